Source: an optimization exercise on an open RTL-to-GDS flow (aim: small area and a short achievable clock period). Production flows keep margins and buffers that such runs may drop.
RTL that was checked went through simulation tests only; none was proved equivalent to the original.
Order is by start time. A run may have started before the one above it ended, and the first run may already hold edits.
Not every run is shown, and edits may drop behaviour that the tests do not exercise.
No functional check of the RTL was part of run 2.
Power figures rest on the tool's default switching activity, not on a simulated workload.

## flow/constraint.sdc

```tcl
create_clock -name core_clock -period 3.3 [get_ports {clock}]
set_input_delay 0.6600 -clock core_clock [delete_from_list [all_inputs] [get_ports {clock}]]
set_output_delay 0.6600 -clock core_clock [all_outputs]
set_load 0.01 [all_outputs]
```

## flow/design.v

```verilog
module counter #(
    parameter W = 32  
    )(
        input logic clock, reset,
        input logic load, cnt_up,
        input logic [W-1:0] cnt_in,
        output logic [W-1:0] cnt_out
    );
    logic [W-1:0] cnt_ff;
    assign cnt_out = cnt_ff;
    always_ff@(posedge clock) begin
        if (reset)
            cnt_ff <= '0;
        else if(load)
            cnt_ff <= cnt_in;
        else if(cnt_up)
            cnt_ff <= cnt_ff + 1'b1;
    end
endmodule
module processing_element1#(
    parameter WIDTH=64
    )(
        input logic clock,
        input logic reset,
        input logic we,
        input logic [WIDTH-1:0] start_range_in, end_range_in,
        input logic [WIDTH-1:0] id_in,
        input logic in_range_in,
        input logic valid_in,
        output logic [WIDTH-1:0] start_range_out, end_range_out,
        output logic [WIDTH-1:0] id_out,
        output logic in_range_out,
        output logic valid_out
    );
    logic [WIDTH-1:0] start_reg, end_reg;
    assign start_range_out = start_reg;
    assign end_range_out = end_reg;
    always_ff@(posedge clock) begin
        if(reset) begin
            start_reg <= '0;
            end_reg <= '0;
            id_out <= '0;
            in_range_out <= '0;
            valid_out <= '0;
        end
        else begin
            if(we) begin
                start_reg <= start_range_in;
                end_reg <= end_range_in;
                in_range_out <= '0;
                valid_out <= '0;
            end
            else begin
                if(valid_in && ((start_reg <= id_in && id_in <= end_reg) || in_range_in)) begin
                    in_range_out <= '1;
                end
                else
                    in_range_out <= '0;
                valid_out <= valid_in;
            end
            id_out <= id_in;
        end
    end
endmodule
module day5_puzzle1#(
    parameter WIDTH=64,
    parameter DEPTH=183
    )(
        input logic clock, reset,
        input logic load_ranges,
        input logic [WIDTH-1:0] start_range, end_range,
        input logic [WIDTH-1:0] id,
        output logic [31:0] total_fresh
    );
    generate
        logic [DEPTH:0][WIDTH-1:0] start_ranges;
        logic [DEPTH:0][WIDTH-1:0] end_ranges;
        logic [DEPTH:0][WIDTH-1:0] ids;
        logic [DEPTH:0] in_range;
        logic [DEPTH:0] valid;
        assign start_ranges[0] = start_range;
        assign end_ranges[0] = end_range;
        assign ids[0] = id;
        assign in_range[0] = '0;
        assign valid[0] = ~load_ranges;
        genvar i;
        for(i=0;i<DEPTH;i++) begin : g_pe
            processing_element1#(.WIDTH(WIDTH)) processing_element_inst(
                .clock(clock),
                .reset(reset),
                .we(load_ranges),
                .start_range_in(start_ranges[i]),
                .end_range_in(end_ranges[i]),
                .start_range_out(start_ranges[i+1]),
                .end_range_out(end_ranges[i+1]),
                .id_in(ids[i]),
                .id_out(ids[i+1]),
                .in_range_in(in_range[i]),
                .in_range_out(in_range[i+1]),
                .valid_in(valid[i]),
                .valid_out(valid[i+1])
                );
        end
        counter #(.W(32)) counter_inst(.clock(clock), .reset(reset), .load('0), .cnt_up(in_range[DEPTH] & ~load_ranges), .cnt_in('0), .cnt_out(total_fresh));
    endgenerate
endmodule
module day5_top(
        input  logic        clock,
        input  logic        reset,
        input  logic        load_ranges,
        input  logic [63:0] start_range,
        input  logic [63:0] end_range,
        input  logic [63:0] id,
        output logic [31:0] total_fresh
    );
    day5_puzzle1 #(.WIDTH(64), .DEPTH(16)) day5_puzzle_inst(
        .clock(clock), .reset(reset), .load_ranges(load_ranges),
        .start_range(start_range), .end_range(end_range), .id(id),
        .total_fresh(total_fresh));
endmodule
```

## flow/config.mk

```make
export PLATFORM = sky130hd
export DESIGN_NAME = day5_top
export DESIGN_NICKNAME = day5_top
export VERILOG_FILES = /design/flow/design.v
export SDC_FILE = /design/flow/constraint.sdc
export NUM_CORES = 4
export LEC_CHECK = 0
export CAP_MARGIN = 20
export CORE_MARGIN = 2
export CORE_UTILIZATION = 40
export SLEW_MARGIN = 20
```

## flow/run.sh

```bash
#!/bin/bash
# synth_recipe.tcl (not shown) runs the flow's synth.tcl, then flattens the netlist and writes it again
# the make line also repeats each setting of config.mk as NAME=value (left out here)
make -C /OpenROAD-flow-scripts/flow DESIGN_CONFIG=/design/flow/config.mk WORK_HOME=/design/flow/orfs CLKGATE_MAP_FILE= SYNTH_SCRIPT=/design/flow/synth_recipe.tcl finish
```

==> results of run 1 <==
## power by group through the flow
stage               Combinational [µW]  Sequential [µW]  Clock, µW
floorplan                         3060            38400          0
global placement                  4290            38500          0
detailed placement                4350            38500          0
CTS                               4360            37700      38900
global route                      4760            37700      40400
finish                            4330            37700      38000
## worst register-to-register path, stage by stage, from the launching register on
cell	delay [ns]
dfxtp_1	0.36
inv_1	0.07
ha_1	0.29
nand4_1	0.21
nor3_1	0.39
nor4b_1	0.70
buf_4	0.27
and4_1	0.21
a31oi_1	0.08
a21boi_0	0.13
a211oi_1	0.20
## metrics by stage
step,setup slack (ns),utilization [%],cells
2_1_floorplan,0.901,-,16100
3_3_place_gp,0.00552,42.3,20900
3_5_place_dp,0.0121,42.3,20900
4_1_cts,0.278,45.3,21500
5_1_grt,0.201,45.3,21500
6_report,0.310,45.3,21500
## final cells by class
type / count / area [µm²]
well taps: 4950 / 6190
inverters: 2095 / 7860
diodes: 2 / 5.00
fillers: 35600 / 202000
clock inverters: 117 / 1390
multi-input cells: 10400 / 76300
repair buffers: 384 / 3910
clock buffers: 476 / 9790
flip-flops and latches: 3071 / 61500
## final timing paths
kind	cells after the start	slack [ns]	endpoint	from
worst max-delay path	10	0.31	register	register
worst max register to register	10	0.31	register	register
worst min-delay path	2	0.17	register	reset
worst min register to register	2	0.45	register	register
## Yosys cell counts (12+ instances only)
master    number  area (µm²)
nand2_1      442        1660
a221o_1       19         190
dfxtp_1     3071       61500
nand3_1      123         616
a211oi_1      69         518
mux2i_1     2049       20500
a21o_1       340        2550
a21boi_0      12        90.1
nand2b_1      13        81.3
a31oi_1       19         119
nor2b_1       53         332
and4_1        77         674
a221oi_1      60         526
nor2_1      3178       11900
o31ai_1       12        90.1
nor4_1        54         338
o21ai_0      278        1390
clkbuf_1     373        1400
and3_1        16         100
o21bai_1      21         158
a21oi_1      761        3810
nor3_1        62         310
buf_1         78         293
xor2_1        18         158
inv_1       2095        7860
ha_1        2049       25600
o21a_1        26         195
buf_2        116         581
o211ai_1      52         390
nand4_1      370        2310
## cell families (layout without fill, tap and decap cells)
logic type / count (synthesis) / in the layout / share of synthesized area (%)
buffers and inverters: 2662 / 3072 / 6.85
XOR/XNOR: 27 / 27 / 0.160
AO/OA/AOI/OAI: 1766 / 1766 / 7.38
other: 0 / 2 / 0
adder cells (fa/ha/maj): 2049 / 2049 / 17.3
multiplexers: 2052 / 2052 / 13.9
AND/OR/NAND/NOR: 4468 / 4468 / 12.8
flip-flops: 3071 / 3071 / 41.6
## metal layers
metal	vias to the layer above	global-route usage, %	wire [µm]
li1	54600	-	-
met1	48200	26.6	182000
met2	1298	28.1	146000
met3	618	1.62	8350
met4	0	8.18	16700
met5	-	0	0
==> impl_metrics.tcl, run 1 <==
set metrics [dict create \
    cp.required_ns 4.13 \
    area_growth_pct 12.9 \
    worst-setup-path-type "register to register" \
    grt_max_degree 200 \
    start_kind "register" \
    cp-end-kind "register" \
    p_sw_share_pct 22.6 \
    slew_headroom_pct 30.5 \
    synth_nets 18300 \
    clockBufferDepth 4 \
    cts_hold_buf 0 \
    finalSetupTns_ns 0 \
    ctsResizeCount 0 \
    wl_per_cell_um 16.5 \
    clkTransAtPathRegs_ns 0.06 \
    root_buffer "clkbuf_16" \
    power-per-cell-area_mw_per_mm2 479 \
    rows 223 \
    fin_area_mm2 0.167 \
    finalWirelength_um 353000 \
    drive_above_1_share_pct 4.44 \
    drc_errors 0 \
    synthCells 16100 \
    via_per_inst 4.88 \
    grt_pass1_wl_um 565000 \
    slowest_delay_ns 0.70 \
    drtPass1Iterations 5 \
    crit_fanout 3 \
    nets 18500 \
    post-route-period-util_pct 90.6 \
    hp-class "input pin to register" \
    setup_viol 0 \
    ys_warn_count 2 \
    maxSlewViolCount 0 \
    clock.fmax_mhz 334 \
    crit_chain "inv_1, ha_1, nand4_1, nor3_1, nor4b_1, buf_4, and4_1, a31oi_1, a21boi_0, a211oi_1" \
    avgSynthCellArea_um2 9.19 \
    gp_congestion 0.865 \
    rsz0062_at_grt "no" \
    die_w_um 612 \
    grt_use_total_pct 18.5 \
    synthArstFlopShare_pct 0 \
    final_common_cell "nor2_1" \
    ir_worst_vdd_mv 0.437 \
    grt_pass1_vias 103000 \
    status "finished clean" \
    syn_area_mm2 0.148 \
    cts_setup_buffers 0 \
    fin_hold_ws_ns 0.168 \
    synth.ff_latch_count 3071 \
    synth_edf_count 0 \
    power_frac_clock_pct 47.5 \
    start_util_pct 40.1 \
    die_area_mm2 0.375 \
    cts_tree "yes" \
    numClockSinks 3071 \
    numCtsBuffers 333 \
    cts_htree_levels 5 \
    hpwlAfterDp_um 270000 \
    post-route-min-period_ns 2.99 \
    clk-insertion-delay-late_ns 0.90 \
    crit_buf_inv 2 \
    fp.coreArea_mm2 0.369 \
    die_h_um 612 \
    power_frac_seq_pct 47.1 \
    final_cell_mix "3,177 x nor2_1, 3,071 x dfxtp_1, 2,095 x inv_1" \
    power.leakage_uw 0.0762 \
    yosysSeqAreaShare_pct 41.6 \
    cp_slowest_cell "nor4b_1" \
    tightest_slew_ns 1.04 \
    dr_total_vias 105000 \
    antenna_found_initial 1 \
    dpl-instance-area_mm2 0.156 \
    ant_nets 0 \
    p_switching_uw 18100 \
    cp.arrival_ns 3.82 \
    fin_worst_skew_ns 0.0338 \
    ys.flop_type "dfxtp_1" \
    total_power_uw 80000 \
    cpLargestDelayFamily "simple AND/OR/NAND/NOR gates" \
    maxCapViolCount 0 \
    ioPinCount 227 \
    gr-total-overflow 0 \
    internal_power_uw 61900 \
    ys_types 75 \
    portBuffers 226 \
    first_iter_violations 5504 \
    combPwrFrac_pct 5.4 \
    finalHoldViolations 0 \
]
==> run 2, diff against run 1 <==
==> flow/design.v (replaced) <==
module day5_top(
        input  logic        clock,
        input  logic        reset,
        input  logic        load_ranges,
        input  logic [63:0] start_range,
        input  logic [63:0] end_range,
        input  logic [63:0] id,
        output logic [31:0] total_fresh
    );
    localparam int DEPTH = 16;
    function automatic logic ge64(input logic [63:0] a, input logic [63:0] b);
        logic [63:0] g, t;
        g = a & ~b;
        t = a | ~b;
        for (int w = 1; w < 64; w = w * 2)
            for (int i = 0; i < 64; i = i + 2 * w) begin
                g[i] = g[i + w] | (t[i + w] & g[i]);
                t[i] = t[i + w] & t[i];
            end
        ge64 = g[0] | t[0];
    endfunction
    logic [DEPTH-1:0][63:0] rs, re;
    always_ff @(posedge clock) begin
        rs[0] <= load_ranges ? start_range : rs[DEPTH-1];
        re[0] <= load_ranges ? end_range   : re[DEPTH-1];
        for (int k = 1; k < DEPTH; k++) begin
            rs[k] <= rs[k-1];
            re[k] <= re[k-1];
        end
    end
    logic [DEPTH-1:0] hit1;
    logic             v1;
    always_ff @(posedge clock) begin
        for (int k = 0; k < DEPTH; k++)
            hit1[k] <= ge64(id, rs[k]) & ge64(re[k], id);
        v1 <= ~reset & ~load_ranges;
    end
    logic f2;
    always_ff @(posedge clock)
        f2 <= ~reset & v1 & (|hit1);
    always_ff @(posedge clock) begin
        if (reset)
            total_fresh <= '0;
        else if (f2)
            total_fresh <= total_fresh + 32'd1;
    end
endmodule
--- a/flow/config.mk
+++ b/flow/config.mk
@@ -6,6 +6,7 @@
 export NUM_CORES = 4
 export LEC_CHECK = 0
+export ABC_AREA = 1
 export CAP_MARGIN = 20
 export CORE_MARGIN = 2
-export CORE_UTILIZATION = 40
+export CORE_UTILIZATION = 55
 export SLEW_MARGIN = 20
==> run 2 against run 1 <==
Compared with the run above: synthesized cell count shrank 28%; combinational power grew 100%; first-iteration DRC count grew 3.0%; largest power group is now sequential cells.
==> impl_metrics.tcl, run 2 <==
set metrics [dict create \
    setup_viol 0 \
    die_area_mm2 0.154 \
    internal_power_uw 45800 \
    syn_area_mm2 0.0830 \
    worst_slack_ns 0.428 \
    synth_edf_count 0 \
    clockBufferDepth 3 \
    fin_hold_ws_ns 0.283 \
    status "finished clean" \
    cts_hold_buf 0 \
    wl_per_cell_um 18.1 \
    rows 142 \
    slowest_delay_ns 0.60 \
    nets 12200 \
    drc_errors 0 \
    fill_cells 13100 \
    diodes 0 \
    start_util_pct 55.4 \
    cts_tree "yes" \
    maxSlewViolCount 0 \
    synth_top_cell_area_share_pct 50.6 \
    finalHoldViolations 0 \
    numCtsBuffers 213 \
    dp_slack_ns -0.302 \
    avgSynthCellArea_um2 7.14 \
    power_frac_clock_pct 39.7 \
    finalWirelength_um 256000 \
    post-route-period-util_pct 87.0 \
    cp-end-kind "register" \
    ys.flop_type "dfxtp_1" \
    reg2reg_depth 13 \
    timing.rr.end "hit1[15]" \
    rsz0062_at_grt "no" \
    ys_types 48 \
    crit_fanout 31 \
    synth.most_common_cell "nand2_1" \
    hold_path_depth 2 \
    drive_above_1_share_pct 6.88 \
    worstSetupEndpoint "hit1[13]" \
    worst-setup-path-type "input pin to register" \
    root_buffer "clkbuf_16" \
    yosysSeqAreaShare_pct 50.6 \
    synth_nets 11800 \
    hpwlAfterDp_um 193000 \
    synthTopCellsByCount "3,567 x nand2_1, 2,098 x dfxtp_1, 1,444 x nor2_1, 1,391 x inv_1, 919 x o21ai_0" \
    power_frac_seq_pct 46.5 \
    min_from "load_ranges" \
    yosysTopAreaCell "dfxtp_1" \
    timing.rr.start "re[1023]" \
    die_h_um 392 \
    synthCells 11600 \
    gp_congestion 1.00 \
    ys_warn_count 1 \
    combPwrFrac_pct 13.8 \
    grt_pass1_vias 68700 \
    numClockSinks 2098 \
    clock.fmax_mhz 348 \
    clk-insertion-delay-late_ns 0.83 \
    crit_chain "clkdlybuf4s50_1, inv_2, nand2_1, nand2_1, nor3_1, nand2_1, nor2_1, nand2_1, nand2_1, nor2_1, nand2_1, nand2_1, nand2_1, nand2_1, inv_1" \
    cp.required_ns 4.06 \
    fp.coreArea_mm2 0.150 \
    ioPinCount 227 \
    p_switching_uw 17600 \
    cts_setup_buffers 0 \
    power.leakage_uw 0.0466 \
    slew_headroom_pct 36.3 \
    hp-class "input pin to register" \
    final_common_cell "nand2_1" \
    gr-total-overflow 0 \
    fin_worst_skew_ns 0.0335 \
    ant_nets 0 \
    grt_max_degree 64 \
    clkTransAtPathRegs_ns 0.06 \
    drtPass1Iterations 8 \
    die_w_um 392 \
    p_sw_share_pct 27.8 \
    antenna_found_initial 9 \
    area_growth_pct 16.1 \
    crit_start "id[6]" \
    tightest_slew_ns 0.953 \
    power-per-cell-area_mw_per_mm2 658 \
    start_kind "input pin" \
    grt_pass1_wl_um 385000 \
    synthTopCellsByArea "dfxtp_1 51%, nand2_1 16%, nor2_1 6.5%, inv_1 6.3%, o21ai_0 5.5%" \
    synthArstFlopShare_pct 0 \
    cts_htree_levels 4 \
    cp_slowest_cell "clkdlybuf4s50_1" \
    portBuffers 226 \
    r2r_slack_ns 0.91 \
    first_iter_violations 5670 \
    synth.ff_latch_count 2098 \
    ctsResizeCount 0 \
    cpMostUsedCell "nand2_1" \
    via_per_inst 5.29 \
    dr_total_vias 74900 \
    post-route-min-period_ns 2.87 \
    final_cell_mix "3,567 x nand2_1, 2,098 x dfxtp_1, 1,444 x nor2_1" \
    cp.arrival_ns 3.63 \
    grt_use_total_pct 32.5 \
    maxCapViolCount 0 \
    ir_worst_vdd_mv 0.550 \
]
## run 2: layout make-up
cell class              count  area, µm²  area share, %
multi-input cells        7643      33400           34.7
inverters                1443       5420           5.62
flip-flops and latches   2098      42000           43.6
well taps                2016       2520           2.62
clock inverters            67        980           1.02
repair buffers            580       5680           5.90
clock buffers             326       6380           6.62
## run 2: how the worst min path moves through the flow
stage / end / slack, ns
floorplan: re[1001] / 0.33
global placement: re[407] / 0.33
detailed placement: re[789] / 0.33
CTS: v1 / 0.26
global route: v1 / 0.28
finish: v1 / 0.28
## run 2: power groups by stage
| stage | combinational, µW | sequential [µW] | clock, µW |
|---|---|---|---|
| 4_1_cts | 8640 | 29400 | 25400 |
| 3_3_place_gp | 8400 | 29900 | 0 |
| 2_1_floorplan | 5440 | 29300 | 0 |
| 6_report | 8770 | 29500 | 25200 |
| 3_5_place_dp | 8570 | 29900 | 0 |
| 5_1_grt | 9700 | 29700 | 26500 |
## run 2: logic make-up after synthesis
| logic type | share of synthesized area [%] |
|---|---|
| simple gates | 27.0 |
| compound gates | 12.6 |
| buf+inv | 9.15 |
| xor+xnor | 0.0950 |
| mux | 0.570 |
| fa+ha+maj | 0.0151 |
| flops | 50.6 |
## run 2: routing by layer
layer	vias to the layer above	global-route usage [%]	part of all wire, %
li1	37300	-	-
met1	34700	45.0	45
met2	2508	49.8	43
met3	442	6.32	8.5
met4	4	13.2	4.2
met5	-	0	0.0086
## run 2: per-stage QoR
| step | power [µW] | setup TNS [ns] | instance area, µm² | util [%] | cells |
|---|---|---|---|---|---|
| final | 63400 | 0 | 96400 | 64.4 | 14200 |
| after global routing | 65900 | 0 | 96400 | 64.4 | 14200 |
| after CTS | 63500 | 0 | 96400 | 64.4 | 14200 |
| after detailed placement | 38500 | -1.49 | 89000 | 59.4 | 13800 |
| after global placement | 38300 | -1.21 | 89000 | 59.4 | 13800 |
| after floorplan | 34800 | 0 | 83000 | - | 11600 |
## run 2: critical path: cells and delay by family
kind | cells | cell delay [ns]
AND/OR/NAND/NOR | 12 | 1.94
buffers and inverters | 3 | 0.98
==> run 3, diff against run 2 <==
--- a/flow/design.v
+++ b/flow/design.v
@@ -39,9 +39,13 @@
     always_ff @(posedge clock)
         f2 <= ~reset & v1 & (|hit1);
+    logic [31:0] carry;
+    always_comb
+        for (int i = 0; i < 32; i++)
+            carry[i] = f2 & (&(total_fresh | ~((32'd1 << i) - 32'd1)));
     always_ff @(posedge clock) begin
         if (reset)
             total_fresh <= '0;
-        else if (f2)
-            total_fresh <= total_fresh + 32'd1;
+        else
+            total_fresh <= total_fresh ^ carry;
     end
 endmodule
--- a/flow/config.mk
+++ b/flow/config.mk
@@ -10,3 +10,6 @@
 export CORE_MARGIN = 2
 export CORE_UTILIZATION = 55
+export CTS_CLUSTER_DIAMETER = 100
+export CTS_CLUSTER_SIZE = 20
+export SETUP_SLACK_MARGIN = 1.5
 export SLEW_MARGIN = 20
==> run 3 against run 2 <==
Compared with the run above: still clean on timing, DRC and antenna; clock skew increased by 0.0012 ns; via count decreased by 0.10%; die area shrank 0.85%; sequential cell count is the same; maximum frequency rose by 50%; combinational power up 11%; clock power decreased by 42%; synthesized cell count is 2.0% lower; core utilization up 1.4 points; final cell count fell by 2.5%; first-iteration DRC count up 14%; clock-buffer cell count down 209; largest cell class unchanged.
==> impl_metrics.tcl, run 3 <==
set metrics [dict create \
    placed_cells_incl_taps 13500 \
    crit_fanout 5 \
    layout.cells.non_filler 13800 \
    synth_nets 11600 \
    finalWirelength_um 262000 \
    cts_htree_levels 3 \
    ant_nets 0 \
    antenna_found_initial 4 \
    portBuffers 226 \
    synth_top_cell_area_share_pct 51.0 \
    crit_chain "buf_6" \
    grt_use_total_pct 32.7 \
    maxCapViolCount 0 \
    ioPinCount 227 \
    ys_warn_count 1 \
    fp.coreArea_mm2 0.148 \
    finalSetupTns_ns 0 \
    synth.most_common_cell "nand2_1" \
    fin_area_mm2 0.0975 \
    first_iter_violations 6444 \
    clk-insertion-delay-late_ns 0.78 \
    start_util_pct 55.5 \
    timing.rr.start "total_fresh[0]" \
    clkTransAtPathRegs_ns 0.08 \
    cp-end-kind "output port" \
    maxSlewViolCount 0 \
    cts_hold_buf 0 \
    gp_congestion 0.967 \
    drtPass1Iterations 6 \
    worst-setup-path-type "register to output port" \
    setup_viol 0 \
    utilization_pct 65.8 \
    numCtsBuffers 114 \
    avgSynthCellArea_um2 7.23 \
    synth.ff_latch_count 2098 \
    cpLargestDelayFamily "flip-flops" \
    cp.required_ns 2.64 \
    dpl-instance-area_mm2 0.0884 \
    nets 12100 \
    grt_pass1_wl_um 386000 \
    cp_slowest_cell "dfxtp_4" \
    grt_use_met3_pct 3.46 \
    drc_errors 0 \
    yosysSeqAreaShare_pct 51.0 \
    post-route-period-util_pct 57.9 \
    clock.fmax_mhz 523 \
    rows 141 \
    final_common_cell "nand2_1" \
    dr_total_vias 74800 \
    cp.arrival_ns 1.25 \
    min_from "re[375]" \
    crit_buf_inv 1 \
    die_area_mm2 0.153 \
    slowest_delay_ns 0.37 \
    hp-class "register to register" \
    start_kind "register" \
    grt_max_degree 62 \
    power-per-cell-area_mw_per_mm2 552 \
    yosysTopAreaCell "dfxtp_1" \
    gr-total-overflow 0 \
    root_buffer "clkbuf_16" \
    hpwlAfterDp_um 187000 \
    finalHoldViolations 0 \
    status "finished clean" \
    drive_above_1_share_pct 14.4 \
    clockBufferDepth 3 \
    top_usage_layer "met2" \
    syn_area_mm2 0.0823 \
    grt_pass1_vias 68200 \
    fin_worst_skew_ns 0.0347 \
    cts_tree "yes" \
    die_h_um 391 \
    die_w_um 391 \
    final_cell_mix "3,340 x nand2_1, 1,999 x dfxtp_1, 1,275 x inv_1" \
    synthTopCellsByCount "3,574 x nand2_1, 2,098 x dfxtp_1, 1,305 x inv_1, 1,264 x nor2_1, 847 x o21ai_0" \
    synthCells 11400 \
    tightest_slew_ns 0.670 \
    slew_headroom_pct 54.9 \
    ys.flop_type "dfxtp_1" \
    post-route-min-period_ns 1.91 \
    numClockSinks 2098 \
    ys_types 53 \
    grt_util_met2_pct 52.2 \
    synth_edf_count 0 \
    ir_worst_vdd_mv 0.469 \
    via_per_inst 5.42 \
    synthArstFlopShare_pct 0 \
    synthTopCellsByArea "dfxtp_1 51%, nand2_1 16%, inv_1 6.0%, nor2_1 5.8%, o21ai_0 5.2%" \
    power.leakage_uw 0.0465 \
    crit_start "total_fresh[4]" \
    rsz0062_at_grt "yes" \
    area_growth_pct 18.5 \
    wl_per_cell_um 18.9 \
    grtUsageMet1_pct 46.0 \
]
run 3: through the flow:
step / total power, µW / setup slack [ns] / hold WS, ns
floorplan: 34800 / 1.45 / 0.326
global placement: 38100 / -0.206 / 0.333
detailed placement: 38300 / -0.206 / 0.335
CTS: 53200 / 1.35 / 0.329
global route: 56000 / 1.35 / 0.341
finish: 53800 / 1.39 / 0.329
run 3: routing by layer:
metal | wire length, µm | vias up
li1 | - | 37000
met1 | 117000 | 35100
met2 | 117000 | 2356
met3 | 17000 | 425
met4 | 10500 | 4
met5 | 27 | -
run 3: cell families (layout without fill, tap and decap cells):
logic type | count (synthesis) | in the layout | synth area share (%)
flops | 2098 | 2098 | 51.0
mux | 39 | 39 | 0.534
other cells | 0 | 1 | 0
buf+inv | 1785 | 2280 | 8.71
xor+xnor | 1 | 1 | 0.0106
simple gates | 5707 | 5708 | 28.0
fa+ha+maj | 1 | 1 | 0.0152
compound gates | 1755 | 1755 | 11.7
run 3: cell type report:
class                      count  area (µm²)
antenna                        1        2.50
clock inverter                 5        66.3
clock buffer                 117        2920
timing repair buffer         800        8620
sequential                  2098       42100
multi-input combinational   7504       35900
timing repair inverter         9        55.1
fill                       12800       50700
inverter                    1349        5330
tap                         1930        2410
run 3: power by group:
part	total [µW]	leakage, µW	internal (µW)	switching (µW)
Sequential	29500	0.0177	27700	1730
Combinational	9770	0.0273	3610	6160
Clock	14600	0.00147	6270	8290
run 3: final timing paths:
kind | endpoint | slack [ns] | depth (start not counted)
min | re[439] | 0.33 | 0
max reg2reg | total_fresh[29] | 1.44 | 13
min reg2reg | re[439] | 0.33 | 0
max | total_fresh[4] | 1.39 | 1
run 3: worst reg2reg max path, delay by kind of cell (launching register included):
| family | cells | cell delay, ns |
|---|---|---|
| AND/OR/NAND/NOR | 10 | 1.03 |
| buffers and inverters | 3 | 0.38 |
| flip-flops | 1 | 0.36 |
run 3: timing repair:
action | CTS | global route
endpoints found under the setup margin | 62 | 64
setup buffers | 108 | 76
pin swaps | 124 | 263
gates resized for setup | 866 | 672
gates cloned | 31 | 16
==> run 4, diff against run 3 <==
==> flow/design.v (replaced) <==
module cmp_node_n(input logic ghn, thn, gln, tln, output logic g, t);
    assign g = ~(ghn & (thn | gln));
    assign t = ~(thn | tln);
endmodule
module cmp_node_p(input logic gh, th, gl, tl, output logic gn, tn);
    assign gn = ~(gh | (th & gl));
    assign tn = ~(th & tl);
endmodule
module cmp_grp(input logic [7:0] a, nb, output logic g, t);
    always_comb begin
        logic [7:0] gg, tt;
        gg = a & nb;
        tt = a | nb;
        for (int w = 1; w < 8; w = w * 2)
            for (int i = 0; i < 8; i = i + 2 * w) begin
                gg[i] = gg[i + w] | (tt[i + w] & gg[i]);
                tt[i] = tt[i + w] & tt[i];
            end
        g = gg[0];
        t = tt[0];
    end
endmodule
module cmp_ge64(input logic [63:0] a, input logic [63:0] nb, output logic ge);
    logic [63:0] ac, nbc;
    assign ac  = {a[63:1], a[0] | nb[0]};
    assign nbc = {nb[63:1], a[0] | nb[0]};
    logic [7:0] gl0, tl0;   
    for (genvar i = 0; i < 8; i++) begin : lg
        cmp_grp u(.a(ac[8*i+7:8*i]), .nb(nbc[8*i+7:8*i]), .g(gl0[i]), .t(tl0[i]));
    end
    logic [3:0] gl1, tl1;   
    for (genvar i = 0; i < 4; i++) begin : nl1
        cmp_node_p u(.gh(gl0[2*i+1]), .th(tl0[2*i+1]), .gl(gl0[2*i]), .tl(tl0[2*i]), .gn(gl1[i]), .tn(tl1[i]));
    end
    logic [1:0] gl2, tl2;   
    for (genvar i = 0; i < 2; i++) begin : nl2
        cmp_node_n u(.ghn(gl1[2*i+1]), .thn(tl1[2*i+1]), .gln(gl1[2*i]), .tln(tl1[2*i]), .g(gl2[i]), .t(tl2[i]));
    end
    logic [0:0] gl3, tl3;   
    for (genvar i = 0; i < 1; i++) begin : nl3
        cmp_node_p u(.gh(gl2[2*i+1]), .th(tl2[2*i+1]), .gl(gl2[2*i]), .tl(tl2[2*i]), .gn(gl3[i]), .tn(tl3[i]));
    end
    assign ge = ~gl3[0];
endmodule
module day5_top(
        input  logic        clock,
        input  logic        reset,
        input  logic        load_ranges,
        input  logic [63:0] start_range,
        input  logic [63:0] end_range,
        input  logic [63:0] id,
        output logic [31:0] total_fresh
    );
    localparam int DEPTH = 16;
    logic [DEPTH-1:0][63:0] nrs, re;
    always_ff @(posedge clock) begin
        nrs[0] <= load_ranges ? ~start_range : nrs[DEPTH-1];
        re[0]  <= load_ranges ? end_range    : re[DEPTH-1];
        for (int k = 1; k < DEPTH; k++) begin
            nrs[k] <= nrs[k-1];
            re[k]  <= re[k-1];
        end
    end
    logic [63:0]      nid;
    logic [DEPTH-1:0] ge_s, le_e;
    assign nid = ~id;
    for (genvar k = 0; k < DEPTH; k++) begin : g_slot
        cmp_ge64 u_s(.a(id),    .nb(nrs[k]), .ge(ge_s[k]));   
        cmp_ge64 u_e(.a(re[k]), .nb(nid),    .ge(le_e[k]));   
    end
    logic [DEPTH-1:0] hit1;
    logic             v1;
    always_ff @(posedge clock) begin
        hit1 <= ge_s & le_e;
        v1   <= ~reset & ~load_ranges;
    end
    logic f2;
    always_ff @(posedge clock)
        f2 <= ~reset & v1 & (|hit1);
    logic [31:0] carry;
    always_comb
        for (int i = 0; i < 32; i++)
            carry[i] = f2 & (&(total_fresh | ~((32'd1 << i) - 32'd1)));
    always_ff @(posedge clock) begin
        if (reset)
            total_fresh <= '0;
        else
            total_fresh <= total_fresh ^ carry;
    end
endmodule
--- a/flow/config.mk
+++ b/flow/config.mk
@@ -6,10 +6,10 @@
 export NUM_CORES = 4
 export LEC_CHECK = 0
-export ABC_AREA = 1
 export CAP_MARGIN = 20
 export CORE_MARGIN = 2
-export CORE_UTILIZATION = 55
+export CORE_UTILIZATION = 60
 export CTS_CLUSTER_DIAMETER = 100
 export CTS_CLUSTER_SIZE = 20
 export SETUP_SLACK_MARGIN = 1.5
 export SLEW_MARGIN = 20
+export SYNTH_HIERARCHICAL = 1
==> run 4 against run 3 <==
Compared with the run above: core utilization rose by 4.7 points; clock skew shrank 0.013 ns; critical endpoint is now hit1[0]; synthesized cell count down 30%; hold slack gained 0.011 ns; highest routed layer unchanged; clock power about the same; non-clock buffer count fell by 220; power fell by 2.9%; final cell count is 25% lower; sequential power rose by 2%; still clean on timing, DRC and antenna.
==> impl_metrics.tcl, run 4 <==
set metrics [dict create \
    cp.required_ns 3.96 \
    grt_max_degree 50 \
    gp_congestion 0.915 \
    finalWirelength_um 223000 \
    maxSlewViolCount 0 \
    finalHoldViolations 0 \
    start_kind "input pin" \
    tightest_slew_ns 0.771 \
    cp.arrival_ns 2.78 \
    start_util_pct 60.2 \
    antenna_found_initial 8 \
    die_w_um 358 \
    synth_nets 8208 \
    portBuffers 226 \
    die_h_um 358 \
    dpl-instance-area_mm2 0.0822 \
    synthCells 8012 \
    r2r_slack_ns 1.20 \
    clk-insertion-delay-late_ns 0.76 \
    power-per-cell-area_mw_per_mm2 592 \
    min_from "nrs[128]" \
    ys_warn_count 8 \
    status "finished clean" \
    rsz0062_at_grt "yes" \
    final_cell_mix "2,044 x dfxtp_1, 1,459 x nor2_1, 616 x nand2_1" \
    setup_viol 0 \
    nets 8885 \
    crit_fanout 16 \
    wl_per_cell_um 21.5 \
    fp.coreArea_mm2 0.125 \
    drive_above_1_share_pct 15.4 \
    gr-total-overflow 0 \
    via_per_inst 6.29 \
    power.leakage_uw 0.0342 \
    fin_worst_skew_ns 0.0213 \
    hp-class "register to register" \
    clock.fmax_mhz 472 \
    area_growth_pct 17.1 \
    timing.rr.end "hit1[0]" \
    cts_tree "yes" \
    root_buffer "clkbuf_16" \
    worst-setup-path-type "input pin to register" \
    rows 130 \
    avgSynthCellArea_um2 9.41 \
    grt_pass1_wl_um 340000 \
    dr_total_vias 65100 \
    clkTransAtPathRegs_ns 0.09 \
    ant_nets 0 \
    slew_headroom_pct 48.4 \
    dp_slack_ns -0.0912 \
    numCtsBuffers 114 \
    fill_cells 9461 \
    min_to "nrs[192]" \
    ioPinCount 227 \
    drc_errors 0 \
    numClockSinks 2098 \
    reg2reg_depth 8 \
    first_iter_violations 6531 \
    worst_slack_ns 1.18 \
    clockBufferDepth 3 \
    timing.rr.start "nrs[0]" \
    die_area_mm2 0.128 \
    finalSetupTns_ns 0 \
    grt_pass1_vias 60700 \
    syn_area_mm2 0.0754 \
    maxCapViolCount 0 \
    grt_use_total_pct 33.5 \
    hpwlAfterDp_um 151000 \
    post-route-period-util_pct 64.2 \
    ir_worst_vdd_mv 0.452 \
    cts_htree_levels 3 \
    cp-end-kind "register" \
    hold_path_depth 0 \
    final_common_cell "dfxtp_1" \
    post-route-min-period_ns 2.12 \
    drtPass1Iterations 7 \
    fin_area_mm2 0.0882 \
]
[run 4: worst max-delay path by stage]
stage                      start        to  slack (ns)  depth (start not counted)
final                     id[45]   hit1[0]        1.18                         11
after global routing      id[15]  hit1[15]        1.17                         13
after global placement    id[13]  hit1[11]       -0.06                         14
after floorplan            id[2]   hit1[0]        1.10                         10
after CTS                 nrs[0]   hit1[0]        1.22                          8
after detailed placement  id[13]  hit1[11]       -0.09                         14
[run 4: layout make-up]
cell class                 instances  area (µm²)  share of cell area (%)
inverter                         166         717                   0.813
timing repair inverter             5        37.5                  0.0425
timing repair buffer             580        6720                    7.62
clock buffer                     122        3000                    3.40
sequential                      2098       42100                    47.7
multi-input combinational       5724       33600                    38.0
clock inverter                     1        8.76                 0.00993
tap                             1650        2060                    2.34
antenna                            3        7.51                 0.00851
[run 4: report_power, final]
part           switching [µW]  internal [µW]
sequential               2220          27700
clock                    7940           6390
combinational            4670           3290
[run 4: metal layers]
layer / vias to the layer above / GRT usage [%] / wire (µm)
met5: - / 0 / 32
met4: 4 / 16.5 / 11800
met3: 473 / 4.92 / 14700
met2: 2434 / 54.3 / 102000
met1: 31200 / 43.9 / 94000
li1: 30900 / - / -
[run 4: critical path, cell delays in order]
cell,delay [ns]
clkdlybuf4s15_1,0.25
bufbuf_16,0.33
a22oi_1,0.18
nor3_1,0.06
a21oi_1,0.12
o211ai_1,0.20
a21oi_2,0.39
o21ai_2,0.11
a21oi_4,0.25
inv_1,0.07
and2_1,0.13
[run 4: through the flow]
stage | std cells | util [%] | hold slack, ns | power (µW)
final | 10300 | 70.5 | 0.340 | 52300
after global routing | 10300 | 70.5 | 0.350 | 54300
after CTS | 10300 | 70.1 | 0.346 | 52200
after detailed placement | 10100 | 65.8 | 0.330 | 37800
after global placement | 10100 | 65.8 | 0.330 | 37600
after floorplan | 8012 | - | 0.323 | 34400
[run 4: repair_timing]
item | in CTS | in global routing
cloned | 34 | 5
resized for setup | 534 | 98
endpoints found under the setup margin | 62 | 67
hold buffers | 0 | 0
pin swaps | 148 | 67
buffers inserted | 67 | 22
==> run 5, diff against run 4 <==
--- a/flow/design.v
+++ b/flow/design.v
@@ -78,13 +78,15 @@
     always_ff @(posedge clock)
         f2 <= ~reset & v1 & (|hit1);
-    logic [31:0] carry;
+    logic [31:0] count, carry;
     always_comb
         for (int i = 0; i < 32; i++)
-            carry[i] = f2 & (&(total_fresh | ~((32'd1 << i) - 32'd1)));
+            carry[i] = f2 & (&(count | ~((32'd1 << i) - 32'd1)));
     always_ff @(posedge clock) begin
         if (reset)
-            total_fresh <= '0;
+            count <= '0;
         else
-            total_fresh <= total_fresh ^ carry;
+            count <= count ^ carry;
     end
+    always_ff @(posedge clock)
+        total_fresh <= count;
 endmodule
==> run 5 against run 4 <==
Compared with the run above: global-route usage rose by 0.52 points; power rose by 2.1%; hold slack got worse by 0.11 ns; non-clock buffer count rose by 54; largest power group unchanged; sequential cell count rose by 32; still clean on timing, DRC and antenna; register-to-register slack improved by 0.02 ns; clock-buffer cell count fell by 1; core utilization rose by 1.3 points; largest cell class unchanged; highest routed layer is now met4; synthesized area rose by 0.85%.
==> impl_metrics.tcl, run 5 <==
set metrics [dict create \
    status "finished clean" \
    cp_slowest_cell "a21oi_2" \
    clock.fmax_mhz 481 \
    crit_chain "or2_1, a22oi_2, o211ai_1, a21oi_2, o21ai_4, a21oi_4, inv_2, and2_1" \
    synthCells 8044 \
    post-route-min-period_ns 2.08 \
    cp.required_ns 3.95 \
    power-per-cell-area_mw_per_mm2 591 \
    drive_above_1_share_pct 17.4 \
    slew_headroom_pct 47.2 \
    start_util_pct 60.4 \
    drtPass1Iterations 6 \
    grt_use_total_pct 34.0 \
    root_buffer "clkbuf_16" \
    crit_buf_inv 1 \
    maxSlewViolCount 0 \
    hp-class "input pin to register" \
    portBuffers 226 \
    ir_worst_vdd_mv 0.452 \
    final_common_cell "dfxtp_1" \
    die_w_um 360 \
    slowest_delay_ns 0.35 \
    diodes 0 \
    layout.cells.non_filler 10400 \
    gp_congestion 0.923 \
    wl_per_cell_um 22.2 \
    ant_nets 0 \
    grt_pass1_vias 61800 \
    ioPinCount 227 \
    maxCapViolCount 0 \
    via_per_inst 6.33 \
    synth_nets 8240 \
    hpwlAfterDp_um 153000 \
    syn_area_mm2 0.0760 \
    post-route-period-util_pct 63.0 \
    fill_cells 9545 \
    rsz0062_at_grt "yes" \
    dr_total_vias 66000 \
    finalHoldViolations 0 \
    total_power_uw 53400 \
    start_kind "register" \
    nets 8970 \
    final_cell_mix "2,057 x dfxtp_1, 1,417 x nor2_1, 607 x nand2_1" \
    clockBufferDepth 3 \
    rows 130 \
    area_growth_pct 18.8 \
    grt_pass1_wl_um 351000 \
    cts_hold_buf 0 \
    cp-end-kind "register" \
    grt_max_degree 49 \
    cts_htree_levels 3 \
    fp.coreArea_mm2 0.126 \
    ff_latch_area_mm2 0.0428 \
    worst-setup-path-type "register to register" \
    crit_fanout 2 \
    die_h_um 360 \
    setup_viol 0 \
    numCtsBuffers 116 \
    power.leakage_uw 0.0349 \
    avgSynthCellArea_um2 9.45 \
    clkTransAtPathRegs_ns 0.08 \
    die_area_mm2 0.130 \
    placed_cells_incl_taps 10100 \
    clk-insertion-delay-late_ns 0.76 \
    ys_warn_count 8 \
    gr-total-overflow 0 \
    antenna_found_initial 2 \
    first_iter_violations 6616 \
    drc_errors 0 \
    cts_tree "yes" \
    finalWirelength_um 232000 \
    fin_worst_skew_ns 0.0234 \
    multiInputGateArea_mm2 0.0341 \
    tightest_slew_ns 0.785 \
    cp.arrival_ns 2.73 \
    numClockSinks 2130 \
    cpLargestDelayFamily "compound AO/OA/AOI/OAI gates" \
]
[run 5: cell type report]
class                      instances  share of cell area (%)
clock buffer                     121                    3.35
clock inverter                     1                  0.0125
inverter                         166                   0.828
multi-input combinational       5723                    37.8
sequential                      2130                    47.4
tap                             1650                    2.29
timing repair buffer             634                    8.33
timing repair inverter             3                  0.0194
[run 5: repair_timing]
| action | CTS | global route |
|---|---|---|
| pin swaps | 141 | 174 |
| buffers inserted | 82 | 28 |
| gates resized for setup | 620 | 299 |
| gates cloned | 40 | 10 |
| endpoints found under the setup margin | 66 | 66 |
[run 5: path summary, 6_finish.rpt]
kind | from | end | slack [ns] | cells after the start
max | nrs[768] | hit1[12] | 1.22 | 8
max reg2reg | nrs[768] | hit1[12] | 1.22 | 8
min | reset | v1 | 0.23 | 2
min reg2reg | nrs[512] | nrs[576] | 0.34 | 0
[run 5: report_power, final]
group	switching, µW	internal, µW
clock network	8110	6470
logic	4830	3530
registers	2280	28100
[run 5: layer usage]
metal  share of wire (%)  up-vias  global-route usage, %
met2                  46     2714                   55.5
met5                   0        -                      0
met1                  42    31700                   44.8
li1                    -    31200                      -
met4                 5.2        0                   16.6
met3                 6.6      479                   4.31
[run 5: stage by stage]
step	hold WS [ns]	util (%)	worst slack (ns)	instance area (µm²)	setup TNS [ns]
3_3_place_gp	0.327	66.0	-0.0881	82900	-0.111
6_report	0.225	71.8	1.22	90300	0
3_5_place_dp	0.330	66.0	-0.144	82900	-0.165
2_1_floorplan	0.323	-	1.10	76100	0
5_1_grt	0.204	71.8	1.13	90300	0
4_1_cts	0.169	70.6	1.25	88800	0
==> run 6, diff against run 5 <==
--- a/flow/design.v
+++ b/flow/design.v
@@ -21,5 +21,5 @@
     end
 endmodule
-module cmp_ge64(input logic [63:0] a, input logic [63:0] nb, output logic ge);
+module cmp_lt64(input logic [63:0] a, input logic [63:0] nb, output logic lt);
     logic [63:0] ac, nbc;
     assign ac  = {a[63:1], a[0] | nb[0]};
@@ -41,5 +41,5 @@
         cmp_node_p u(.gh(gl2[2*i+1]), .th(tl2[2*i+1]), .gl(gl2[2*i]), .tl(tl2[2*i]), .gn(gl3[i]), .tn(tl3[i]));
     end
-    assign ge = ~gl3[0];
+    assign lt = gl3[0];
 endmodule
 module day5_top(
@@ -63,30 +63,29 @@
     end
     logic [63:0]      nid;
-    logic [DEPTH-1:0] ge_s, le_e;
+    logic [DEPTH-1:0] lt_s, gt_e;
     assign nid = ~id;
     for (genvar k = 0; k < DEPTH; k++) begin : g_slot
-        cmp_ge64 u_s(.a(id),    .nb(nrs[k]), .ge(ge_s[k]));   
-        cmp_ge64 u_e(.a(re[k]), .nb(nid),    .ge(le_e[k]));   
+        cmp_lt64 u_s(.a(id),    .nb(nrs[k]), .lt(lt_s[k]));   
+        cmp_lt64 u_e(.a(re[k]), .nb(nid),    .lt(gt_e[k]));   
     end
-    logic [DEPTH-1:0] hit1;
+    logic [DEPTH-1:0] below1, above1;
     logic             v1;
     always_ff @(posedge clock) begin
-        hit1 <= ge_s & le_e;
-        v1   <= ~reset & ~load_ranges;
+        below1 <= lt_s;
+        above1 <= gt_e;
+        v1     <= ~reset & ~load_ranges;
     end
     logic f2;
     always_ff @(posedge clock)
-        f2 <= ~reset & v1 & (|hit1);
-    logic [31:0] count, carry;
+        f2 <= ~reset & v1 & (|(~below1 & ~above1));
+    logic [31:0] carry;
     always_comb
         for (int i = 0; i < 32; i++)
-            carry[i] = f2 & (&(count | ~((32'd1 << i) - 32'd1)));
+            carry[i] = f2 & (&(total_fresh | ~((32'd1 << i) - 32'd1)));
     always_ff @(posedge clock) begin
         if (reset)
-            count <= '0;
+            total_fresh <= '0;
         else
-            count <= count ^ carry;
+            total_fresh <= total_fresh ^ carry;
     end
-    always_ff @(posedge clock)
-        total_fresh <= count;
 endmodule
--- a/flow/config.mk
+++ b/flow/config.mk
@@ -11,5 +11,5 @@
 export CTS_CLUSTER_DIAMETER = 100
 export CTS_CLUSTER_SIZE = 20
-export SETUP_SLACK_MARGIN = 1.5
+export SETUP_SLACK_MARGIN = 1.3
 export SLEW_MARGIN = 20
 export SYNTH_HIERARCHICAL = 1
==> run 6 against run 5 <==
Compared with the run above: highest routed layer is now met5; non-clock buffer count is 94 lower; register-to-register slack improved by 0.17 ns; clock-buffer cell count did not move; clock power barely moved; cell area decreased by 4.1%; largest cell class unchanged; combinational power down 7.2%; sequential cell count decreased by 16; global-route usage increased by 0.094 points; sequential power barely moved; critical endpoint is now below1[1]; synthesized area fell by 0.90%; maximum frequency is 0.39% higher; largest power group unchanged.
==> impl_metrics.tcl, run 6 <==
set metrics [dict create \
    status "finished clean" \
    fin_worst_skew_ns 0.0176 \
    crit_fanout 12 \
    gp_congestion 0.926 \
    die_area_mm2 0.128 \
    cp-end-kind "register" \
    cp.required_ns 3.94 \
    drtPass1Iterations 7 \
    die_h_um 358 \
    nets 8806 \
    final_cell_mix "2,081 x dfxtp_1, 1,508 x nor2_1, 611 x nand2_1" \
    grt_pass1_wl_um 343000 \
    start_util_pct 60.7 \
    root_buffer "clkbuf_16" \
    cts_htree_levels 3 \
    power-per-cell-area_mw_per_mm2 606 \
    clockBufferDepth 3 \
    highest_layer "met5" \
    portBuffers 226 \
    crit_start "id[40]" \
    wl_per_cell_um 22.1 \
    post-route-min-period_ns 2.07 \
    avgSynthCellArea_um2 9.46 \
    dr_total_vias 64600 \
    maxCapViolCount 0 \
    wl_met2_um 104000 \
    numCtsBuffers 115 \
    finalHoldViolations 0 \
    fp.coreArea_mm2 0.124 \
    cpMostUsedCell "a21oi_2" \
    gr-total-overflow 0 \
    numClockSinks 2114 \
    cp.arrival_ns 2.71 \
    area_growth_pct 15.0 \
    ioPinCount 227 \
    clock.fmax_mhz 483 \
    post-route-period-util_pct 62.7 \
    dr_wl_met3_um 16100 \
    tightest_slew_ns 0.708 \
    slew_headroom_pct 52.8 \
    worstSetupEndpoint "below1[1]" \
    worst_slack_ns 1.23 \
    ys_warn_count 8 \
    first_iter_violations 6623 \
    r2r_slack_ns 1.39 \
    die_w_um 358 \
    dpl-instance-area_mm2 0.0819 \
    hpwlAfterDp_um 155000 \
    finalWirelength_um 227000 \
    clk-insertion-delay-late_ns 0.76 \
    rsz0062_at_grt "yes" \
    final_common_cell "dfxtp_1" \
    syn_area_mm2 0.0753 \
    start_kind "input pin" \
    synthCells 7960 \
    drc_errors 0 \
    rows 129 \
    timing.rr.end "below1[2]" \
    cts_tree "yes" \
    setup_viol 0 \
    finalSetupTns_ns 0 \
    grt_use_total_pct 34.1 \
    fin_area_mm2 0.0866 \
    drive_above_1_share_pct 13.8 \
    grt_max_degree 49 \
    maxSlewViolCount 0 \
    cp_num_cells 7 \
    dp_slack_ns -0.0245 \
    clkTransAtPathRegs_ns 0.08 \
    cp_slowest_cell "clkdlybuf4s50_1" \
    ir_worst_vdd_mv 0.462 \
    crit_buf_inv 2 \
    fill_cells 9569 \
    timing.rr.start "nrs[133]" \
    antenna_found_initial 17 \
    hp-class "register to register" \
    crit_chain "clkdlybuf4s50_1, buf_4, a22oi_1, o211ai_1, a21oi_2, o21ai_4, a21oi_2" \
    slowest_delay_ns 0.72 \
    power.leakage_uw 0.0334 \
    via_per_inst 6.30 \
    worst-setup-path-type "input pin to register" \
    cpLargestDelayFamily "compound AO/OA/AOI/OAI gates" \
    wl_met1_um 94800 \
    ant_nets 0 \
    reg2reg_depth 7 \
    grt_pass1_vias 59700 \
    synth_nets 8156 \
]
run 6: cell types whose count changed in the layout (fill, tap and decap cells not counted), moves of 25 or more:
cell,delta
nor2_1,+91
buf_12,-31
clkinvlp_4,+25
a22oi_1,+37
o21ai_0,+25
buf_6,-54
inv_1,-39
a22oi_2,-37
nor2_2,-75
dfxtp_2,-32
run 6: how the worst min path moves through the flow:
stage / startpoint / endpoint / cells after the start
floorplan: nrs[64] / nrs[128] / 0
global placement: nrs[256] / nrs[320] / 0
detailed placement: re[256] / re[320] / 0
CTS: re[384] / re[448] / 0
global route: re[384] / re[448] / 0
finish: re[384] / re[448] / 0
run 6: worst register-to-register path, cell delays in order, from the launching register on:
cell	delay [ns]
dfxtp_1	0.38
nor2_1	0.07
nor3_2	0.22
nand2_1	0.07
o211ai_1	0.37
a21oi_2	0.21
o21ai_4	0.33
a21oi_2	0.14
run 6: layer usage:
metal  track usage, %  vias to the layer above
li1                 -                    30700
met1             44.8                    30900
met2             54.8                     2589
met3             5.34                      443
met4             17.2                       12
met5                0                        -
run 6: report_power, final:
part	internal [µW]	total [µW]	switching, µW
logic	3130	7760	4630
registers	28000	30200	2250
clock network	6460	14500	8010
total	37600	52500	14900
run 6: layout make-up:
| type | count | area (µm²) | share of cell area [%] |
|---|---|---|---|
| Sequential cell | 2114 | 42400 | 49.0 |
| Clock buffer | 121 | 3030 | 3.50 |
| Timing Repair Buffer | 540 | 5660 | 6.54 |
| Tap cell | 1637 | 2050 | 2.37 |
| Clock inverter | 1 | 8.76 | 0.0101 |
| Antenna cell | 10 | 25.0 | 0.0289 |
| Timing Repair inverter | 14 | 90.1 | 0.104 |
| Multi-Input combinational cell | 5693 | 32700 | 37.7 |
| Inverter | 132 | 682 | 0.788 |
run 6: timing repair:
action                     in CTS  in global routing
hold buffers                    0                  0
gates resized for setup       265                 74
buffers inserted               61                 20
pin swaps                      19                 26
gates cloned                   25                  7
setup endpoints to repair      68                 37
run 6: stage by stage:
| step | instances | total power [µW] | hold WS (ns) | util [%] |
|---|---|---|---|---|
| after floorplan | 7960 | 34600 | 0.323 | - |
| after global placement | 10000 | 37800 | 0.329 | 66.0 |
| final | 10300 | 52500 | 0.342 | 69.7 |
| after global routing | 10300 | 54500 | 0.349 | 69.7 |
| after CTS | 10200 | 52300 | 0.346 | 69.4 |
| after detailed placement | 10000 | 38000 | 0.329 | 66.0 |
==> run 7, diff against run 6 <==
--- a/flow/config.mk
+++ b/flow/config.mk
@@ -11,5 +11,5 @@
 export CTS_CLUSTER_DIAMETER = 100
 export CTS_CLUSTER_SIZE = 20
-export SETUP_SLACK_MARGIN = 1.3
+export SETUP_SLACK_MARGIN = 1.5
 export SLEW_MARGIN = 20
 export SYNTH_HIERARCHICAL = 1
==> run 7 against run 6 <==
Compared with the run above: sequential cell count unchanged; non-clock buffer count increased by 88; register-to-register slack improved by 0.04 ns; final cell count increased by 0.97%; power increased by 0.66%; wire length increased by 2.3%; combinational power increased by 3.4%; die area unchanged; sequential share of layout area decreased by 0.90 points; clock power about the same.
==> impl_metrics.tcl, run 7 <==
set metrics [dict create \
    cts_hold_buf 0 \
    maxCapViolCount 0 \
    area_growth_pct 17.3 \
    cp.arrival_ns 2.58 \
    clock.fmax_mhz 520 \
    clkTransAtPathRegs_ns 0.09 \
    post-route-period-util_pct 58.3 \
    post-route-min-period_ns 1.92 \
    numClockSinks 2114 \
    numCtsBuffers 115 \
    fill_cells 9458 \
    power-per-cell-area_mw_per_mm2 598 \
    timing.rr.end "above1[11]" \
    via_per_inst 6.33 \
    crit_start "id[7]" \
    crit_fanout 5 \
    start_util_pct 60.7 \
    multiInputGateArea_mm2 0.0331 \
    worst-setup-path-type "input pin to register" \
    finalHoldViolations 0 \
    wl_per_cell_um 22.4 \
    grt_use_total_pct 34.6 \
    drc_errors 0 \
    slowest_delay_ns 0.48 \
    ff_latch_area_mm2 0.0424 \
    utilization_pct 71.2 \
    clk-insertion-delay-late_ns 0.76 \
    drive_above_1_share_pct 16.3 \
    ys_warn_count 8 \
    maxSlewViolCount 0 \
    cp_slowest_cell "o211ai_1" \
    ant_nets 0 \
    dr_total_vias 65600 \
    start_kind "input pin" \
    die_area_mm2 0.128 \
    synthCells 7960 \
    grt_pass1_vias 60500 \
    slew_headroom_pct 59.0 \
    root_buffer "clkbuf_16" \
    antenna_found_initial 13 \
    synth_nets 8156 \
    power.leakage_uw 0.0339 \
    finalSetupTns_ns 0 \
    ir_worst_vdd_mv 0.524 \
    hpwlAfterDp_um 156000 \
    rows 129 \
    portBuffers 226 \
    worstSetupEndpoint "above1[9]" \
    grt_max_degree 49 \
    cp.required_ns 3.96 \
    crit_chain "buf_8, clkinvlp_4, buf_6, buf_6, nor2_2, nor3_2, nand2_1, o211ai_1, a21oi_2, o21ai_2, a21oi_2" \
    final_cell_mix "2,040 x dfxtp_1, 1,439 x nor2_1, 610 x nand2_1" \
    nets 8903 \
    tightest_slew_ns 0.613 \
    grt_pass1_wl_um 349000 \
    setup_viol 0 \
    r2r_slack_ns 1.43 \
    drtPass1Iterations 9 \
    cts_htree_levels 3 \
    fp.coreArea_mm2 0.124 \
    syn_area_mm2 0.0753 \
    avgSynthCellArea_um2 9.46 \
    fin_worst_skew_ns 0.0268 \
    gr-total-overflow 0 \
    cp-end-kind "register" \
    finalWirelength_um 232000 \
    timing.rr.start "re[711]" \
    ioPinCount 227 \
    die_w_um 358 \
    first_iter_violations 6580 \
    cts_tree "yes" \
    reg2reg_depth 7 \
    final_common_cell "dfxtp_1" \
    rsz0062_at_grt "yes" \
    gp_congestion 0.918 \
    hp-class "register to register" \
    die_h_um 358 \
    status "finished clean" \
    clockBufferDepth 3 \
]
run 7: critical path, delay by kind of cell:
family | cells | cell delay (ns)
AOI/OAI and AO/OA | 4 | 1.08
and+or+nand+nor | 3 | 0.32
buffers and inverters | 4 | 0.49
run 7: area by class of cell:
class                   count  share of cell area [%]
clock buffers             121                    3.43
well taps                1637                    2.32
flip-flops and latches   2114                    48.0
diodes                     13                  0.0368
repair inverters           23                   0.193
repair buffers            628                    7.70
inverters                 132                   0.789
multi-input cells        5693                    37.5
clock inverters             1                 0.00992
run 7: worst min-delay path by stage:
stage              from  cells after the start       end  slack, ns
3_5_place_dp   nrs[256]                      0  nrs[320]       0.33
4_1_cts         re[704]                      0   re[768]       0.35
3_3_place_gp   nrs[256]                      0  nrs[320]       0.33
6_report        re[704]                      0   re[768]       0.34
2_1_floorplan   nrs[64]                      0  nrs[128]       0.32
5_1_grt        nrs[320]                      0  nrs[384]       0.35
run 7: routing by layer:
metal | up-vias | share of wire, % | track usage (%)
met3 | 523 | 7.4 | 5.51
met2 | 2711 | 46 | 55.7
met1 | 31400 | 41 | 45.6
li1 | 30900 | - | -
met5 | - | 0.032 | 0
met4 | 12 | 5.7 | 16.7
run 7: per-stage QoR:
step	worst slack [ns]	power [µW]	hold slack, ns	instances	instance area, µm²
after detailed placement	-0.00550	38000	0.330	10000	81700
after global routing	1.37	54800	0.351	10400	88300
after global placement	0.0368	37800	0.330	10000	81700
final	1.38	52800	0.343	10400	88300
after CTS	1.38	52400	0.349	10300	86900
after floorplan	1.31	34600	0.323	7960	75500
run 7: repair_timing:
item,in CTS,in global routing
setup endpoints to repair,72,68
endpoints found under the hold margin,0,0
pin swaps,60,146
buffers inserted,111,57
resized for setup,472,238
cloned,32,15
run 7: power breakdown:
group	internal, µW	switching (µW)	total, µW
logic	3270	4750	8020
registers	28000	2280	30300
clock network	6460	8050	14500
total	37700	15100	52800
==> run 8, diff against run 7 <==
--- a/flow/design.v
+++ b/flow/design.v
@@ -43,4 +43,26 @@
     assign lt = gl3[0];
 endmodule
+module cmp_le64(input logic [63:0] a, input logic [63:0] nb, output logic le);
+    logic [63:0] ac, nbc;
+    assign ac  = a;
+    assign nbc = nb;
+    logic [7:0] gl0, tl0;   
+    for (genvar i = 0; i < 8; i++) begin : lg
+        cmp_grp u(.a(ac[8*i+7:8*i]), .nb(nbc[8*i+7:8*i]), .g(gl0[i]), .t(tl0[i]));
+    end
+    logic [3:0] gl1, tl1;   
+    for (genvar i = 0; i < 4; i++) begin : nl1
+        cmp_node_p u(.gh(gl0[2*i+1]), .th(tl0[2*i+1]), .gl(gl0[2*i]), .tl(tl0[2*i]), .gn(gl1[i]), .tn(tl1[i]));
+    end
+    logic [1:0] gl2, tl2;   
+    for (genvar i = 0; i < 2; i++) begin : nl2
+        cmp_node_n u(.ghn(gl1[2*i+1]), .thn(tl1[2*i+1]), .gln(gl1[2*i]), .tln(tl1[2*i]), .g(gl2[i]), .t(tl2[i]));
+    end
+    logic [0:0] gl3, tl3;   
+    for (genvar i = 0; i < 1; i++) begin : nl3
+        cmp_node_p u(.gh(gl2[2*i+1]), .th(tl2[2*i+1]), .gl(gl2[2*i]), .tl(tl2[2*i]), .gn(gl3[i]), .tn(tl3[i]));
+    end
+    assign le = gl3[0];
+endmodule
 module day5_top(
         input  logic        clock,
@@ -53,30 +75,28 @@
     );
     localparam int DEPTH = 16;
-    logic [DEPTH-1:0][63:0] nrs, re;
+    logic [DEPTH-1:0][63:0] nrs, nre;
     always_ff @(posedge clock) begin
         nrs[0] <= load_ranges ? ~start_range : nrs[DEPTH-1];
-        re[0]  <= load_ranges ? end_range    : re[DEPTH-1];
+        nre[0] <= load_ranges ? ~end_range   : nre[DEPTH-1];
         for (int k = 1; k < DEPTH; k++) begin
             nrs[k] <= nrs[k-1];
-            re[k]  <= re[k-1];
+            nre[k] <= nre[k-1];
         end
     end
-    logic [63:0]      nid;
-    logic [DEPTH-1:0] lt_s, gt_e;
-    assign nid = ~id;
+    logic [DEPTH-1:0] lt_s, le_e;
     for (genvar k = 0; k < DEPTH; k++) begin : g_slot
-        cmp_lt64 u_s(.a(id),    .nb(nrs[k]), .lt(lt_s[k]));   
-        cmp_lt64 u_e(.a(re[k]), .nb(nid),    .lt(gt_e[k]));   
+        cmp_lt64 u_s(.a(id), .nb(nrs[k]), .lt(lt_s[k]));   
+        cmp_le64 u_e(.a(id), .nb(nre[k]), .le(le_e[k]));   
     end
-    logic [DEPTH-1:0] below1, above1;
+    logic [DEPTH-1:0] below1, within1;
     logic             v1;
     always_ff @(posedge clock) begin
-        below1 <= lt_s;
-        above1 <= gt_e;
-        v1     <= ~reset & ~load_ranges;
+        below1  <= lt_s;
+        within1 <= le_e;
+        v1      <= ~reset & ~load_ranges;
     end
     logic f2;
     always_ff @(posedge clock)
-        f2 <= ~reset & v1 & (|(~below1 & ~above1));
+        f2 <= ~reset & v1 & (|(~below1 & within1));
     logic [31:0] carry;
     always_comb
==> run 8 against run 7 <==
Compared with the run above: wire length fell by 6.4%; clock-buffer cell count fell by 2; clock skew rose by 0.0032 ns; highest routed layer unchanged; cell area fell by 2.7%; global-route usage fell by 2.2 points; first-iteration DRC count fell by 4.7%; sequential cell count did not move; final cell count fell by 2.1%; maximum frequency rose by 1.0%; register-to-register slack got worse by 0.03 ns.
==> impl_metrics.tcl, run 8 <==
set metrics [dict create \
    grt_max_degree 97 \
    status "finished clean" \
    hpwlAfterDp_um 153000 \
    post-route-min-period_ns 1.90 \
    placed_cells_incl_taps 9950 \
    maxSlewViolCount 0 \
    slew_headroom_pct 53.4 \
    start_util_pct 60.6 \
    drtPass1Iterations 8 \
    cp.arrival_ns 2.53 \
    antenna_found_initial 2 \
    numClockSinks 2114 \
    rsz0062_at_grt "yes" \
    final_cell_mix "2,009 x dfxtp_1, 1,473 x nor2_1, 606 x nand2_1" \
    fill_cells 9716 \
    multiInputGateArea_mm2 0.0330 \
    clkTransAtPathRegs_ns 0.09 \
    avgSynthCellArea_um2 9.45 \
    grt_use_total_pct 32.5 \
    gr-total-overflow 0 \
    clk-insertion-delay-late_ns 0.75 \
    layout.cells.non_filler 10100 \
    die_w_um 358 \
    wl_met2_um 96100 \
    tightest_slew_ns 0.697 \
    area_growth_pct 14.3 \
    fin_worst_skew_ns 0.0300 \
    finalSetupTns_ns 0 \
    grt_pass1_wl_um 330000 \
    worst-setup-path-type "register to register" \
    drive_above_1_share_pct 13.0 \
    root_buffer "clkbuf_16" \
    total_power_uw 52500 \
    crit_fanout 3 \
    syn_area_mm2 0.0752 \
    grt_pass1_vias 58100 \
    highest_layer "met5" \
    dr_wl_met3_um 15100 \
    hp-class "register to register" \
    wl_per_cell_um 21.4 \
    ioPinCount 227 \
    start_kind "register" \
    numCtsBuffers 115 \
    diodes 0 \
    via_per_inst 6.28 \
    ir_worst_vdd_mv 0.458 \
    ant_nets 0 \
    synth_nets 8162 \
    cts_tree "yes" \
    slowest_delay_ns 0.56 \
    power-per-cell-area_mw_per_mm2 610 \
    cpMostUsedCell "a21oi_2" \
    power.leakage_uw 0.0335 \
    maxCapViolCount 0 \
    cpLargestDelayFamily "compound AO/OA/AOI/OAI gates" \
    post-route-period-util_pct 57.7 \
    ys_warn_count 8 \
    cts_htree_levels 3 \
    crit_buf_inv 0 \
    crit_chain "nor2_4, nor3_4, nand2_1, o211ai_1, a21oi_2, o21ai_4, a21oi_2" \
    ff_latch_area_mm2 0.0425 \
    wl_met1_um 95200 \
    cp_slowest_cell "o211ai_1" \
    setup_viol 0 \
    fp.coreArea_mm2 0.124 \
    cp-end-kind "register" \
    cp.required_ns 3.93 \
    dr_total_vias 63700 \
    nets 8698 \
    die_area_mm2 0.128 \
    fin_hold_ws_ns 0.347 \
    finalWirelength_um 217000 \
    first_iter_violations 6273 \
    clockBufferDepth 3 \
    rows 129 \
    synthCells 7966 \
    clock.fmax_mhz 525 \
    final_common_cell "dfxtp_1" \
    portBuffers 226 \
    die_h_um 358 \
    drc_errors 0 \
    finalHoldViolations 0 \
    gp_congestion 0.938 \
]
==> run 8: cell types whose count changed in the layout (fill, tap and decap cells not counted), sizes merged, moves of 7 or more <==
cell	before	now
dlygate4sd2	13	0
mux2	65	1
bufbuf	11	2
inv	79	147
buf	444	288
xnor2	5	12
clkinvlp	76	0
mux2i	64	128
diode	13	0
or2	32	18
==> run 8: final cells by class <==
| type | count | share of cell area [%] |
|---|---|---|
| well taps | 1637 | 2.38 |
| clock buffers | 119 | 3.46 |
| multi-input cells | 5684 | 38.4 |
| inverters | 146 | 0.637 |
| flip-flops and latches | 2114 | 49.4 |
| clock inverters | 2 | 0.0204 |
| repair buffers | 441 | 5.73 |
==> run 8: stage by stage <==
| stage | cell area [µm²] | setup WS, ns | utilization [%] |
|---|---|---|---|
| 5_1_grt | 86000 | 1.36 | 69.3 |
| 6_report | 86000 | 1.40 | 69.3 |
| 3_3_place_gp | 80900 | 0.194 | 65.2 |
| 4_1_cts | 84900 | 1.36 | 68.4 |
| 3_5_place_dp | 80900 | 0.143 | 65.2 |
| 2_1_floorplan | 75200 | 1.52 | - |
==> run 8: final timing paths <==
kind                               start          to  slack [ns]  cells past startpoint
worst min-delay path            nrs[896]    nrs[960]        0.35                      0
worst min register to register  nrs[896]    nrs[960]        0.35                      0
worst max register to register  nrs[727]  below1[11]        1.40                      7
worst max-delay path            nrs[727]  below1[11]        1.40                      7
==> run 8: where the power goes <==
part	internal (µW)	switching, µW	total, µW
sequential	28000	2180	30200
combinational	3110	4870	7970
clock	6370	7950	14300
==> run 8: what timing repair did <==
item,4_1_cts,5_1_grt
cloned,4,6
buffers inserted,39,23
hold buffers,0,0
endpoints found under the setup margin,67,69
gates resized for setup,322,245
endpoints found under the hold margin,0,0
pin swaps,57,160
==> run 8: per-layer routing <==
| layer | up-vias | track usage, % |
|---|---|---|
| met5 | - | 0 |
| met4 | 2 | 15.2 |
| met3 | 402 | 4.88 |
| met2 | 2317 | 50.2 |
| met1 | 30500 | 44.8 |
| li1 | 30500 | - |
==> run 9, diff against run 8 <==
--- a/flow/config.mk
+++ b/flow/config.mk
@@ -8,5 +8,5 @@
 export CAP_MARGIN = 20
 export CORE_MARGIN = 2
-export CORE_UTILIZATION = 60
+export CORE_UTILIZATION = 50
 export CTS_CLUSTER_DIAMETER = 100
 export CTS_CLUSTER_SIZE = 20
==> run 9 against run 8 <==
Compared with the run above: largest power group unchanged; cell area grew 1.0%; combinational power grew 2%; still clean on timing, DRC and antenna; maximum frequency shrank 1.5%; clock-buffer cell count shrank 2; highest routed layer is now met4; clock skew shrank 0.0070 ns; wire length grew 6.0%; first-iteration DRC count shrank 15%; sequential power is essentially flat; die area grew 20%; sequential share of layout area shrank 0.49 points.
==> impl_metrics.tcl, run 9 <==
set metrics [dict create \
    rows 142 \
    numCtsBuffers 115 \
    wl_per_cell_um 21.8 \
    tightest_slew_ns 0.726 \
    cts_hold_buf 0 \
    antenna_found_initial 4 \
    hpwlAfterDp_um 162000 \
    ys_warn_count 8 \
    gp_congestion 0.959 \
    grtUsageMet1_pct 40.7 \
    ioPinCount 227 \
    clock.fmax_mhz 517 \
    post-route-min-period_ns 1.93 \
    crit_fanout 2 \
    grt_util_met2_pct 44.0 \
    finalSetupTns_ns 0 \
    syn_area_mm2 0.0752 \
    grt_use_met3_pct 3.87 \
    rsz0062_at_grt "yes" \
    clkTransAtPathRegs_ns 0.08 \
    multiInputGateArea_mm2 0.0331 \
    dpl-instance-area_mm2 0.0816 \
    grt_pass1_vias 57500 \
    start_kind "register" \
    finalHoldViolations 0 \
    setup_viol 0 \
    ff_latch_area_mm2 0.0425 \
    power-per-cell-area_mw_per_mm2 607 \
    clk-insertion-delay-late_ns 0.75 \
    synth_nets 8162 \
    cp-end-kind "register" \
    cp_slowest_cell "o211ai_1" \
    crit_chain "nor2_4, nor3_4, nand2_1, o211ai_1, a21oi_4, o21ai_4, a21oi_2" \
    first_iter_violations 5320 \
    maxSlewViolCount 0 \
    grt_pass1_wl_um 343000 \
    synthCells 7966 \
    cts_tree "yes" \
    placed_cells_incl_taps 10300 \
    post-route-period-util_pct 58.6 \
    ant_nets 0 \
    ir_worst_vdd_mv 0.414 \
    die_h_um 392 \
    nets 8726 \
    gr-total-overflow 0 \
    clockBufferDepth 3 \
    drive_above_1_share_pct 13.5 \
    area_growth_pct 15.4 \
    dr_total_vias 63300 \
    die_area_mm2 0.154 \
    fin_worst_skew_ns 0.0230 \
    layout.cells.non_filler 10600 \
    cts_htree_levels 3 \
    finalWirelength_um 230000 \
    power.leakage_uw 0.0337 \
    maxCapViolCount 0 \
    fp.coreArea_mm2 0.150 \
    final_common_cell "dfxtp_1" \
    fin_area_mm2 0.0869 \
    fill_cells 13100 \
    hp-class "input pin to register" \
    status "finished clean" \
    slowest_delay_ns 0.51 \
    cp.arrival_ns 2.57 \
    drc_errors 0 \
    cp.required_ns 3.93 \
    worst-setup-path-type "register to register" \
    grt_max_degree 97 \
    top_usage_layer "met2" \
    root_buffer "clkbuf_16" \
    start_util_pct 50.3 \
    via_per_inst 6.00 \
    numClockSinks 2114 \
    drtPass1Iterations 6 \
    die_w_um 392 \
    avgSynthCellArea_um2 9.45 \
    grt_use_total_pct 28.5 \
    final_cell_mix "1,999 x dfxtp_1, 1,468 x nor2_1, 602 x nand2_1" \
    portBuffers 226 \
    fin_hold_ws_ns 0.325 \
    slew_headroom_pct 51.4 \
]
[run 9: cell count changes in the layout (fill, tap and decap cells not counted), sizes merged]
cell           change
buf               +31
bufbuf             -1
clkbuf             -3
clkdlybuf4s50      -1
diode              +1
inv                +1
[run 9: critical path: cells and delay by family (launching register included)]
kind | cells | cell delay, ns
flops | 1 | 0.36
compound gates | 4 | 1.13
simple gates | 3 | 0.33
[run 9: repair_timing]
| item | in CTS | in global routing |
|---|---|---|
| pin swaps | 63 | 159 |
| buffers inserted | 45 | 23 |
| resized for setup | 330 | 250 |
| gates cloned | 3 | 11 |
| endpoints found under the setup margin | 68 | 69 |
[run 9: layer usage]
layer	vias to the layer above	share of wire, %	routed length [µm]
li1	30500	-	-
met1	30400	45	105000
met2	2153	44	101000
met3	299	6.7	15500
met4	0	4.0	9280
met5	-	0	0
[run 9: worst paths after layout]
kind	slack (ns)	startpoint	cells after the start	endpoint
worst max-delay path	1.37	nrs[775]	7	below1[12]
worst min-delay path	0.32	load_ranges	2	nre[4]
worst max register to register	1.37	nrs[775]	7	below1[12]
worst min register to register	0.35	nrs[576]	0	nrs[640]
[run 9: power breakdown]
part           leakage [µW]  internal [µW]  switching (µW)  total [µW]
Sequential           0.0178          28000            2190       30200
Combinational        0.0144           3160            5000        8160
Clock               0.00145           6280            8070       14300
[run 9: cell type report]
class | count | share of cell area, %
Sequential cell | 2114 | 48.9
Multi-Input combinational cell | 5684 | 38.1
Timing Repair Buffer | 469 | 6.08
Clock buffer | 117 | 3.37
Tap cell | 2016 | 2.90
Inverter | 146 | 0.631
Clock inverter | 3 | 0.0303
Antenna cell | 1 | 0.00288
[run 9: stage by stage]
| step | power (µW) | util (%) | worst slack (ns) |
|---|---|---|---|
| after global placement | 38200 | 54.6 | 0.00261 |
| final | 52700 | 58.1 | 1.37 |
| after floorplan | 34400 | - | 1.52 |
| after global routing | 54900 | 58.1 | 1.29 |
| after CTS | 52600 | 57.2 | 1.38 |
| after detailed placement | 38300 | 54.6 | -0.0223 |
==> run 10, diff against run 9 <==
--- a/flow/config.mk
+++ b/flow/config.mk
@@ -8,5 +8,5 @@
 export CAP_MARGIN = 20
 export CORE_MARGIN = 2
-export CORE_UTILIZATION = 50
+export CORE_UTILIZATION = 45
 export CTS_CLUSTER_DIAMETER = 100
 export CTS_CLUSTER_SIZE = 20
==> run 10 against run 9 <==
Compared with the run above: sequential power is essentially flat; non-clock buffer count grew 42; clock power is essentially flat; cell area grew 0.23%; maximum frequency shrank 6.2%; synthesized area is the same; sequential share of layout area shrank 0.14 points; first-iteration DRC count grew 1.9%; sequential cell count is the same; core utilization shrank 5.8 points; critical path depth is the same; critical path type unchanged; largest cell class unchanged; highest routed layer unchanged.
==> impl_metrics.tcl, run 10 <==
set metrics [dict create \
    rsz0062_at_grt "yes" \
    fp.coreArea_mm2 0.167 \
    start_util_pct 45.1 \
    cpMostUsedCell "a21oi_2" \
    grt_pass1_wl_um 340000 \
    min_from "nrs[216]" \
    finalHoldViolations 0 \
    drc_errors 0 \
    slowest_delay_ns 0.57 \
    dp_slack_ns 0.0217 \
    dr_total_vias 63300 \
    numCtsBuffers 116 \
    die_area_mm2 0.170 \
    via_per_inst 5.86 \
    maxSlewViolCount 0 \
    ant_nets 0 \
    final_cell_mix "2,024 x dfxtp_1, 1,490 x nor2_1, 598 x nand2_1" \
    drtPass1Iterations 6 \
    hold_path_depth 0 \
    cp_slowest_cell "o211ai_1" \
    fin_hold_ws_ns 0.348 \
    die_w_um 413 \
    hp-class "register to register" \
    min_to "nrs[280]" \
    ir_worst_vdd_mv 0.552 \
    dr_wl_met3_um 12100 \
    cp.arrival_ns 2.70 \
    slew_headroom_pct 43.6 \
    post-route-min-period_ns 2.06 \
    avgSynthCellArea_um2 9.45 \
    hpwlAfterDp_um 160000 \
    root_buffer "clkbuf_16" \
    ys_warn_count 8 \
    worst_slack_ns 1.24 \
    gp_congestion 0.879 \
    cpLargestDelayFamily "compound AO/OA/AOI/OAI gates" \
    power.leakage_uw 0.0338 \
    ioPinCount 227 \
    nets 8769 \
    r2r_slack_ns 1.24 \
    clockBufferDepth 3 \
    crit_fanout 3 \
    syn_area_mm2 0.0752 \
    status "finished clean" \
    final_common_cell "dfxtp_1" \
    cp.required_ns 3.94 \
    timing.rr.start "nrs[837]" \
    fin_worst_skew_ns 0.0332 \
    crit_buf_inv 0 \
    grt_use_total_pct 25.3 \
    clock.fmax_mhz 485 \
    first_iter_violations 5421 \
    worst-setup-path-type "register to register" \
    clkTransAtPathRegs_ns 0.08 \
    numClockSinks 2114 \
    gr-total-overflow 0 \
    power-per-cell-area_mw_per_mm2 607 \
    finalSetupTns_ns 0 \
    crit_chain "nor2_2, nor3_4, nand2_1, o211ai_1, a21oi_2, o21ai_2, a21oi_2" \
    utilization_pct 52.2 \
    tightest_slew_ns 0.842 \
    fin_area_mm2 0.0871 \
    post-route-period-util_pct 62.4 \
    cts_htree_levels 3 \
    highest_layer "met4" \
    cts_tree "yes" \
    rows 150 \
    dpl-instance-area_mm2 0.0821 \
    antenna_found_initial 4 \
    grt_pass1_vias 58400 \
    synthCells 7966 \
    drive_above_1_share_pct 13.5 \
    cts_hold_buf 0 \
    area_growth_pct 15.7 \
    die_h_um 413 \
    grt_max_degree 97 \
    wl_per_cell_um 20.9 \
    portBuffers 226 \
    cp-end-kind "register" \
    timing.rr.end "below1[13]" \
    finalWirelength_um 225000 \
    reg2reg_depth 7 \
    maxCapViolCount 0 \
    start_kind "register" \
    wl_met1_um 102000 \
    setup_viol 0 \
    synth_nets 8162 \
    clk-insertion-delay-late_ns 0.77 \
    wl_met2_um 102000 \
]
==> run 10: final cells by class <==
cell class	instances	area, µm²
well taps	2204	2760
multi-input cells	5684	32900
flip-flops and latches	2114	42500
repair buffers	511	5290
clock buffers	119	2980
clock inverters	8	87.6
diodes	3	7.51
fillers	15000	79600
inverters	146	548
==> run 10: how the worst max path moves through the flow <==
stage               startpoint               to  cells past startpoint
3_3_place_gp             id[7]       within1[1]                      9
3_5_place_dp            id[14]       within1[1]                     10
4_1_cts        total_fresh[25]  total_fresh[25]                      1
5_1_grt               nrs[837]       below1[13]                      7
6_report              nrs[837]       below1[13]                      7
2_1_floorplan      load_ranges           nre[0]                      4
==> run 10: worst reg2reg max path, stage by stage (launching register included) <==
cell,delay [ns]
dfxtp_2,0.35
nor2_2,0.05
nor3_4,0.21
nand2_1,0.07
o211ai_1,0.57
a21oi_2,0.25
o21ai_2,0.35
a21oi_2,0.10
==> run 10: repair_timing <==
action	CTS	global route
setup buffers	50	23
endpoints found under the setup margin	67	68
gates resized for setup	382	134
pin swaps	82	87
gates cloned	3	5
==> run 10: power by group <==
part / internal [µW] / total, µW / switching [µW]
Combinational: 3150 / 7980 / 4830
Sequential: 28000 / 30200 / 2220
Clock: 6410 / 14600 / 8210
Total: 37600 / 52800 / 15300
==> run 10: routing by layer <==
layer,up-vias,GRT usage [%]
met2,1955,40.7
li1,30600,-
met3,336,3.08
met5,-,0
met1,30400,35.0
met4,0,8.95
==> run 10: metrics by stage <==
step | total power [µW] | std cells
final | 52800 | 10800
after global routing | 55100 | 10800
after CTS | 53000 | 10800
after detailed placement | 38300 | 10600
after global placement | 38200 | 10600
after floorplan | 34400 | 7966
==> run 11, diff against run 10 <==
--- a/flow/design.v
+++ b/flow/design.v
@@ -1,10 +1,2 @@
-module cmp_node_n(input logic ghn, thn, gln, tln, output logic g, t);
-    assign g = ~(ghn & (thn | gln));
-    assign t = ~(thn | tln);
-endmodule
-module cmp_node_p(input logic gh, th, gl, tl, output logic gn, tn);
-    assign gn = ~(gh | (th & gl));
-    assign tn = ~(th & tl);
-endmodule
 module cmp_grp(input logic [7:0] a, nb, output logic g, t);
     always_comb begin
@@ -29,17 +21,15 @@
         cmp_grp u(.a(ac[8*i+7:8*i]), .nb(nbc[8*i+7:8*i]), .g(gl0[i]), .t(tl0[i]));
     end
-    logic [3:0] gl1, tl1;   
-    for (genvar i = 0; i < 4; i++) begin : nl1
-        cmp_node_p u(.gh(gl0[2*i+1]), .th(tl0[2*i+1]), .gl(gl0[2*i]), .tl(tl0[2*i]), .gn(gl1[i]), .tn(tl1[i]));
+    always_comb begin
+        logic [7:0] gg, tt;
+        gg = gl0;
+        tt = tl0;
+        for (int w = 1; w < 8; w = w * 2)
+            for (int i = 0; i < 8; i = i + 2 * w) begin
+                gg[i] = gg[i + w] | (tt[i + w] & gg[i]);
+                tt[i] = tt[i + w] & tt[i];
+            end
+        lt = ~gg[0];
     end
-    logic [1:0] gl2, tl2;   
-    for (genvar i = 0; i < 2; i++) begin : nl2
-        cmp_node_n u(.ghn(gl1[2*i+1]), .thn(tl1[2*i+1]), .gln(gl1[2*i]), .tln(tl1[2*i]), .g(gl2[i]), .t(tl2[i]));
-    end
-    logic [0:0] gl3, tl3;   
-    for (genvar i = 0; i < 1; i++) begin : nl3
-        cmp_node_p u(.gh(gl2[2*i+1]), .th(tl2[2*i+1]), .gl(gl2[2*i]), .tl(tl2[2*i]), .gn(gl3[i]), .tn(tl3[i]));
-    end
-    assign lt = gl3[0];
 endmodule
 module cmp_le64(input logic [63:0] a, input logic [63:0] nb, output logic le);
@@ -51,17 +41,15 @@
         cmp_grp u(.a(ac[8*i+7:8*i]), .nb(nbc[8*i+7:8*i]), .g(gl0[i]), .t(tl0[i]));
     end
-    logic [3:0] gl1, tl1;   
-    for (genvar i = 0; i < 4; i++) begin : nl1
-        cmp_node_p u(.gh(gl0[2*i+1]), .th(tl0[2*i+1]), .gl(gl0[2*i]), .tl(tl0[2*i]), .gn(gl1[i]), .tn(tl1[i]));
+    always_comb begin
+        logic [7:0] gg, tt;
+        gg = gl0;
+        tt = tl0;
+        for (int w = 1; w < 8; w = w * 2)
+            for (int i = 0; i < 8; i = i + 2 * w) begin
+                gg[i] = gg[i + w] | (tt[i + w] & gg[i]);
+                tt[i] = tt[i + w] & tt[i];
+            end
+        le = ~gg[0];
     end
-    logic [1:0] gl2, tl2;   
-    for (genvar i = 0; i < 2; i++) begin : nl2
-        cmp_node_n u(.ghn(gl1[2*i+1]), .thn(tl1[2*i+1]), .gln(gl1[2*i]), .tln(tl1[2*i]), .g(gl2[i]), .t(tl2[i]));
-    end
-    logic [0:0] gl3, tl3;   
-    for (genvar i = 0; i < 1; i++) begin : nl3
-        cmp_node_p u(.gh(gl2[2*i+1]), .th(tl2[2*i+1]), .gl(gl2[2*i]), .tl(tl2[2*i]), .gn(gl3[i]), .tn(tl3[i]));
-    end
-    assign le = gl3[0];
 endmodule
 module day5_top(
--- a/flow/config.mk
+++ b/flow/config.mk
@@ -8,5 +8,5 @@
 export CAP_MARGIN = 20
 export CORE_MARGIN = 2
-export CORE_UTILIZATION = 45
+export CORE_UTILIZATION = 60
 export CTS_CLUSTER_DIAMETER = 100
 export CTS_CLUSTER_SIZE = 20
==> run 11 against run 10 <==
Compared with the run above: largest power group unchanged; sequential share of layout area rose by 0.89 points; sequential power hardly changed; critical path depth decreased by 1; clock power about the same; synthesized area shrank 0.96%; non-clock buffer count down 20; still clean on timing, DRC and antenna; final cell count decreased by 5.5%; sequential cell count unchanged; highest routed layer is now met5; via count is 2.2% higher.
==> impl_metrics.tcl, run 11 <==
set metrics [dict create \
    final_common_cell "dfxtp_1" \
    slowest_delay_ns 0.37 \
    crit_chain "buf_4, nand4_1, or2_4, nor4_4, nand4_1, mux2_4" \
    multiInputGateArea_mm2 0.0322 \
    synthCells 7966 \
    cpMostUsedCell "nand4_1" \
    finalHoldViolations 0 \
    cts_htree_levels 3 \
    worst-setup-path-type "register to register" \
    clk-insertion-delay-late_ns 0.76 \
    finalWirelength_um 220000 \
    utilization_pct 69.2 \
    slew_headroom_pct 48.0 \
    rsz0062_at_grt "yes" \
    clock.fmax_mhz 524 \
    post-route-min-period_ns 1.91 \
    crit_start "total_fresh[15]" \
    hold_path_depth 0 \
    clockBufferDepth 3 \
    portBuffers 226 \
    post-route-period-util_pct 57.9 \
    avgSynthCellArea_um2 9.35 \
    cp_num_cells 6 \
    rows 129 \
    hp-class "register to register" \
    die_h_um 356 \
    numCtsBuffers 115 \
    nets 8748 \
    fin_area_mm2 0.0854 \
    cp.arrival_ns 2.55 \
    fin_worst_skew_ns 0.0254 \
    start_util_pct 60.4 \
    tightest_slew_ns 0.780 \
    cp.required_ns 3.94 \
    drc_errors 0 \
    ff_latch_area_mm2 0.0424 \
    ant_nets 0 \
    die_area_mm2 0.127 \
    maxCapViolCount 0 \
    start_kind "register" \
    maxSlewViolCount 0 \
    ys_warn_count 10 \
    diodes 0 \
    synth_nets 8162 \
    wl_per_cell_um 21.6 \
    r2r_slack_ns 1.39 \
    drive_above_1_share_pct 11.7 \
    grt_max_degree 74 \
    grt_pass1_vias 58100 \
    antenna_found_initial 6 \
    grt_pass1_wl_um 328000 \
    cpLargestDelayFamily "simple AND/OR/NAND/NOR gates" \
    ir_worst_vdd_mv 0.514 \
    timing.rr.start "total_fresh[15]" \
    dr_total_vias 64600 \
    crit_buf_inv 1 \
    crit_fanout 3 \
    worstSetupEndpoint "total_fresh[31]" \
    hpwlAfterDp_um 155000 \
    die_w_um 356 \
    clkTransAtPathRegs_ns 0.09 \
    drtPass1Iterations 6 \
    cts_tree "yes" \
    dpl-instance-area_mm2 0.0807 \
    power-per-cell-area_mw_per_mm2 611 \
    status "finished clean" \
    finalSetupTns_ns 0 \
    area_growth_pct 14.6 \
    fin_hold_ws_ns 0.351 \
    gr-total-overflow 0 \
    numClockSinks 2114 \
    first_iter_violations 6971 \
    syn_area_mm2 0.0745 \
    reg2reg_depth 6 \
    fp.coreArea_mm2 0.123 \
    final_cell_mix "2,045 x dfxtp_1, 1,496 x nor2_1, 606 x nand2_1" \
    fill_cells 9675 \
    gp_congestion 0.917 \
    cp-end-kind "register" \
    via_per_inst 6.34 \
    power.leakage_uw 0.0336 \
    root_buffer "clkbuf_16" \
    ioPinCount 227 \
    timing.rr.end "total_fresh[31]" \
    setup_viol 0 \
    cp_slowest_cell "dfxtp_4" \
    grt_use_total_pct 32.8 \
]
==> run 11: repair_timing <==
item,CTS,global route
resized for setup,336,189
cloned,2,6
pin swaps,49,107
buffers inserted,36,12
setup endpoints to repair,77,69
hold buffers,0,0
==> run 11: layer usage <==
| metal | up-vias | share of wire (%) | global-route usage (%) |
|---|---|---|---|
| met1 | 30900 | 45 | 47.5 |
| met4 | 8 | 3.9 | 12.8 |
| met5 | - | 0.020 | 0 |
| li1 | 30600 | - | - |
| met2 | 2746 | 43 | 49.7 |
| met3 | 380 | 7.9 | 4.30 |
==> run 11: metrics by stage <==
step           setup WS, ns  power (µW)  std cells
4_1_cts                1.38       51900      10200
3_3_place_gp          0.118       37600      10000
3_5_place_dp         0.0264       37800      10000
5_1_grt                1.30       54200      10200
2_1_floorplan          1.52       34200       7966
6_report               1.39       52200      10200
==> run 11: final cells by class <==
class	instances	share of cell area, %
inverters	146	0.642
flip-flops and latches	2114	49.7
repair buffers	491	6.04
clock inverters	6	0.0791
multi-input cells	5684	37.7
clock buffers	117	3.43
well taps	1637	2.40
==> run 11: power by group <==
group          internal, µW  switching [µW]
clock network          6300            8030
registers             28000            2230
logic                  3050            4600
==> run 11: worst reg2reg max path, delay by kind of cell, from the launching register on <==
kind	cells	cell delay (ns)
and+or+nand+nor	4	1.00
DFF	1	0.37
buffers and inverters	1	0.13
muxes	1	0.33
==> run 11: how the worst min path moves through the flow <==
stage	startpoint	slack [ns]	end
4_1_cts	nrs[614]	0.35	nrs[678]
5_1_grt	nrs[320]	0.35	nrs[384]
6_report	nre[320]	0.35	nre[384]
3_3_place_gp	nrs[576]	0.33	nrs[640]
3_5_place_dp	nrs[320]	0.33	nrs[384]
2_1_floorplan	nrs[64]	0.32	nrs[128]
==> run 12, diff against run 11 <==
--- a/flow/design.v
+++ b/flow/design.v
@@ -87,13 +87,19 @@
     always_ff @(posedge clock)
         f2 <= ~reset & v1 & (|(~below1 & within1));
-    logic [31:0] carry;
-    always_comb
-        for (int i = 0; i < 32; i++)
-            carry[i] = f2 & (&(total_fresh | ~((32'd1 << i) - 32'd1)));
+    logic [3:0]  lo;
+    logic [27:0] hi, hi_inc;
+    logic        wrap;
+    assign wrap = f2 & (&lo);
     always_ff @(posedge clock) begin
-        if (reset)
-            total_fresh <= '0;
-        else
-            total_fresh <= total_fresh ^ carry;
+        if (reset) begin
+            lo <= '0;
+            hi <= '0;
+        end else begin
+            lo <= lo + {3'd0, f2};
+            if (wrap)
+                hi <= hi_inc;
+        end
+        hi_inc <= hi + 28'd1;
     end
+    assign total_fresh = {hi, lo};
 endmodule
==> run 12 against run 11 <==
Compared with the run above: maximum frequency down 6.8%; setup slack worse by 0.14 ns; critical path depth grew 1; combinational power about the same; critical path type unchanged.
==> impl_metrics.tcl, run 12 <==
set metrics [dict create \
    dp_slack_ns -0.0586 \
    clkTransAtPathRegs_ns 0.09 \
    final_cell_mix "2,068 x dfxtp_1, 1,469 x nor2_1, 664 x nand2_1" \
    first_iter_violations 7315 \
    crit_fanout 3 \
    rsz0062_at_grt "yes" \
    dpl-instance-area_mm2 0.0817 \
    power-per-cell-area_mw_per_mm2 608 \
    fin_area_mm2 0.0868 \
    numClockSinks 2142 \
    tightest_slew_ns 0.738 \
    maxCapViolCount 0 \
    root_buffer "clkbuf_16" \
    start_util_pct 60.3 \
    syn_area_mm2 0.0754 \
    die_h_um 358 \
    synthCells 8051 \
    hp-class "input pin to register" \
    post-route-period-util_pct 62.1 \
    cp.arrival_ns 2.69 \
    grt_max_degree 75 \
    clock.fmax_mhz 488 \
    drive_above_1_share_pct 11.8 \
    ys_warn_count 10 \
    fin_worst_skew_ns 0.0190 \
    cp.required_ns 3.94 \
    post-route-min-period_ns 2.05 \
    finalHoldViolations 0 \
    nets 8856 \
    power.leakage_uw 0.0342 \
    slew_headroom_pct 50.6 \
    final_common_cell "dfxtp_1" \
    drc_errors 0 \
    start_kind "register" \
    area_growth_pct 15.2 \
    gr-total-overflow 0 \
    fill_cells 9664 \
    numCtsBuffers 117 \
    maxSlewViolCount 0 \
    wl_per_cell_um 21.1 \
    ir_worst_vdd_mv 0.554 \
    antenna_found_initial 6 \
    status "finished clean" \
    worst-setup-path-type "register to register" \
    via_per_inst 6.28 \
    grt_pass1_wl_um 330000 \
    cp-end-kind "register" \
    hpwlAfterDp_um 150000 \
    ant_nets 0 \
    portBuffers 226 \
    ioPinCount 227 \
    worst_slack_ns 1.25 \
    clockBufferDepth 3 \
    cts_tree "yes" \
    die_w_um 358 \
    gp_congestion 0.919 \
    grt_pass1_vias 58900 \
    drtPass1Iterations 7 \
    synth_nets 8249 \
    setup_viol 0 \
    fp.coreArea_mm2 0.125 \
    rows 130 \
    avgSynthCellArea_um2 9.36 \
    die_area_mm2 0.129 \
    clk-insertion-delay-late_ns 0.76 \
    cts_hold_buf 0 \
    grt_use_total_pct 32.4 \
    finalWirelength_um 217000 \
    cts_htree_levels 3 \
    dr_total_vias 64800 \
]
run 12: path summary, 6_finish.rpt:
check	depth (start not counted)	slack, ns	endpoint	start
worst max-delay path	7	1.25	within1[9]	nre[577]
worst min-delay path	2	0.28	nrs[26]	load_ranges
worst max register to register	7	1.25	within1[9]	nre[577]
worst min register to register	0	0.34	nrs[448]	nrs[384]
run 12: area by class of cell:
type                            instances  area [µm²]  area share, %
Sequential cell                      2142       43000           49.6
Multi-Input combinational cell       5743       32600           37.5
Timing Repair Buffer                  513        5570           6.41
Clock buffer                          119        2980           3.43
Tap cell                             1650        2060           2.38
Inverter                              141         529          0.610
Clock inverter                          6        63.8         0.0735
Antenna cell                            1        2.50        0.00288
run 12: where the power goes:
part	switching [µW]	total, µW	internal, µW
Sequential	2270	30600	28300
Clock	8120	14500	6400
Combinational	4530	7670	3150
Total	14900	52800	37900
run 12: per-stage QoR:
step | utilization, % | power [µW] | setup TNS (ns) | instances | hold slack (ns)
floorplan | - | 34500 | 0 | 8051 | 0.324
finish | 69.4 | 52800 | 0 | 10300 | 0.277
global placement | 65.3 | 38000 | -0.0100 | 10100 | 0.330
detailed placement | 65.3 | 38200 | -0.0586 | 10100 | 0.331
CTS | 68.7 | 52500 | 0 | 10300 | 0.235
global route | 69.4 | 54800 | 0 | 10300 | 0.236
run 12: metal layers:
layer	vias to the layer above	share of wire (%)	track usage (%)
li1	30900	-	-
met1	31000	46	47.9
met2	2590	43	48.6
met3	338	7.4	4.26
met4	4	3.5	11.3
met5	-	0.011	0
run 12: worst max-delay path: stages, from the launching register on:
cell and delay, ns:
dfxtp_1 0.41, o22ai_1 0.11, nor2_1 0.12, nand2_1 0.06
o211ai_1 0.61, a21oi_2 0.25, o21ai_4 0.28, a21oi_2 0.08
run 12: timing repair:
item,in CTS,in global routing
cloned,5,7
setup endpoints to repair,66,70
pin swaps,34,91
resized for setup,357,179
buffers inserted,42,19

[re-timing with driven ports]
How much do the figures lean on ideal ports? The routed layouts below were timed once more, with nothing changed but the port constraints. Step 1 assumes that a clkbuf_16 drives the clock port and a buf_2 every other input. Step 2 adds t to the input delays and takes it off the output delays; t is the mean of the earliest and latest rising clock arrival at the registers after step 1. Input paths then give back, and output paths get back, about the clock's delay inside the block. Three values: no drivers, after step 1, after step 2; two values: the first two.
| run | shift t [ns] | setup WS [ns] | clock arrival spread, ns |
|---|---|---|---|
| run 1 | 0.994 | 0.310 / 0.310 / 0.014 | 0.045 / 0.045 |
| run 2 | 0.893 | 0.428 / 0.479 / -0.415 | 0.038 / 0.039 |
| run 3 | 0.849 | 1.390 / 1.308 / 0.670 | 0.046 / 0.046 |
| run 4 | 0.824 | 1.180 / 1.203 / 0.407 | 0.025 / 0.026 |
| run 5 | 0.824 | 1.221 / 1.221 / 0.441 | 0.026 / 0.026 |
| run 6 | 0.839 | 1.230 / 1.260 / 0.421 | 0.023 / 0.023 |
| run 7 | 0.825 | 1.378 / 1.335 / 0.586 | 0.034 / 0.034 |
| run 8 | 0.813 | 1.397 / 1.328 / 0.642 | 0.032 / 0.032 |
| run 9 | 0.825 | 1.367 / 1.340 / 0.587 | 0.027 / 0.027 |
| run 10 | 0.835 | 1.240 / 1.240 / 0.545 | 0.038 / 0.039 |
| run 11 | 0.824 | 1.390 / 1.343 / 0.698 | 0.026 / 0.026 |
| run 12 | 0.830 | 1.251 / 1.251 / 0.477 | 0.024 / 0.024 |
Met with ideal ports but missed after step 2: setup timing in run 2. For run 2, which loses most, drivers alone change the setup slack by +0.051 ns; drivers and shift together by -0.843 ns.
